This is an optimization exercise on Yosys and OpenROAD, whose aim is small area, not a production implementation. Where RTL was checked, it was by simulation tests only, not by an equivalence proof against the original. Runs are listed by start time; runs that overlapped did not see each other's results, and the first one shown may already differ from the original design. Not every run is shown, and edits may drop behaviour that the tests do not exercise. The RTL of runs 1 to 4 was laid out without a check of its function. The flow treats the clock pin as an ideal source, which a real chip does not have. Power figures rest on the tool's default switching activity, not on a simulated workload.

**design/flow/config.mk**
```make
export PLATFORM = sky130hd
export DESIGN_NAME = lab3
export DESIGN_NICKNAME = lab3
export VERILOG_FILES = /design/flow/design.v
export SDC_FILE = /design/flow/constraint.sdc
export NUM_CORES = 4
export LEC_CHECK = 0
export CAP_MARGIN = 20
export CORE_MARGIN = 2
export CORE_UTILIZATION = 40
export PLACE_DENSITY = 0.6
export SLEW_MARGIN = 20
```
**design/flow/constraint.sdc**
```tcl
create_clock -name core_clock -period 20.0 [get_ports {clk_50M}]
set_input_delay 4.0000 -clock core_clock [delete_from_list [all_inputs] [get_ports {clk_50M}]]
set_output_delay 4.0000 -clock core_clock [all_outputs]
set_load 0.01 [all_outputs]
```
**design/flow/design.v**
```verilog
module debounce(key,clk,out,reset);
input key,clk,reset;
reg pre_key;
output out;
reg [22:0]div_count;
reg out;
wire ck_1kHz;
wire ck_1k_pos;
assign ck_1kHz=div_count[16];
reg ck_1k_d1;
reg ck_1k_d2;
assign ck_1k_pos=ck_1k_d1 & ~ck_1k_d2;
always @(posedge clk or negedge reset)
begin
	if(!reset)
	begin
		pre_key<=1'b1;
		div_count<=23'b0;
		ck_1k_d1<=1'b0;
		ck_1k_d2<=1'b0;
		out<=1'b1;
	end
   else begin	
	div_count<=div_count+1;
	ck_1k_d1<= ck_1kHz;
	ck_1k_d2<= ck_1k_d1;
	if(ck_1k_pos==1)
	begin
			if(pre_key==key)
					begin  out<=key; end
			else
					begin  out<=out; end
			pre_key<=key;			
	end
  end
end
 endmodule 
module lab3(clk_50M,key0,key1,key2,reset_n,RS,RW,DB,EN,ON);
input clk_50M,key0,key1,key2,reset_n;
output  EN,ON;
output RS,RW;
output [7:0]DB;
wire key0,key1,key2;
wire clk_50M;
reg RS,RW;
reg EN,ON;
reg [7:0]DB;
reg [20:0] counter;   
reg [3:0]init_set;     
reg [32:0]count_sec;   
reg delay_flag;   
reg  [3:0]state_counter;
reg  [2:0]counter_ST;    
reg [19:0]delay;
parameter state_initial=3'b000;
parameter state_send_address=3'b001;
parameter state_send_data=3'b010;
parameter state_delay=3'b011;
parameter state_send_delay_after=3'b100;
reg   [1:0] state;  
reg   [2:0] address;  
reg   [2:0] address_1;
reg   [2:0] address_2;
reg   [19:0] delay_state;
wire key_0,key_1,key_2;
wire neg_key0,neg_key1,neg_key2;
  debounce D1(.clk(clk_50M),.key(key0),.out(key_0),.reset(reset_n));
  debounce D2(.clk(clk_50M),.key(key1),.out(key_1),.reset(reset_n));
  debounce D3(.clk(clk_50M),.key(key2),.out(key_2),.reset(reset_n));
reg key_0_d1;
reg key_0_d2;
reg key_1_d1;
reg key_1_d2;
reg key_2_d1;
reg key_2_d2;
assign neg_key0=~key_0_d1 & key_0_d2;
assign neg_key1=~key_1_d1 & key_1_d2;
assign neg_key2=~key_2_d1 & key_2_d2; 
reg [3:0] S_1;reg [3:0] S_10;reg [3:0] M_1;reg [3:0] M_10;reg [3:0] H_1;reg [3:0] H_10;
always @ (posedge clk_50M or negedge reset_n)
begin
	if(!reset_n)
   begin
	counter<=21'd0;	
	count_sec<=33'd0;
	DB<=8'b0;
   init_set<=4'd0;
	address<=3'b0;
	address_1<=3'b0;
	address_2<=3'b0;
	state<=state_initial;
	ON<=1'b1;
	EN<=1'b0;
	 key_0_d1<=1'b0;
   key_0_d2<= 1'b0;
   key_1_d1<= 1'b0;
   key_1_d2<=1'b0;
   key_2_d1<=1'b0;
   key_2_d2<=1'b0;
	RW<=1'b1;
	RS<=1'b0;
	state_counter<=4'b0;
	counter_ST<=3'b0;
	delay_flag<=1'b0;
	delay<=20'd0;
	delay_state<=20'd0;
	H_1<=0;
	H_10<=0;
	S_1<=0;
	S_10<=0;
	M_10<=0;
	M_1<=0;   
	end
	else
	begin
	    ON<=1'b1;
		 key_0_d1<= key_0;
		 key_0_d2<= key_0_d1;
		 key_1_d1<= key_1;
		 key_1_d2<= key_1_d1;
		 key_2_d1<= key_2;
		 key_2_d2<= key_2_d1;
		if(neg_key0==1)
		begin
				if(S_1<4'd9)
				begin
						S_1<=S_1+1'b1;
				end
				else if(S_1>=4'd9)
				begin
					S_1<=4'd0;
					if(S_10<4'd5)
					begin
							S_10<=S_10+1'b1;
					end
					else if(S_10>=4'd5)
					begin
							S_10<=4'd0;
					end
		     end
		end	  
	 else	if(neg_key1==1'b1)
		begin
			if(M_1<4'd9)
			begin
					M_1<=M_1+1'b1;
			end
			else if(M_1>=4'd9)
			begin
					M_1<=4'd0;
					if(M_10<4'd5)
					begin
							M_10<=M_10+1'b1;
					end
					else if(M_10>=4'd5)
					begin
							M_10<=4'd0;
					end
			end
		end
	 else	if(neg_key2==1)
		begin
			if(H_1<4'd9)
			begin
				if(H_10==4'd2 && H_1>=4'd3)
				begin
					H_10<=4'd0; H_1<=4'd0;
				end
				else begin
				H_1<=H_1+1'b1;
				end
			end
		   else if(H_1>=4'd9)
			begin
					H_1<=4'd0;
					if(H_10<4'd2)
					begin
							H_10<=H_10+1'b1;
					end
					else if(H_10>=4'd2)
					begin
							H_10<=4'd0;
					end
			end
	 end	
		if(counter_ST<3'd7)
		begin
		counter_ST<=counter_ST+1'b1;
		end
		else if(counter_ST>=3'd7)    
		begin
			if(state_counter<4'd7)    
			begin
			state_counter<=state_counter+1'b1;
			end
			else if(state_counter>=4'd7)
			begin
				if(state_counter>=4'd7 && delay_flag==1'b1)
					begin
					state_counter<=4'd0;
					delay_flag<=1'b0;
					end
			   else if(state_counter>=4'd7 && delay_flag==1'b0)
				begin
						state_counter<=4'd7;
				end  
			end
			counter_ST<=3'd0;
		end
		case(state_counter)    
				4'd0: begin   EN<=1'b0;        delay_flag<=1'b0;      end
				4'd1: begin   EN<=1'b0;              end
				4'd2: begin   EN<=1'b1;              end
			   4'd3: begin   EN<=1'b1;              end
			   4'd4: begin   EN<=1'b1;              end
				4'd5: begin   EN<=1'b0;              end
				4'd6: begin   EN<=1'b0;              end
				4'd7: begin   EN<=1'b0;              end
			endcase	
       if(count_sec<31'd50_00_0000 )
		 begin
		      count_sec<=count_sec+1'b1;
	    end
		 else if(count_sec>=31'd50_00_0000)
	    begin
			count_sec<=31'd0;
		 if(S_1<4'd9)
		 begin
			S_1<=S_1+1'b1;
		 end 
		 else if(S_1>=4'd9)
		 begin
			S_1<=4'b0;
			if(S_10<4'd5)
			begin
					S_10<=S_10+1'b1;
			end
			else if(S_10>=4'd5)
			begin
					S_10<=4'd0;
					if(M_1<4'd9)
					begin
						M_1<=M_1+1'b1;
					end
					else if(M_1>=4'd9)
					begin
							M_1<=4'b0;
							if(M_10<4'd5)
							begin
								M_10<=M_10+1'b1;
							end
							else if(M_10>=4'd5)
							begin
									M_10<=4'b0;
									if(H_1<4'd9)
									begin
										if(H_10==4'd2 && H_1>=4'd3)
										begin
											H_1<=4'd0; H_10<=4'd0;
										end
										else begin
												H_1<=H_1+1'b1;
										end
									end
									else if(H_1>=4'd9)
									begin
									H_1<=4'b0;
									if(H_10<4'd2)
									begin
									H_10<=H_10+1'b1;
									end
								else if(H_10>=4'd2 )
									begin
									H_10<=4'd0;
									end
							end
						end
					end
			  end
		end
	end
   	if(counter<21'd2000000)
			begin
				counter<=counter+1'd1;
			end
		else if(counter>=21'd2000000)	
		   begin
			  if(state==state_initial)
			  begin 
					if(init_set==0)
					begin
						if(state_counter>=4'd0 && state_counter<4'd7)
						begin
								RS<=0; RW<=0; 
						end
						if(state_counter>=4'd0 && state_counter< 4'd7)
						begin
								DB<=8'b00111000;  
						end
						if(state_counter>=4'd7)
						begin
								if(delay<20'd250)
								begin
										delay<=delay+1'd1;
										delay_flag<=1'b0;
								end
								else if(delay>=20'd250) begin
									init_set<=init_set+1'b1;
									delay<=20'd0;
									delay_flag<=1'b1;
								end                    
						end	
				 end
					else if (init_set==1)
					begin
						if(state_counter>=4'd0 && state_counter<4'd7)
						begin
								RS<=1'b0; RW<=1'b0;
						end
						if(state_counter>=4'd0 && state_counter< 4'd7)
						begin
								DB<=8'b00001100;  
						end
						if(state_counter>=4'd7)
						begin
								if(delay<20'd250)
								begin
										delay<=delay+1'd1;
										delay_flag<=1'b0;
								end
								else if(delay>=20'd250)
								begin
								init_set<=init_set+1'b1;
								delay<=20'd0;
								delay_flag<=1'b1;
								end                      
						end
					end	
					else if(init_set==2)
					begin
						if(state_counter>=4'd0 && state_counter<4'd7)
						begin
								RS<=0;  RW<=0; 
						end		
						if(state_counter>=4'd0 && state_counter< 4'd7)
						begin
								DB<=8'b00000001;   
						end
						if(state_counter>=4'd7)
						begin
								if(delay<20'd90000)
								begin
										delay<=delay+1'd1;
										delay_flag<=1'b0;
								end
								else if(delay>=20'd90000)
								begin
								init_set<=init_set+1'b1;
								delay<=20'd0;
								delay_flag<=1'b1;
								end
                  end  				
					end
					else if (init_set==3)
					begin
						if(state_counter>=4'd0 && state_counter<4'd7)
						begin
								RS<=0;   RW<=0;
						end
						if(state_counter>=4'd0 && state_counter< 4'd7)
						begin	
								DB<=8'b00000110; 
					   end
						if(state_counter>=4'd7)
						begin
								if(delay<20'd250)
								begin
										delay<=delay+1'd1;
										delay_flag<=1'b0;
								end
								else if(delay>=20'd250)
								begin
								state<=state_send_address;
								delay<=20'd0;
								delay_flag<=1'b1;
								end
						end
					end
			 end	
				else  if(state==state_send_address)
				begin
					case (address_2)
					3'b000:begin	if(state_counter>=4'd0 && state_counter< 4'd7)   
								begin  
									DB<=8'b10000000; 
								end 
								else if(state_counter>=4'd7)
								begin   
										if(delay<20'd250)
										begin 
												delay<=delay+1'd1;   
												delay_flag<=1'b0;
										end
										else if(delay>=20'd250)
										begin    
												delay<=20'd0; 
												state<=state_send_data; 
												delay_flag<=1'b1;
										end  
								end       
					if(state_counter>=4'd0 && state_counter<4'd7)
					begin
						RS<=0;
						RW<=0;
					end
				end
			endcase
		 	end		
				else  if(state==state_send_data)
				begin
					if(state_counter>=4'd0 && state_counter<4'd7)
					begin
							RW<=1'b0;
							RS<=1'b1;
					end
					 case(address_1) 
					 3'b000:begin if(state_counter>=4'd0 && state_counter< 4'd7)begin DB<=8'b00110000+H_10;  end   else if(state_counter>=4'd7)begin 		if(delay<20'd250)begin  delay<=delay+1'd1; delay_flag<=1'b0;   end else if(delay>=20'd250)begin  delay_flag<=1'b1;  delay<=20'd0;    address_1<=address_1+1'b1;      end    end  end
					 3'b001:begin if(state_counter>=4'd0 && state_counter< 4'd7)begin DB<=8'b00110000+H_1;   end   else if(state_counter>=4'd7)begin  		if(delay<20'd250)begin  delay<=delay+1'd1; delay_flag<=1'b0;  end else if(delay>=20'd250)begin   delay_flag<=1'b1; delay<=20'd0;      address_1<=address_1+1'b1;     end   end  end
					 3'b010:begin if(state_counter>=4'd0 && state_counter< 4'd7)begin DB<=8'b00111010;       end   else if(state_counter>=4'd7)begin 		if(delay<20'd250)begin  delay<=delay+1'd1; delay_flag<=1'b0;  end else if(delay>=20'd250)begin   delay_flag<=1'b1; delay<=20'd0;      address_1<=address_1+1'b1;    end   end  end 
					 3'b011:begin if(state_counter>=4'd0 && state_counter< 4'd7)begin DB<=8'b00110000+M_10;  end   else if(state_counter>=4'd7)begin  	   if(delay<20'd250)begin  delay<=delay+1'd1; delay_flag<=1'b0;  end else if(delay>=20'd250)begin   delay_flag<=1'b1; delay<=20'd0;      address_1<=address_1+1'b1;    end   end  end
					 3'b100:begin if(state_counter>=4'd0 && state_counter< 4'd7)begin DB<=8'b00110000+M_1;   end   else if(state_counter>=4'd7)begin  		if(delay<20'd250)begin  delay<=delay+1'd1; delay_flag<=1'b0;  end else if(delay>=20'd250)begin   delay_flag<=1'b1; delay<=20'd0;      address_1<=address_1+1'b1;    end   end  end
					 3'b101:begin if(state_counter>=4'd0 && state_counter< 4'd7)begin DB<=8'b00111010;       end   else if(state_counter>=4'd7)begin  		if(delay<20'd250)begin  delay<=delay+1'd1; delay_flag<=1'b0;  end else if(delay>=20'd250)begin   delay_flag<=1'b1; delay<=20'd0;       address_1<=address_1+1'b1; end    end  end
					 3'b110:begin if(state_counter>=4'd0 && state_counter< 4'd7)begin DB<=8'b00110000+S_10;  end   else if(state_counter>=4'd7)begin   		if(delay<20'd250)begin  delay<=delay+1'd1; delay_flag<=1'b0;  end else if(delay>=20'd250)begin   delay_flag<=1'b1; delay<=20'd0;      address_1<=address_1+1'b1;     end    end   end
					 3'b111:begin if(state_counter>=4'd0 && state_counter< 4'd7)begin DB<=8'b00110000+S_1;   end   else if(state_counter>=4'd7)begin  		if(delay<20'd250)begin  delay<=delay+1'd1; delay_flag<=1'b0;  end else if(delay>=20'd250)begin   delay_flag<=1'b1; delay<=20'd0;  state<=state_send_address; address_2<=3'b0;    address_1<=3'b0;      end     end   end
				    endcase
				end
		   end
      end
  end
endmodule
```
**design/flow/run.sh**
```bash
#!/bin/bash
# synth_recipe.tcl (not shown) runs the flow's synth.tcl, then flattens the netlist and writes it again
# the make line also repeats each setting of config.mk as NAME=value (left out here)
make -C /OpenROAD-flow-scripts/flow DESIGN_CONFIG=/design/flow/config.mk WORK_HOME=/design/flow/orfs CLKGATE_MAP_FILE= SYNTH_SCRIPT=/design/flow/synth_recipe.tcl finish
```
==> results by group, run 1 <==
Cells and area
  • Layout filler cell count: 2164
  • Post-synthesis to final-layout area growth: 10.92%
  • Non-filler instance count after layout: 1275
  • Net count reported at finish: 991
  • Antenna diodes: 0
  • Ratio of cells with drive above 1 in the final layout: 5.717%

Worst hold path
  • Path class of the lowest-slack min-delay path: reg -> reg

Critical path
  • Data required time of the worst path: 16.00 ns
  • Maximum cell stage delay along the critical path: 0.53 ns
  • Cell type of the slowest stage on the worst timing path: dfstp_2
  • Setup CP Type: reg -> out
  • Element type at the critical path end: primary output
  • Launching element type of the critical path: flip-flop
  • Worst Path Max Fanout: 2
  • Cell chain of the critical path: clkdlybuf4s50_1
  • Kind of cell adding the most delay to the critical path: flip-flops
  • Worst path bufs/invs: 1
  • CP Data Arrival Time: 1.48 ns

Flow run
  • Number of max-capacitance violations reported: 0

Drt
  • Overall via count from detail_route: 6573
  • Antenna-violating nets left: 0
  • First DRT Iteration DRCs: 456
  • Remaining DRCs: 0
  • DRT Wirelength: 17.54 mm
  • Ratio of routed vias to standard cells: 5.155
  • Number of detailed-route iterations in the first pass: 6
  • DR WL/cell: 13.76 µm

Logic synthesis
  • Post-synth top area cell: dfrtp_1
  • Number of warning messages in the yosys log: 2
  • Portion of synthesized cell area occupied by the leading cell type: 49.71%
  • Number of distinct library cell variants in the gate-level netlist after synthesis: 65
  • Area contributors post-synth: dfrtp_1, xnor2_1, ha_1, nor2_1, nand2_1
  • Sequential share of the synthesized area: 51.67%
  • Top post-synthesis cells by count: dfrtp_1, nor2_1, nand2_1
  • Number of flops mapped to enable cells by yosys: 0
  • Gate count after technology mapping: 931
  • Register bit count reported by yosys: 193
  • Average cell area after synthesis: 10.06 µm²
  • Cell with the most instances after synthesis: dfrtp_1
  • Asr flop ratio synth: 100.0%
  • Syn Std Cell Area: 0.009364 mm²
  • Top flip-flop cell by instance count after synthesis: dfrtp_1

Placed design
  • Routability congestion estimate: 0.8070
  • Pre-CTS setup slack: 14.19 ns
  • Detailed placement HPWL: 11.90 mm
  • Post-Place Cells: 1243
  • PortBufs: 14

Global routing
  • Via count of the first global-routing pass: 6434
  • Number of antenna violations at the first check in global routing: 0
  • Grt total ovfl: 0
  • Largest net degree at the start of global routing: 123
  • Total routing resource utilization after global routing: 15.44%
  • Global-route wire length before repair: 30.77 mm

Clocking
  • Sink count of the clock tree: 193
  • CTS tree: done
  • CTS Buffer Depth: 2
  • Count of buffers added by post-CTS timing repair for setup: 0
  • Hold Buf Count CTS: 0
  • H-tree levels: 4
  • Clock latency (worst-skew pair): 0.44 ns
  • Number of buffers added by the clock tree synthesis step: 17
  • Reg clk slew, reported paths: 0.08 ns
  • Clock Root Buffer: clkbuf_16
  • Number of gates resized after cts: 0

Timing
  • Final Max Slew Viols: 0
  • Max Freq: 0.1824 GHz
  • Final Critical Period: 5.482 ns
  • Hold Fails Final Rpt: 0
  • Setup_tns: 0 ns
  • Total setup violations reported at the end of the flow: 0
  • Tightest Pin Transition: 0.9594 ns
  • Unrepaired setup endpoints after global routing: false
  • Worst slew margin: 36.04%
  • Hold slack: 0.3794 ns
  • Final Worst Setup Slack: 14.52 ns
  • Share of the clock period used by the worst path after layout: 27.41%
  • Worst clock skew: 0.01059 ns

Floorplanning
  • Die ar.: 0.02465 mm²
  • Standard cell core area: 0.02278 mm²
  • Count of pins on the block boundary: 17
  • # rows: 55
  • Starting density of the core: 41.11%
  • Width of the chip: 157.0 µm
  • Die Span Y: 157.0 µm

Power and ir drop
  • Overall power: 0.0007731 W
  • Worst-case vdd ir drop: 40.99 µV
  • Static leakage power: 4.591 nW
  • Power density over the cells: 74.44 mW/mm²

Run status
  • Run status: complete, no violations
## area by class of cell
type | instances | area, µm² | area share [%]
Multi-Input combinational cell | 671 | 4254 | 40.96
Sequential cell | 193 | 4838 | 46.58
Clock inverter | 13 | 126.4 | 1.217
Inverter | 51 | 191.4 | 1.843
Clock buffer | 19 | 432.9 | 4.168
Timing Repair Buffer | 15 | 151.4 | 1.458
Tap cell | 313 | 391.6 | 3.771
## layout by cell type, fill, tap and decap left out, types with 12 or more instances in the layout
cell type / instances
a21o_1: 12
a21oi_1: 26
and3_1: 23
clkbuf_16: 17
clkdlybuf4s50_1: 13
dfrtp_1: 186
ha_1: 37
inv_1: 51
nand2_1: 80
nand3_1: 58
nand4_1: 21
nor2_1: 83
nor3_1: 30
o21ai_0: 40
o21ai_1: 12
o31ai_1: 13
xnor2_1: 54
xor2_1: 32
## cell families after synthesis
kind of cell	count (synthesis)	share of synthesized area, %
xor+xnor	86	8.044
flops	193	51.67
other cells	2	0.08020
compound gates	163	11.48
simple gates	364	19.21
mux	12	1.390
fa+ha+maj	37	4.944
buf+inv	74	3.180
## state kept, by name, indices dropped and copies added (netlist names), 2 cells and up
signal         cells
address_1          3
count_sec         33
state_counter      4
D3.div_count      17
D1.div_count      17
M_10               4
S_1                4
M_1                4
counter           21
state              2
init_set           4
counter_ST         3
S_10               4
H_1                4
H_10               4
delay             20
DB                 6
D2.div_count      17
## per-layer routing
metal  wire length (µm)  up-vias  global-route usage [%]  share of wire (%)
met5                  0        -                       0                  0
met4                190        0                   4.325                1.1
met3                511       16                   3.552                2.9
met2               8179       74                   25.04                 47
met1               8661     3195                   20.80                 49
li1                   -     3288                       -                  -
## where the power goes
| part | switching [W] | internal (W) |
|---|---|---|
| Clock | 0.000160 | 0.000164 |
| Combinational | 0.0000239 | 0.0000140 |
| Sequential | 0.0000115 | 0.000399 |
| Total | 0.000196 | 0.000577 |
## per-stage QoR
stage          utilization [%]  instance area, µm²
2_1_floorplan                -                9390
3_3_place_gp             43.14                9827
3_5_place_dp             43.14                9827
4_1_cts                  45.60               10390
5_1_grt                  45.60               10390
6_report                 45.60               10390
## final timing paths
check | start | end | slack, ns | cells after the start
max | RW$_DFFE_PN1P_ | RW | 14.52 | 1
max in group asynchronous | reset_n | DB[5]$_DFFE_PN0P_ | 14.82 | 2
max reg2reg | address_1[0]$_DFFE_PN0P_ | delay[10]$_DFFE_PN0P_ | 16.98 | 8
min in group asynchronous | reset_n | D1.div_count[6]$_DFF_PN0_ | 3.71 | 1
min reg2reg | D3.ck_1k_d1$_DFF_PN0_ | D3.ck_1k_d2$_DFF_PN0_ | 0.38 | 0
min | D3.ck_1k_d1$_DFF_PN0_ | D3.ck_1k_d2$_DFF_PN0_ | 0.38 | 0
==> run 2: changes to the inputs <==
==> design/flow/design.v (replaced) <==
module debounce(key, clk, reset, sample, fell);
input key, clk, reset, sample;
output reg fell;
reg pre_key;
reg out;
always @(posedge clk or negedge reset)
begin
	if (!reset) begin
		pre_key <= 1'b1;
		out <= 1'b1;
	end else if (sample) begin
		pre_key <= key;
		if (pre_key == key) out <= key;
	end
end
always @(posedge clk)
	if (sample) fell <= out & ~pre_key & ~key;
endmodule
module lab3(clk_50M,key0,key1,key2,reset_n,RS,RW,DB,EN,ON);
input clk_50M,key0,key1,key2,reset_n;
output EN,ON;
output RS,RW;
output [7:0] DB;
reg [16:0] div;
reg [25:0] count_sec;
reg [8:0] q;
localparam [3:0] I_ADDR = 4'b1000, I_INIT = 4'b1001, I_PRE = 4'b1100;
reg [3:0] idx;
reg [3:0] dbl;    
reg [3:0] S_1; reg [2:0] S_10;
reg [3:0] M_1; reg [2:0] M_10;
reg [3:0] H_1; reg [1:0] H_10;
wire sample = (div == 17'd65537);
wire apply  = (div == 17'd65539);
wire f0, f1, f2;
debounce D1(.clk(clk_50M), .key(key0), .reset(reset_n), .sample(sample), .fell(f0));
debounce D2(.clk(clk_50M), .key(key1), .reset(reset_n), .sample(sample), .fell(f1));
debounce D3(.clk(clk_50M), .key(key2), .reset(reset_n), .sample(sample), .fell(f2));
wire tick  = &(count_sec | ~26'd50000000);
wire start = &(count_sec[25:9] | ~17'd4083);
wire neg0 = apply & f0;
wire neg1 = apply & f1 & ~f0;
wire neg2 = apply & f2 & ~f0 & ~f1;
wire s1_9  = S_1[3] & S_1[0];
wire s10_5 = S_10[2] & S_10[0];
wire m1_9  = M_1[3] & M_1[0];
wire m10_5 = M_10[2] & M_10[0];
wire h1_9  = H_1[3] & H_1[0];
wire h_23  = H_10[1] & H_1[1] & H_1[0];
wire inc_s = neg0 | tick;
wire inc_m = neg1 | (tick & s1_9 & s10_5);
wire inc_h = neg2 | (tick & s1_9 & s10_5 & m1_9 & m10_5);
wire hold   = (idx == I_PRE) & q[8] & ~q[0] & ~start;
wire inc_q  = (div[2:0] == 3'd0) & ~hold;
wire wrap   = inc_q & q[8] & q[0];
wire [8:0] q_next = wrap ? 9'd0 : q + {8'd0, inc_q};
reg [3:0] idx_step;
always @* begin
	case (idx)
		I_ADDR: idx_step = 4'd0;
		I_INIT: idx_step = 4'd1;
		I_PRE:  idx_step = count_sec[20] ? I_INIT : I_PRE;
		default: idx_step = idx + 4'd1;
	endcase
end
wire [3:0] idx_next = wrap ? idx_step : idx;
reg [3:0] byte_lo;
always @* begin
	case (idx_next)
		4'd0: byte_lo = S_1;
		4'd1: byte_lo = {1'b0, S_10};
		4'd2: byte_lo = 4'd10;
		4'd3: byte_lo = M_1;
		4'd4: byte_lo = {1'b0, M_10};
		4'd5: byte_lo = 4'd10;
		4'd6: byte_lo = H_1;
		4'd7: byte_lo = {2'b0, H_10};
		I_INIT: byte_lo = 4'd6;
		default: byte_lo = 4'd0;
	endcase
end
wire load = (q_next < 9'd7);
assign ON = 1'b1;
assign EN = (q >= 9'd2) & (q <= 9'd4);
assign RS = ~idx[3];
assign RW = idx[3] & idx[2];
assign DB = {idx == I_ADDR, 1'b0, RS, RS, dbl};
always @(posedge clk_50M or negedge reset_n)
begin
	if (!reset_n) begin
		div <= 17'd0;
		count_sec <= 26'd0;
		q <= 9'd257;
		idx <= I_PRE;
		dbl <= 4'd0;
		S_1 <= 0; S_10 <= 0; M_1 <= 0; M_10 <= 0; H_1 <= 0; H_10 <= 0;
	end else begin
		div <= div + 1'b1;
		count_sec <= tick ? 26'd0 : count_sec + 1'b1;
		q <= q_next;
		idx <= idx_next;
		if (load) dbl <= byte_lo;
		if (inc_s) begin
			S_1 <= s1_9 ? 4'd0 : S_1 + 1'b1;
			if (s1_9) S_10 <= s10_5 ? 3'd0 : S_10 + 1'b1;
		end
		if (inc_m) begin
			M_1 <= m1_9 ? 4'd0 : M_1 + 1'b1;
			if (m1_9) M_10 <= m10_5 ? 3'd0 : M_10 + 1'b1;
		end
		if (inc_h) begin
			if (h_23) begin
				H_1 <= 4'd0; H_10 <= 2'd0;
			end else if (h1_9) begin
				H_1 <= 4'd0; H_10 <= H_10 + 1'b1;
			end else
				H_1 <= H_1 + 1'b1;
		end
	end
end
endmodule
==> run 2 against run 1 <==
Effect of this change:
- still clean on timing, DRC and antenna
- first-iteration DRC count down 42%
- die area is 50% lower
- clock-buffer cell count decreased by 10
- clock power is 49% lower
- clock skew decreased by 0.0041 ns
- largest cell class unchanged
- largest power group unchanged
- highest routed layer unchanged
==> results by group, run 2 <==
Logic synthesis
  • Top flip-flop cell by instance count after synthesis: dfrtp_1 (unchanged)
  • Register bit count reported by yosys: 89 (was 193)
  • Portion of synthesized cell area occupied by the leading cell type: 41.17% (was 49.71%)
  • Average cell area after synthesis: 9.766 µm² (was 10.06 µm²)
  • Syn Std Cell Area: 0.004619 mm² (was 0.009364 mm²)
  • Cell with the most instances after synthesis: dfrtp_1 (unchanged)
  • Gate count after technology mapping: 473 (was 931)
  • Number of warning messages in the yosys log: 2 (unchanged)
  • Area contributors post-synth: dfrtp_1, dfstp_2, xor2_1, xnor2_1, o21ai_0 (was dfrtp_1, xnor2_1, ha_1, nor2_1, nand2_1)
  • Post-synth top area cell: dfrtp_1 (unchanged)
  • Top post-synthesis cells by count: dfrtp_1, nor2_1, nand2_1 (unchanged)
  • Sequential share of the synthesized area: 48.81% (was 51.67%)
  • Number of distinct library cell variants in the gate-level netlist after synthesis: 61 (was 65)
  • Number of flops mapped to enable cells by yosys: 3 (was 0)
  • Asr flop ratio synth: 96.63% (was 100.0%)

Timing
  • Final Critical Period: 6.083 ns (was 5.482 ns)
  • Tightest Pin Transition: 0.7959 ns (was 0.9594 ns)
  • Setup_tns: 0 ns (unchanged)
  • Final Worst Setup Slack: 13.92 ns (was 14.52 ns)
  • Final Max Slew Viols: 0 (unchanged)
  • Worst slew margin: 46.94% (was 36.04%)
  • Max Freq: 0.1644 GHz (was 0.1824 GHz)
  • Total setup violations reported at the end of the flow: 0 (unchanged)
  • Hold Fails Final Rpt: 0 (unchanged)
  • Share of the clock period used by the worst path after layout: 30.41% (was 27.41%)
  • Unrepaired setup endpoints after global routing: false (unchanged)
  • Worst clock skew: 0.006494 ns (was 0.01059 ns)

Critical path
  • Cell chain of the critical path: or4_1 > nor4_1 > clkdlybuf4s50_1 (was clkdlybuf4s50_1)
  • Kind of cell adding the most delay to the critical path: simple AND/OR/NAND/NOR gates (was flip-flops)
  • Data required time of the worst path: 16.00 ns (about the same)
  • Critical register-to-register path startpoint: div[0]$_DFF_PN0_ (was address_1[0]$_DFFE_PN0P_)
  • Element type at the critical path end: primary output (unchanged)
  • First element of the critical path: q[7]$_DFF_PN0_ (was RW$_DFFE_PN1P_)
  • Maximum cell stage delay along the critical path: 0.58 ns (was 0.53 ns)
  • Launching element type of the critical path: flip-flop (unchanged)
  • Worst path bufs/invs: 1 (unchanged)
  • Setup CP Type: reg -> out (unchanged)
  • Cell type of the slowest stage on the worst timing path: clkdlybuf4s50_1 (was dfstp_2)
  • Worst Path Max Fanout: 5 (was 2)
  • CP Data Arrival Time: 2.08 ns (was 1.48 ns)

Drt
  • DR WL/cell: 13.69 µm (was 13.76 µm)
  • Overall via count from detail_route: 3324 (was 6573)
  • First DRT Iteration DRCs: 266 (was 456)
  • Ratio of routed vias to standard cells: 5.259 (was 5.155)
  • Number of detailed-route iterations in the first pass: 4 (was 6)
  • Remaining DRCs: 0 (unchanged)
  • DRT Wirelength: 8.654 mm (was 17.54 mm)
  • Antenna-violating nets left: 0 (unchanged)

Clocking
  • Hold Buf Count CTS: 0 (unchanged)
  • Number of buffers added by the clock tree synthesis step: 9 (was 17)
  • CTS tree: done (unchanged)
  • Reg clk slew, reported paths: 0.06 ns (was 0.08 ns)
  • Clock Root Buffer: clkbuf_16 (unchanged)
  • CTS Buffer Depth: 2 (unchanged)
  • H-tree levels: 3 (was 4)
  • Clock latency (worst-skew pair): 0.34 ns (was 0.44 ns)
  • Number of gates resized after cts: 0 (unchanged)
  • Count of buffers added by post-CTS timing repair for setup: 0 (unchanged)
  • Sink count of the clock tree: 89 (was 193)

Power and ir drop
  • Overall power: 0.0003526 W (was 0.0007731 W)
  • Cell internal pwr: 0.0002785 W (was 0.0005773 W)
  • Static leakage power: 2.212 nW (was 4.591 nW)
  • Clock power share: 47.4% (was 42.0%)
  • Switching Fraction: 21.03% (was 25.32%)
  • Worst-case vdd ir drop: 34.45 µV (was 40.99 µV)
  • Part of the power in registers: 51.3% (was 53.1%)
  • Total net switching power: 0.00007418 W (was 0.0001958 W)
  • Comb pwr share: 1.3% (was 4.9%)
  • Power density over the cells: 68.46 mW/mm² (was 74.44 mW/mm²)

Cells and area
  • Layout filler cell count: 1099 (was 2164)
  • Most flops, register: count_sec (unchanged)
  • Biggest registers after layout: count_sec x26, div x17, q x9 (was count_sec x33, counter x21, delay x20)
  • Antenna diodes: 0 (unchanged)
  • Area used by multi-input combinational logic: 0.002187 mm² (was 0.004254 mm²)
  • Reg area: 0.002255 mm² (was 0.004838 mm²)
  • Number of flip-flops in the largest register: 26 (was 33)
  • Most common cell after layout, fill and taps aside: dfrtp_1 (unchanged)
  • Post-synthesis to final-layout area growth: 11.51% (was 10.92%)
  • Net count reported at finish: 502 (was 991)
  • Highest-count cells in the layout ignoring fill and taps: dfrtp_1, nor2_1, nand2_1 (unchanged)
  • Ratio of cells with drive above 1 in the final layout: 8.384% (was 5.717%)

Placed design
  • PortBufs: 14 (unchanged)
  • Routability congestion estimate: 0.7765 (was 0.8070)
  • Detailed placement HPWL: 5.891 mm (was 11.90 mm)
  • Pre-CTS setup slack: 14.26 ns (was 14.19 ns)

Global routing
  • Grt total ovfl: 0 (unchanged)
  • Via count of the first global-routing pass: 3247 (was 6434)
  • Largest net degree at the start of global routing: 86 (was 123)
  • Number of antenna violations at the first check in global routing: 0 (unchanged)
  • Global-route wire length before repair: 15.37 mm (was 30.77 mm)
  • Total routing resource utilization after global routing: 14.94% (was 15.44%)

Flow run
  • Number of max-capacitance violations reported: 0 (unchanged)

Floorplanning
  • Width of the chip: 111.5 µm (was 157.0 µm)
  • Die ar.: 0.01242 mm² (was 0.02465 mm²)
  • # rows: 39 (was 55)
  • Die Span Y: 111.5 µm (was 157.0 µm)
  • Standard cell core area: 0.01132 mm² (was 0.02278 mm²)
  • Starting density of the core: 40.80% (was 41.11%)
  • Count of pins on the block boundary: 17 (unchanged)

Worst hold path
  • Path class of the lowest-slack min-delay path: reg -> reg (unchanged)
  • Hold wc startpoint: div[16]$_DFF_PN0_ (was D3.ck_1k_d1$_DFF_PN0_)

Run status
  • Run status: complete, no violations (unchanged)
[run 2: cell types whose count changed after synthesis, moves of 21 or more]
| cell | change |
|---|---|
| xnor2_1 | -32 |
| nand2_1 | -37 |
| dfrtp_1 | -110 |
| nor2_1 | -37 |
| ha_1 | -24 |
| nand3_1 | -30 |
| inv_1 | -33 |
| nor3_1 | -21 |
[run 2: worst paths after layout]
kind	end	slack (ns)	depth (start not counted)
max	EN	13.92	3
min	div[16]$_DFF_PN0_	0.47	1
max reg2reg	dbl[1]$_DFFE_PN0N_	16.87	10
min reg2reg	div[16]$_DFF_PN0_	0.47	1
max in group asynchronous	dbl[1]$_DFFE_PN0N_	15.63	2
min in group asynchronous	count_sec[0]$_DFF_PN0_	3.44	1
[run 2: logic make-up after synthesis]
group                    synth area share, %
AND/OR/NAND/NOR                        21.59
buffers and inverters                  3.846
AO/OA/AOI/OAI                          11.08
XOR/XNOR                               9.101
multiplexers                           1.896
other                                 0.1626
adder cells (fa/ha/maj)                3.521
flip-flops                             48.81
[run 2: power by group through the flow]
| stage | logic [W] | clock network, W | registers, W |
|---|---|---|---|
| final | 0.00000463 | 0.000167 | 0.000181 |
| after global routing | 0.00000556 | 0.000181 | 0.000181 |
| after CTS | 0.00000496 | 0.000173 | 0.000181 |
| after detailed placement | 0.00000496 | 0 | 0.000184 |
| after global placement | 0.00000483 | 0 | 0.000184 |
| after floorplan | 0.000000596 | 0 | 0.000184 |
[run 2: area by class of cell]
type	count	area share [%]
flip-flops and latches	89	43.77
multi-input cells	347	42.46
clock buffers	9	4.372
well taps	143	3.473
repair buffers	16	3.036
inverters	21	1.530
clock inverters	7	1.360
[run 2: routing by layer]
metal | vias up | track usage, % | part of all wire (%) | wire length (µm)
li1 | 1672 | - | - | -
met1 | 1598 | 20.97 | 50 | 4363
met2 | 44 | 23.09 | 45 | 3923
met3 | 10 | 2.341 | 2.6 | 227
met4 | 0 | 6.420 | 1.6 | 140
met5 | - | 0 | 0 | 0
[run 2: stage by stage]
step / hold slack, ns / cell area [µm²] / utilization, % / instances
after floorplan: 0.4339 / 4619 / - / 473
after global placement: 0.4555 / 4852 / 42.86 / 616
after detailed placement: 0.4500 / 4852 / 42.86 / 616
after CTS: 0.4638 / 5147 / 45.47 / 632
after global routing: 0.5053 / 5151 / 45.50 / 632
final: 0.4657 / 5151 / 45.50 / 632
==> run 3: changes to the inputs <==
--- a/design/flow/design.v
+++ b/design/flow/design.v
@@ -23,7 +23,10 @@
 output [7:0] DB;
 reg [16:0] div;
+localparam [25:0] CS_INIT  = 26'h2bf2131;   
+localparam [25:0] CS_LAST  = 26'h15f9098;   
+localparam [25:0] CS_START = 26'h051e238;   
 reg [25:0] count_sec;
 reg [8:0] q;
-localparam [3:0] I_ADDR = 4'b1000, I_INIT = 4'b1001, I_PRE = 4'b1100;
+localparam [3:0] I_ADDR = 4'b1000, I_INIT = 4'b1001, I_PRE = 4'b1100, I_GO = 4'b1101;
 reg [3:0] idx;
 reg [3:0] dbl;    
@@ -37,6 +40,6 @@
 debounce D2(.clk(clk_50M), .key(key1), .reset(reset_n), .sample(sample), .fell(f1));
 debounce D3(.clk(clk_50M), .key(key2), .reset(reset_n), .sample(sample), .fell(f2));
-wire tick  = &(count_sec | ~26'd50000000);
-wire start = &(count_sec[25:9] | ~17'd4083);
+wire tick  = (count_sec == CS_LAST);
+wire start = (count_sec == CS_START);
 wire neg0 = apply & f0;
 wire neg1 = apply & f1 & ~f0;
@@ -51,5 +54,5 @@
 wire inc_m = neg1 | (tick & s1_9 & s10_5);
 wire inc_h = neg2 | (tick & s1_9 & s10_5 & m1_9 & m10_5);
-wire hold   = (idx == I_PRE) & q[8] & ~q[0] & ~start;
+wire hold   = (idx == I_PRE) & q[8] & ~q[0];
 wire inc_q  = (div[2:0] == 3'd0) & ~hold;
 wire wrap   = inc_q & q[8] & q[0];
@@ -60,9 +63,10 @@
 		I_ADDR: idx_step = 4'd0;
 		I_INIT: idx_step = 4'd1;
-		I_PRE:  idx_step = count_sec[20] ? I_INIT : I_PRE;
+		I_PRE:  idx_step = I_PRE;
+		I_GO:   idx_step = I_INIT;
 		default: idx_step = idx + 4'd1;
 	endcase
 end
-wire [3:0] idx_next = wrap ? idx_step : idx;
+wire [3:0] idx_next = wrap ? idx_step : (start & (idx == I_PRE)) ? I_GO : idx;
 reg [3:0] byte_lo;
 always @* begin
@@ -90,5 +94,5 @@
 	if (!reset_n) begin
 		div <= 17'd0;
-		count_sec <= 26'd0;
+		count_sec <= CS_INIT;
 		q <= 9'd257;
 		idx <= I_PRE;
@@ -97,5 +101,5 @@
 	end else begin
 		div <= div + 1'b1;
-		count_sec <= tick ? 26'd0 : count_sec + 1'b1;
+		count_sec <= {count_sec[24:0], count_sec[25] ^ count_sec[5] ^ count_sec[1] ^ count_sec[0] ^ tick};
 		q <= q_next;
 		idx <= idx_next;
--- a/design/flow/config.mk
+++ b/design/flow/config.mk
@@ -9,4 +9,7 @@
 export CORE_MARGIN = 2
 export CORE_UTILIZATION = 40
+export CTS_BUF_LIST = sky130_fd_sc_hd__clkbuf_8
+export CTS_CLUSTER_DIAMETER = 500
+export CTS_CLUSTER_SIZE = 100
 export PLACE_DENSITY = 0.6
 export SLEW_MARGIN = 20
==> run 3 against run 2 <==
Effect of this change:
- design area is 6.4% lower
- non-clock buffer count down 1
- combinational power fell by 2%
- die area is 4.9% lower
- hold slack got worse by 0.11 ns
- clock skew increased by 0.0060 ns
- global-route usage increased by 0.33 points
- flip-flop and latch count did not move
- via count fell by 9.2%
- setup slack gained 0.17 ns
- sequential power barely moved
- clock-buffer cell count is the same
==> results by group, run 3 <==
Logic synthesis
  • Number of distinct library cell variants in the gate-level netlist after synthesis: 74 (was 61)
  • Area contributors post-synth: dfrtp_1, dfstp_2, nand2_1, o21ai_0, ha_1 (was dfrtp_1, dfstp_2, xor2_1, xnor2_1, o21ai_0)
  • Gate count after technology mapping: 416 (was 473)
  • Portion of synthesized cell area occupied by the leading cell type: 35.97% (was 41.17%)
  • Number of warning messages in the yosys log: 2 (unchanged)
  • Number of flops mapped to enable cells by yosys: 3 (unchanged)
  • Syn Std Cell Area: 0.004383 mm² (was 0.004619 mm²)
  • Asr flop ratio synth: 96.63% (unchanged)
  • Top post-synthesis cells by count: dfrtp_1, nand2_1, o21ai_0 (was dfrtp_1, nor2_1, nand2_1)
  • Cell with the most instances after synthesis: dfrtp_1 (unchanged)
  • Post-synth top area cell: dfrtp_1 (unchanged)
  • Top flip-flop cell by instance count after synthesis: dfrtp_1 (unchanged)
  • Sequential share of the synthesized area: 51.81% (was 48.81%)
  • Register bit count reported by yosys: 89 (unchanged)
  • Average cell area after synthesis: 10.54 µm² (was 9.766 µm²)

Placed design
  • PortBufs: 14 (unchanged)
  • Routability congestion estimate: 0.8290 (was 0.7765)
  • Detailed placement HPWL: 5.710 mm (was 5.891 mm)

Floorplanning
  • Starting density of the core: 40.79% (was 40.80%)
  • Die Span Y: 108.7 µm (was 111.5 µm)
  • Width of the chip: 108.7 µm (was 111.5 µm)
  • Die ar.: 0.01181 mm² (was 0.01242 mm²)
  • # rows: 38 (was 39)
  • Count of pins on the block boundary: 17 (unchanged)
  • Standard cell core area: 0.01075 mm² (was 0.01132 mm²)

Critical path
  • CP Data Arrival Time: 1.92 ns (was 2.08 ns)
  • Launching element type of the critical path: flip-flop (unchanged)
  • Worst path bufs/invs: 2 (was 1)
  • Setup CP Type: reg -> out (unchanged)
  • Maximum cell stage delay along the critical path: 0.53 ns (was 0.58 ns)
  • Element type at the critical path end: primary output (unchanged)
  • Data required time of the worst path: 16.00 ns (about the same)
  • Worst Path Max Fanout: 6 (was 5)
  • Cell chain of the critical path: inv_1 > ha_1 > nand2_1 > nor2_1 > clkdlybuf4s50_1 (was or4_1 > nor4_1 > clkdlybuf4s50_1)
  • Kind of cell adding the most delay to the critical path: buffers and inverters (was simple AND/OR/NAND/NOR gates)
  • Cell type of the slowest stage on the worst timing path: clkdlybuf4s50_1 (unchanged)

Clocking
  • Number of gates resized after cts: 0 (unchanged)
  • Hold Buf Count CTS: 0 (unchanged)
  • Clock latency (worst-skew pair): 0.35 ns (was 0.34 ns)
  • CTS Buffer Depth: 2 (unchanged)
  • H-tree levels: 3 (unchanged)
  • Sink count of the clock tree: 89 (unchanged)
  • CTS tree: done (unchanged)
  • Count of buffers added by post-CTS timing repair for setup: 0 (unchanged)
  • Number of buffers added by the clock tree synthesis step: 9 (unchanged)
  • Reg clk slew, reported paths: 0.09 ns (was 0.06 ns)
  • Clock Root Buffer: clkbuf_8 (was clkbuf_16)

Cells and area
  • Biggest registers after layout: count_sec x26, div x17, q x9 (unchanged)
  • Net count reported at finish: 445 (was 502)
  • Antenna diodes: 0 (unchanged)
  • Ratio of cells with drive above 1 in the final layout: 13.86% (was 8.384%)
  • Post-synthesis to final-layout area growth: 9.991% (was 11.51%)
  • Highest-count cells in the layout ignoring fill and taps: dfrtp_1, nand2_1, o21ai_0 (was dfrtp_1, nor2_1, nand2_1)
  • Most flops, register: count_sec (unchanged)
  • Most common cell after layout, fill and taps aside: dfrtp_1 (unchanged)
  • Number of flip-flops in the largest register: 26 (unchanged)
  • End-of-flow core utilization: 44.86% (was 45.50%)

Drt
  • Remaining DRCs: 0 (unchanged)
  • Number of detailed-route iterations in the first pass: 4 (unchanged)
  • First DRT Iteration DRCs: 273 (was 266)
  • Antenna-violating nets left: 0 (unchanged)
  • Overall via count from detail_route: 3019 (was 3324)
  • DRT Wirelength: 8.148 mm (was 8.654 mm)
  • DR WL/cell: 14.22 µm (was 13.69 µm)
  • Ratio of routed vias to standard cells: 5.269 (was 5.259)

Worst hold path
  • Path class of the lowest-slack min-delay path: reg -> reg (unchanged)

Timing
  • Setup_tns: 0 ns (unchanged)
  • Final Max Slew Viols: 0 (unchanged)
  • Final Critical Period: 5.917 ns (was 6.083 ns)
  • Unrepaired setup endpoints after global routing: false (unchanged)
  • Worst slew margin: 52.37% (was 46.94%)
  • Hold Fails Final Rpt: 0 (unchanged)
  • Max Freq: 0.1690 GHz (was 0.1644 GHz)
  • Tightest Pin Transition: 0.7144 ns (was 0.7959 ns)
  • Share of the clock period used by the worst path after layout: 29.59% (was 30.41%)
  • Total setup violations reported at the end of the flow: 0 (unchanged)
  • Worst clock skew: 0.01252 ns (was 0.006494 ns)

Power and ir drop
  • Power density over the cells: 65.74 mW/mm² (was 68.46 mW/mm²)
  • Overall power: 0.0003169 W (was 0.0003526 W)
  • Worst-case vdd ir drop: 39.32 µV (was 34.45 µV)
  • Static leakage power: 2.071 nW (was 2.212 nW)

Global routing
  • Global-route wire length before repair: 14.10 mm (was 15.37 mm)
  • Number of antenna violations at the first check in global routing: 0 (unchanged)
  • Grt total ovfl: 0 (unchanged)
  • Total routing resource utilization after global routing: 15.27% (was 14.94%)
  • Largest net degree at the start of global routing: 81 (was 86)
  • Via count of the first global-routing pass: 2859 (was 3247)

Flow run
  • Number of max-capacitance violations reported: 0 (unchanged)

Run status
  • Run status: complete, no violations (unchanged)
## run 3: changes by cell type after synthesis, moves of 7 or more
cell     before  now
nor2_1       46   25
nand4_1      14    7
dfrtp_1      76   63
xor2_1       26    9
nand2_1      43   53
dfstp_2      10   23
nand3_1      28   15
## run 3: cell type report
cell class	instances	area, µm²
Clock inverter	7	88.84
Sequential cell	89	2271
Fill cell	1043	5924
Tap cell	140	175.2
Multi-Input combinational cell	296	1949
Inverter	17	63.81
Timing Repair Buffer	15	148.9
Clock buffer	9	123.9
## run 3: report_power, final
group	switching [W]	internal, W
Clock	0.0000621	0.0000695
Sequential	0	0.000181
Combinational	0.00000367	0.000000874
## run 3: cell families (layout without fill, tap and decap cells)
| kind of cell | Yosys count | in the layout | synth area share (%) |
|---|---|---|---|
| AOI/OAI and AO/OA | 83 | 83 | 12.70 |
| xor gates and xnor gates | 26 | 26 | 5.196 |
| adders and majority gates | 12 | 12 | 3.426 |
| buffers and inverters | 31 | 48 | 3.711 |
| DFF | 89 | 89 | 51.81 |
| muxes | 7 | 7 | 1.798 |
| other | 2 | 2 | 0.1713 |
| and+or+nand+nor | 166 | 166 | 21.18 |
## run 3: per-stage QoR
step                worst slack (ns)  std cells  area (µm²)  hold slack, ns
CTS                            14.07        573        4817          0.3622
finish                         14.08        573        4821          0.3577
global placement               14.52        557        4604          0.3523
global route                   13.93        573        4821          0.3625
floorplan                      14.98        416        4383          0.3477
detailed placement             14.47        557        4604          0.3572
## run 3: path summary, 6_finish.rpt
kind	from	to	slack [ns]	cells after the start
worst max-delay path	idx[0]$_DFF_PN0_	DB[7]	14.08	5
worst min-delay path	count_sec[16]$_DFF_PN1_	count_sec[17]$_DFF_PN1_	0.36	0
worst max register to register	div[1]$_DFF_PN0_	dbl[0]$_DFFE_PN0N_	16.77	12
worst min register to register	count_sec[16]$_DFF_PN1_	count_sec[17]$_DFF_PN1_	0.36	0
max in group asynchronous	reset_n	div[0]$_DFF_PN0_	15.66	2
min in group asynchronous	reset_n	q[3]$_DFF_PN0_	3.44	1
## run 3: routing by layer
metal | track usage [%] | wire length (µm) | vias to the layer above
met5 | 0 | 0 | -
met4 | 3.571 | 69 | 0
met3 | 4.124 | 270 | 6
met2 | 22.72 | 3668 | 40
met1 | 22.27 | 4139 | 1475
li1 | - | - | 1498
==> run 4: changes to the inputs <==
--- a/design/flow/config.mk
+++ b/design/flow/config.mk
@@ -9,7 +9,4 @@
 export CORE_MARGIN = 2
 export CORE_UTILIZATION = 40
-export CTS_BUF_LIST = sky130_fd_sc_hd__clkbuf_8
-export CTS_CLUSTER_DIAMETER = 500
-export CTS_CLUSTER_SIZE = 100
 export PLACE_DENSITY = 0.6
 export SLEW_MARGIN = 20
==> run 4 against run 3 <==
Effect of this change:
- synthesized area did not move
- global-route usage stayed put
- total power grew 0.36%
- clock-buffer cell count increased by 2
- first-iteration DRC count stayed put
- non-clock buffer count did not move
- critical endpoint unchanged
- largest power group unchanged
==> results by group, run 4 <==
Clocking
  • CTS tree: done (unchanged)
  • Number of gates resized after cts: 0 (unchanged)
  • CTS Buffer Depth: 2 (unchanged)
  • Number of buffers added by the clock tree synthesis step: 9 (unchanged)
  • H-tree levels: 3 (unchanged)
  • Reg clk slew, reported paths: 0.09 ns (about the same)
  • Hold Buf Count CTS: 0 (unchanged)
  • Clock Root Buffer: clkbuf_8 (unchanged)
  • Clock latency (worst-skew pair): 0.35 ns (about the same)
  • Sink count of the clock tree: 89 (unchanged)
  • Count of buffers added by post-CTS timing repair for setup: 0 (unchanged)

Critical path
  • Worst Path Max Fanout: 6 (unchanged)
  • Worst path bufs/invs: 2 (unchanged)
  • Kind of cell adding the most delay to the critical path: buffers and inverters (unchanged)
  • Cell type of the slowest stage on the worst timing path: clkdlybuf4s50_1 (unchanged)
  • Element type at the critical path end: primary output (unchanged)
  • Data required time of the worst path: 16.00 ns (about the same)
  • Launching element type of the critical path: flip-flop (unchanged)
  • Cell chain of the critical path: inv_1 > ha_1 > nand2_1 > nor2_1 > clkdlybuf4s50_1 (unchanged)
  • Setup CP Type: reg -> out (unchanged)
  • CP Data Arrival Time: 1.92 ns (about the same)
  • Maximum cell stage delay along the critical path: 0.53 ns (about the same)

Floorplanning
  • Die Span Y: 108.7 µm (unchanged)
  • # rows: 38 (unchanged)
  • Starting density of the core: 40.79% (unchanged)
  • Standard cell core area: 0.01075 mm² (unchanged)
  • Die ar.: 0.01181 mm² (unchanged)
  • Width of the chip: 108.7 µm (unchanged)
  • Count of pins on the block boundary: 17 (unchanged)

Cells and area
  • End-of-flow core utilization: 44.86% (unchanged)
  • Ratio of cells with drive above 1 in the final layout: 13.86% (unchanged)
  • Highest-count cells in the layout ignoring fill and taps: dfrtp_1, nand2_1, o21ai_0 (unchanged)
  • Net count reported at finish: 445 (unchanged)
  • Number of flip-flops in the largest register: 26 (unchanged)
  • Post-synthesis to final-layout area growth: 9.991% (unchanged)
  • Most flops, register: count_sec (unchanged)
  • Non-filler instance count after layout: 573 (unchanged)
  • Post-Layout Inst Area: 0.004821 mm² (unchanged)
  • Biggest registers after layout: count_sec x26, div x17, q x9 (unchanged)
  • Antenna diodes: 0 (unchanged)
  • Most common cell after layout, fill and taps aside: dfrtp_1 (unchanged)

Global routing
  • Via count of the first global-routing pass: 2859 (unchanged)
  • Largest net degree at the start of global routing: 81 (unchanged)
  • Global-route wire length before repair: 14.10 mm (unchanged)
  • Total routing resource utilization after global routing: 15.27% (unchanged)
  • Grt total ovfl: 0 (unchanged)
  • Number of antenna violations at the first check in global routing: 0 (unchanged)

Logic synthesis
  • Area contributors post-synth: dfrtp_1, dfstp_2, nand2_1, o21ai_0, ha_1 (unchanged)
  • Asr flop ratio synth: 96.63% (unchanged)
  • Post-synth top area cell: dfrtp_1 (unchanged)
  • Number of warning messages in the yosys log: 2 (unchanged)
  • Number of distinct library cell variants in the gate-level netlist after synthesis: 74 (unchanged)
  • Gate count after technology mapping: 416 (unchanged)
  • Top post-synthesis cells by count: dfrtp_1, nand2_1, o21ai_0 (unchanged)
  • Syn Std Cell Area: 0.004383 mm² (unchanged)
  • Cell with the most instances after synthesis: dfrtp_1 (unchanged)
  • Top flip-flop cell by instance count after synthesis: dfrtp_1 (unchanged)
  • Register bit count reported by yosys: 89 (unchanged)
  • Number of flops mapped to enable cells by yosys: 3 (unchanged)
  • Portion of synthesized cell area occupied by the leading cell type: 35.97% (unchanged)
  • Average cell area after synthesis: 10.54 µm² (unchanged)
  • Sequential share of the synthesized area: 51.81% (unchanged)

Timing
  • Final Critical Period: 5.924 ns (was 5.917 ns)
  • Worst slew margin: 52.34% (was 52.37%)
  • Setup_tns: 0 ns (unchanged)
  • Tightest Pin Transition: 0.7148 ns (was 0.7144 ns)
  • Final Max Slew Viols: 0 (unchanged)
  • Unrepaired setup endpoints after global routing: false (unchanged)
  • Share of the clock period used by the worst path after layout: 29.62% (was 29.59%)
  • Total setup violations reported at the end of the flow: 0 (unchanged)
  • Worst clock skew: 0.01271 ns (was 0.01252 ns)
  • Max Freq: 0.1688 GHz (was 0.1690 GHz)
  • Hold Fails Final Rpt: 0 (unchanged)

Placed design
  • Routability congestion estimate: 0.8290 (unchanged)
  • PortBufs: 14 (unchanged)
  • Post-Place Cells: 557 (unchanged)
  • Detailed placement HPWL: 5.710 mm (unchanged)
  • Placed cell areas: 0.004604 mm² (unchanged)

Drt
  • DR WL/cell: 14.25 µm (was 14.22 µm)
  • Overall via count from detail_route: 3020 (was 3019)
  • Ratio of routed vias to standard cells: 5.271 (was 5.269)
  • Antenna-violating nets left: 0 (unchanged)
  • Number of detailed-route iterations in the first pass: 4 (unchanged)
  • Remaining DRCs: 0 (unchanged)
  • DRT Wirelength: 8.167 mm (was 8.148 mm)
  • First DRT Iteration DRCs: 273 (unchanged)

Run status
  • Run status: complete, no violations (unchanged)

Power and ir drop
  • Overall power: 0.0003181 W (was 0.0003169 W)
  • Power density over the cells: 65.98 mW/mm² (was 65.74 mW/mm²)
  • Static leakage power: 2.063 nW (was 2.071 nW)
  • Worst-case vdd ir drop: 39.48 µV (was 39.32 µV)

Worst hold path
  • Path class of the lowest-slack min-delay path: reg -> reg (unchanged)

Flow run
  • Number of max-capacitance violations reported: 0 (unchanged)
-- run 4: cell types whose count changed in the layout (fill, tap and decap cells not counted), sizes merged --
cell / change
inv: -2
clkbuf: +2
-- run 4: where the power goes --
group | switching [W] | leakage [nW] | internal [W]
registers | 0 | 1.13 | 0.000181
logic | 0.00000367 | 0.830 | 0.000000874
clock network | 0.0000622 | 0.104 | 0.0000705
-- run 4: cell type report --
type                            count  area [µm²]
Sequential cell                    89        2271
Fill cell                        1043        5924
Clock buffer                       11       131.4
Clock inverter                      5       81.33
Tap cell                          140       175.2
Inverter                           17       63.81
Multi-Input combinational cell    296        1949
Timing Repair Buffer               15       148.9
-- run 4: cells by family (layout without fill, tap and decap cells) --
logic type / Yosys count / after routing / share of synthesized area, %
DFF: 89 / 89 / 51.81
and+or+nand+nor: 166 / 166 / 21.18
AOI/OAI and AO/OA: 83 / 83 / 12.70
other: 2 / 2 / 0.1713
xor gates and xnor gates: 26 / 26 / 5.196
buffers and inverters: 31 / 48 / 3.711
adders and majority gates: 12 / 12 / 3.426
muxes: 7 / 7 / 1.798
-- run 4: worst paths after layout --
| check | from | endpoint | slack, ns | cells after the start |
|---|---|---|---|---|
| setup / recovery | idx[0]$_DFF_PN0_ | DB[7] | 14.08 | 5 |
| max in group asynchronous | reset_n | div[0]$_DFF_PN0_ | 15.66 | 2 |
| min in group asynchronous | reset_n | q[3]$_DFF_PN0_ | 3.44 | 1 |
| hold reg to reg | count_sec[16]$_DFF_PN1_ | count_sec[17]$_DFF_PN1_ | 0.36 | 0 |
| hold / removal | count_sec[16]$_DFF_PN1_ | count_sec[17]$_DFF_PN1_ | 0.36 | 0 |
| setup reg to reg | div[1]$_DFF_PN0_ | dbl[0]$_DFFE_PN0N_ | 16.77 | 12 |
-- run 4: metrics by stage --
step                hold slack (ns)  setup WS [ns]
floorplan                    0.3477          14.98
finish                       0.3581          14.08
global route                 0.3627          13.93
detailed placement           0.3572          14.47
global placement             0.3523          14.52
CTS                          0.3625          14.07
-- run 4: metal layers --
metal | vias to the layer above | global-route usage (%) | routed length (µm)
met5 | - | 0 | 0
met4 | 0 | 3.571 | 69
met3 | 6 | 4.124 | 285
met2 | 40 | 22.72 | 3677
met1 | 1478 | 22.27 | 4135
li1 | 1496 | - | -
==> run 5: changes to the inputs <==
--- a/design/flow/design.v
+++ b/design/flow/design.v
@@ -1,7 +1,8 @@
-module debounce(key, clk, reset, sample, fell);
+module debounce(key, clk, reset, sample, fall);
 input key, clk, reset, sample;
-output reg fell;
+output fall;
 reg pre_key;
 reg out;
+assign fall = out & ~pre_key & ~key;
 always @(posedge clk or negedge reset)
 begin
@@ -14,6 +15,4 @@
 	end
 end
-always @(posedge clk)
-	if (sample) fell <= out & ~pre_key & ~key;
 endmodule
 module lab3(clk_50M,key0,key1,key2,reset_n,RS,RW,DB,EN,ON);
@@ -37,12 +36,15 @@
 wire apply  = (div == 17'd65539);
 wire f0, f1, f2;
-debounce D1(.clk(clk_50M), .key(key0), .reset(reset_n), .sample(sample), .fell(f0));
-debounce D2(.clk(clk_50M), .key(key1), .reset(reset_n), .sample(sample), .fell(f1));
-debounce D3(.clk(clk_50M), .key(key2), .reset(reset_n), .sample(sample), .fell(f2));
+debounce D1(.clk(clk_50M), .key(key0), .reset(reset_n), .sample(sample), .fall(f0));
+debounce D2(.clk(clk_50M), .key(key1), .reset(reset_n), .sample(sample), .fall(f1));
+debounce D3(.clk(clk_50M), .key(key2), .reset(reset_n), .sample(sample), .fall(f2));
+reg [1:0] key_field;
+always @(posedge clk_50M)
+	if (sample) key_field <= f0 ? 2'd1 : f1 ? 2'd2 : f2 ? 2'd3 : 2'd0;
 wire tick  = (count_sec == CS_LAST);
 wire start = (count_sec == CS_START);
-wire neg0 = apply & f0;
-wire neg1 = apply & f1 & ~f0;
-wire neg2 = apply & f2 & ~f0 & ~f1;
+wire neg0 = apply & (key_field == 2'd1);
+wire neg1 = apply & (key_field == 2'd2);
+wire neg2 = apply & (key_field == 2'd3);
 wire s1_9  = S_1[3] & S_1[0];
 wire s10_5 = S_10[2] & S_10[0];
==> design/flow/flow/run.sh (new file) <==
#!/bin/bash
# Own flow: the standard synthesis, its gates re-mapped for area by ABC
# (registers untouched), then the standard layout with smaller port buffers
# and a clock tree without dummy loads.
set -euo pipefail
W=$(pwd)
R=$W/orfs/results/$FLOW_PLATFORM/lab3/base
FLOWDIR=$(cd "$(dirname "${BASH_SOURCE[0]}")" && pwd)

bash standard.sh synth > $W/flow_synth.log 2>&1
cp $R/1_2_yosys.v $W/standard_1_2_yosys.v
REABC_LIB=$FLOW_HOME/platforms/$FLOW_PLATFORM/lib/sky130_fd_sc_hd__tt_025C_1v80.lib \
REABC_IN=$W/standard_1_2_yosys.v REABC_OUT=$W/reabc_1_2_yosys.v \
  yosys -c $FLOWDIR/reabc.tcl > $W/flow_reabc.log 2>&1
cp $W/reabc_1_2_yosys.v $R/1_2_yosys.v
rm -f $R/1_synth.odb $R/1_synth.sdc

bash standard.sh \
  "BUFFER_PORTS_ARGS=-buffer_cell sky130_fd_sc_hd__buf_1" \
  "CTS_ARGS=-sink_clustering_enable -repair_clock_nets -dont_use_dummy_load -buf_list sky130_fd_sc_hd__clkbuf_8" \
  finish > $W/flow_finish.log 2>&1
==> design/flow/flow/reabc.tcl (new file) <==
# Re-map the combinational logic of the standard synthesis for area.
# The flip-flops and tie cells of the standard netlist are kept as they are
# (same instances, names and cell types); only the gates between them are
# re-synthesised by ABC.
yosys -import
set lib $::env(REABC_LIB)
read_liberty -ignore_miss_func $lib
read_verilog $::env(REABC_IN)
hierarchy -top $::env(FLOW_TOP)
blackbox sky130_fd_sc_hd__df* sky130_fd_sc_hd__edf* sky130_fd_sc_hd__sdf* sky130_fd_sc_hd__dl* sky130_fd_sc_hd__conb*
flatten
opt_clean
stat -liberty $lib
abc -liberty $lib -dont_use sky130_fd_sc_hd__conb_1 -dont_use sky130_fd_sc_hd__fill_1 -dont_use sky130_fd_sc_hd__fill_2 -dont_use sky130_fd_sc_hd__fill_4 -dont_use sky130_fd_sc_hd__fill_8 -dont_use sky130_fd_sc_hd__lpflow_bleeder_1 -dont_use sky130_fd_sc_hd__lpflow_clkbufkapwr_1 -dont_use sky130_fd_sc_hd__lpflow_clkbufkapwr_16 -dont_use sky130_fd_sc_hd__lpflow_clkbufkapwr_2 -dont_use sky130_fd_sc_hd__lpflow_clkbufkapwr_4 -dont_use sky130_fd_sc_hd__lpflow_clkbufkapwr_8 -dont_use sky130_fd_sc_hd__lpflow_clkinvkapwr_1 -dont_use sky130_fd_sc_hd__lpflow_clkinvkapwr_16 -dont_use sky130_fd_sc_hd__lpflow_clkinvkapwr_2 -dont_use sky130_fd_sc_hd__lpflow_clkinvkapwr_4 -dont_use sky130_fd_sc_hd__lpflow_clkinvkapwr_8 -dont_use sky130_fd_sc_hd__lpflow_decapkapwr_12 -dont_use sky130_fd_sc_hd__lpflow_decapkapwr_3 -dont_use sky130_fd_sc_hd__lpflow_decapkapwr_4 -dont_use sky130_fd_sc_hd__lpflow_decapkapwr_6 -dont_use sky130_fd_sc_hd__lpflow_decapkapwr_8 -dont_use sky130_fd_sc_hd__lpflow_inputiso0n_1 -dont_use sky130_fd_sc_hd__lpflow_inputiso0p_1 -dont_use sky130_fd_sc_hd__lpflow_inputiso1n_1 -dont_use sky130_fd_sc_hd__lpflow_inputiso1p_1 -dont_use sky130_fd_sc_hd__lpflow_inputisolatch_1 -dont_use sky130_fd_sc_hd__lpflow_isobufsrc_1 -dont_use sky130_fd_sc_hd__lpflow_isobufsrc_16 -dont_use sky130_fd_sc_hd__lpflow_isobufsrc_2 -dont_use sky130_fd_sc_hd__lpflow_isobufsrc_4 -dont_use sky130_fd_sc_hd__lpflow_isobufsrc_8 -dont_use sky130_fd_sc_hd__lpflow_isobufsrckapwr_16 -dont_use sky130_fd_sc_hd__lpflow_lsbuf_lh_hl_isowell_tap_1 -dont_use sky130_fd_sc_hd__lpflow_lsbuf_lh_hl_isowell_tap_2 -dont_use sky130_fd_sc_hd__lpflow_lsbuf_lh_hl_isowell_tap_4 -dont_use sky130_fd_sc_hd__lpflow_lsbuf_lh_isowell_4 -dont_use sky130_fd_sc_hd__lpflow_lsbuf_lh_isowell_tap_1 -dont_use sky130_fd_sc_hd__lpflow_lsbuf_lh_isowell_tap_2 -dont_use sky130_fd_sc_hd__lpflow_lsbuf_lh_isowell_tap_4 -dont_use sky130_fd_sc_hd__probe_p_8 -dont_use sky130_fd_sc_hd__probec_p_8  -script "+strash;&get,-n;&dch,-f;&if,-a,-K,6;&mfs;&st;&dch,-f;&nf,-a,-R,1000;&put"
opt_clean -purge
hilomap -singleton -hicell sky130_fd_sc_hd__conb_1 HI -locell sky130_fd_sc_hd__conb_1 LO
insbuf -buf sky130_fd_sc_hd__buf_4 A X
splitnets
opt_clean -purge
select $::env(FLOW_TOP)
stat -liberty $lib
write_verilog -noattr -nohex -nodec -selected $::env(REABC_OUT)
==> design/flow/standard.sh (new file) <==
#!/bin/bash
# synth_recipe.tcl (not shown) runs the flow's synth.tcl, then flattens the netlist and writes it again
# the make line also repeats each setting of config.mk as NAME=value (left out here)
make -C /OpenROAD-flow-scripts/flow DESIGN_CONFIG=/design/flow/config.mk WORK_HOME=/design/flow/orfs CLKGATE_MAP_FILE= SYNTH_SCRIPT=/design/flow/synth_recipe.tcl "${@:-finish}"
removed: design/flow/run.sh
==> run 5 against run 4 <==
Effect of this change:
- clock skew rose by 0.013 ns
- synthesized cell count fell by 15%
- still clean on timing, DRC and antenna
- via count fell by 13%
- critical path depth fell by 1
- non-clock buffer count did not move
- sequential share of layout area rose by 8.7 points
- highest routed layer unchanged
- flip-flop and latch count fell by 1
- first-iteration DRC count fell by 59%
- total power fell by 13%
- clock power fell by about 30%
==> results by group, run 5 <==
Critical path
  • Element type at the critical path end: primary output (unchanged)
  • Worst Path Max Fanout: 5 (was 6)
  • Cell type of the slowest stage on the worst timing path: dfrtp_1 (was clkdlybuf4s50_1)
  • Kind of cell adding the most delay to the critical path: simple AND/OR/NAND/NOR gates (was buffers and inverters)
  • Launching element type of the critical path: flip-flop (unchanged)
  • Data required time of the worst path: 16.00 ns (about the same)
  • Worst path bufs/invs: 1 (was 2)
  • Cell chain of the critical path: nor4_1 > nand2_1 > nor3b_1 > buf_1 (was inv_1 > ha_1 > nand2_1 > nor2_1 > clkdlybuf4s50_1)
  • Maximum cell stage delay along the critical path: 0.42 ns (was 0.53 ns)
  • Reg2reg setup slack: 16.50 ns (was 16.77 ns)
  • Setup CP Type: reg -> out (unchanged)
  • CP Data Arrival Time: 1.53 ns (was 1.92 ns)

Timing
  • Max Freq: 0.1807 GHz (was 0.1688 GHz)
  • Setup_tns: 0 ns (unchanged)
  • Hold Fails Final Rpt: 0 (unchanged)
  • Share of the clock period used by the worst path after layout: 27.67% (was 29.62%)
  • Tightest Pin Transition: 0.7485 ns (was 0.7148 ns)
  • Final Max Slew Viols: 0 (unchanged)
  • Unrepaired setup endpoints after global routing: false (unchanged)
  • Final Critical Period: 5.534 ns (was 5.924 ns)
  • Total setup violations reported at the end of the flow: 0 (unchanged)
  • Worst clock skew: 0.02599 ns (was 0.01271 ns)
  • Worst slew margin: 50.10% (was 52.34%)

Drt
  • DRT Wirelength: 6.804 mm (was 8.167 mm)
  • First DRT Iteration DRCs: 113 (was 273)
  • DR WL/cell: 14.12 µm (was 14.25 µm)
  • Overall via count from detail_route: 2614 (was 3020)
  • Number of detailed-route iterations in the first pass: 4 (unchanged)
  • Antenna-violating nets left: 0 (unchanged)
  • Ratio of routed vias to standard cells: 5.423 (was 5.271)
  • Remaining DRCs: 0 (unchanged)

Global routing
  • Global-route wire length before repair: 11.96 mm (was 14.10 mm)
  • Via count of the first global-routing pass: 2500 (was 2859)
  • Grt total ovfl: 0 (unchanged)
  • Largest net degree at the start of global routing: 87 (was 81)
  • Total routing resource utilization after global routing: 15.02% (was 15.27%)
  • Number of antenna violations at the first check in global routing: 0 (unchanged)

Logic synthesis
  • Gate count after technology mapping: 354 (was 416)
  • Average cell area after synthesis: 10.57 µm² (was 10.54 µm²)
  • Syn Std Cell Area: 0.003741 mm² (was 0.004383 mm²)
  • Number of warning messages in the yosys log: 2 (unchanged)

Floorplanning
  • Starting density of the core: 40.87% (was 40.79%)
  • Standard cell core area: 0.009153 mm² (was 0.01075 mm²)
  • Count of pins on the block boundary: 17 (unchanged)
  • Die ar.: 0.01014 mm² (was 0.01181 mm²)
  • Width of the chip: 100.7 µm (was 108.7 µm)
  • Die Span Y: 100.7 µm (was 108.7 µm)
  • # rows: 35 (was 38)

Clocking
  • CTS tree: done (unchanged)
  • Sink count of the clock tree: 88 (was 89)
  • CTS Buffer Depth: 2 (unchanged)
  • Count of buffers added by post-CTS timing repair for setup: 0 (unchanged)
  • Number of buffers added by the clock tree synthesis step: 9 (unchanged)
  • Hold Buf Count CTS: 0 (unchanged)
  • H-tree levels: 3 (unchanged)
  • Clock latency (worst-skew pair): 0.35 ns (about the same)
  • Number of gates resized after cts: 0 (unchanged)
  • Clock Root Buffer: clkbuf_8 (unchanged)
  • Reg clk slew, reported paths: 0.09 ns (about the same)

Cells and area
  • Ratio of cells with drive above 1 in the final layout: 9.164% (was 13.86%)
  • Biggest registers after layout: count_sec x26, div x17, q x9 (unchanged)
  • Number of flip-flops in the largest register: 26 (unchanged)
  • Most common cell after layout, fill and taps aside: dfrtp_1 (unchanged)
  • Antenna diodes: 0 (unchanged)
  • Highest-count cells in the layout ignoring fill and taps: dfrtp_1, nor2_1, nand2_1, a21oi_1, dfstp_2 (was dfrtp_1, nand2_1, o21ai_0)
  • Post-synthesis to final-layout area growth: 7.425% (was 9.991%)
  • Most flops, register: count_sec (unchanged)
  • Net count reported at finish: 378 (was 445)
  • End-of-flow core utilization: 43.91% (was 44.86%)
  • Layout filler cell count: 882 (was 1043)

Worst hold path
  • Path class of the lowest-slack min-delay path: reg -> reg (unchanged)

Flow run
  • Number of max-capacitance violations reported: 0 (unchanged)

Power and ir drop
  • Cell internal pwr: 0.0002194 W (was 0.0002522 W)
  • Clock power share: 33.9% (was 41.7%)
  • Power density over the cells: 68.76 mW/mm² (was 65.98 mW/mm²)
  • Static leakage power: 1.777 nW (was 2.063 nW)
  • Comb pwr share: 1.5% (was 1.4%)
  • Total net switching power: 0.00005692 W (was 0.00006588 W)
  • Part of the power in registers: 64.6% (was 56.8%)
  • Switching Fraction: 20.60% (was 20.71%)
  • Worst-case vdd ir drop: 34.37 µV (was 39.48 µV)

Run status
  • Run status: complete, no violations (unchanged)

Placed design
  • Detailed placement HPWL: 4.718 mm (was 5.710 mm)
  • Routability congestion estimate: 0.8173 (was 0.8290)
  • PortBufs: 14 (unchanged)
==> run 5: final timing paths <==
check,from,endpoint,depth (start not counted)
worst max-delay path,q[4]$_DFF_PN0_,EN,4
worst min-delay path,count_sec[22]$_DFF_PN0_,count_sec[23]$_DFF_PN1_,0
worst max register to register,div[0]$_DFF_PN0_,dbl[2]$_DFFE_PN0N_,10
worst min register to register,count_sec[22]$_DFF_PN0_,count_sec[23]$_DFF_PN1_,0
max in group asynchronous,reset_n,M_1[1]$_DFFE_PN0N_,2
min in group asynchronous,reset_n,count_sec[14]$_DFF_PN0_,2
==> run 5: power by group through the flow <==
stage	Combinational, W	Sequential (W)	Clock (W)
3_3_place_gp	0.00000425	0.000182	0
4_1_cts	0.00000438	0.000179	0.0000978
3_5_place_dp	0.00000436	0.000182	0
2_1_floorplan	0.000000358	0.000182	0
6_report	0.00000413	0.000179	0.0000936
5_1_grt	0.00000496	0.000179	0.000105
==> run 5: cell type report <==
| type | count | area, µm² | area share, % |
|---|---|---|---|
| sequential | 88 | 2241 | 55.76 |
| multi-input combinational | 245 | 1395 | 34.71 |
| tap | 111 | 138.9 | 3.456 |
| clock buffer | 9 | 123.9 | 3.082 |
| timing repair buffer | 15 | 67.56 | 1.681 |
| inverter | 14 | 52.55 | 1.308 |
==> run 5: per-layer routing <==
metal / track usage [%] / vias up / routed length (µm)
li1: - / 1293 / -
met1: 21.79 / 1286 / 3506
met2: 22.05 / 33 / 3095
met3: 3.953 / 2 / 158
met4: 4.742 / 0 / 44
met5: 0 / - / 0
==> run 5: per-stage QoR <==
stage | cells | power [W] | hold slack, ns | cell area, µm² | setup slack [ns]
finish | 482 | 0.0002763 | 0.3567 | 4019 | 14.47
global route | 482 | 0.0002883 | 0.3657 | 4019 | 14.36
CTS | 482 | 0.0002807 | 0.3632 | 4015 | 14.45
detailed placement | 473 | 0.0001862 | 0.3539 | 3891 | 14.86
global placement | 473 | 0.0001861 | 0.3501 | 3891 | 14.83
floorplan | 354 | 0.0001823 | 0.3472 | 3741 | 14.94
==> run 6: changes to the inputs <==
--- a/design/flow/design.v
+++ b/design/flow/design.v
@@ -21,5 +21,6 @@
 output RS,RW;
 output [7:0] DB;
-reg [16:0] div;
+reg [16:0] kdiv;
+reg [2:0] sub;
 localparam [25:0] CS_INIT  = 26'h2bf2131;   
 localparam [25:0] CS_LAST  = 26'h15f9098;   
@@ -33,6 +34,8 @@
 reg [3:0] M_1; reg [2:0] M_10;
 reg [3:0] H_1; reg [1:0] H_10;
-wire sample = (div == 17'd65537);
-wire apply  = (div == 17'd65539);
+wire kz14   = (kdiv[15:2] == 14'd0);
+wire kz16   = kz14 & ~kdiv[1] & ~kdiv[0];
+wire sample = kz16 & ~kdiv[16];                           
+wire apply  = kz14 & kdiv[1] & ~kdiv[0] & ~kdiv[16];      
 wire f0, f1, f2;
 debounce D1(.clk(clk_50M), .key(key0), .reset(reset_n), .sample(sample), .fall(f0));
@@ -57,5 +60,5 @@
 wire inc_h = neg2 | (tick & s1_9 & s10_5 & m1_9 & m10_5);
 wire hold   = (idx == I_PRE) & q[8] & ~q[0];
-wire inc_q  = (div[2:0] == 3'd0) & ~hold;
+wire inc_q  = (sub == 3'd0) & ~hold;
 wire wrap   = inc_q & q[8] & q[0];
 wire [8:0] q_next = wrap ? 9'd0 : q + {8'd0, inc_q};
@@ -95,5 +98,6 @@
 begin
 	if (!reset_n) begin
-		div <= 17'd0;
+		kdiv <= 17'h00081;
+		sub <= 3'd0;
 		count_sec <= CS_INIT;
 		q <= 9'd257;
@@ -102,5 +106,6 @@
 		S_1 <= 0; S_10 <= 0; M_1 <= 0; M_10 <= 0; H_1 <= 0; H_10 <= 0;
 	end else begin
-		div <= div + 1'b1;
+		kdiv <= {kdiv[15:0], kdiv[16] ^ kdiv[13] ^ kz16};
+		sub <= sub + 1'b1;
 		count_sec <= {count_sec[24:0], count_sec[25] ^ count_sec[5] ^ count_sec[1] ^ count_sec[0] ^ tick};
 		q <= q_next;
==> design/flow/flow/run.sh (replaced) <==
#!/bin/bash
# Own flow: the standard synthesis, its gates re-mapped for area by ABC
# (registers untouched; the smallest of a few ABC scripts is kept), then the
# standard layout with small port buffers and a clock tree without dummy loads.
set -euo pipefail
W=$(pwd)
R=$W/orfs/results/$FLOW_PLATFORM/lab3/base
FLOWDIR=$(cd "$(dirname "${BASH_SOURCE[0]}")" && pwd)

bash standard.sh synth > $W/flow_synth.log 2>&1
cp $R/1_2_yosys.v $W/standard_1_2_yosys.v

SCRIPTS=(
  "strash;&get,-n;&dch,-f;&if,-a,-K,6;&mfs;&st;&dch,-f;&nf,-a,-R,1000;&put"
  "strash;&get,-n;&dch,-f;&nf,-a,-R,1000;&put"
  "strash;&get,-n;&st;&syn2;&dch,-f;&nf,-a,-R,1000;&put"
  "strash;dc2;dch,-f;map,-a;amap"
  "strash;&get,-n;&dch,-f;&if,-a,-K,4;&mfs;&st;&dch,-f;&nf,-a,-R,1000;&put"
)
for i in "${!SCRIPTS[@]}"; do
  REABC_LIB=$FLOW_HOME/platforms/$FLOW_PLATFORM/lib/sky130_fd_sc_hd__tt_025C_1v80.lib \
  REABC_IN=$W/standard_1_2_yosys.v REABC_OUT=$W/reabc_$i.v REABC_SCRIPT="${SCRIPTS[$i]}" \
    yosys -c $FLOWDIR/reabc.tcl > $W/flow_reabc_$i.log 2>&1 &
done
wait
best=""; best_area=""
for i in "${!SCRIPTS[@]}"; do
  [[ -s $W/reabc_$i.v && -s $W/reabc_$i.v.area ]] || continue
  a=$(grep "Chip area" $W/reabc_$i.v.area | awk '{print $NF}')
  echo "script $i area $a" >> $W/flow_reabc_choice.log
  if [[ -z "$best" ]] || awk -v a="$a" -v b="$best_area" 'BEGIN{exit !(a<b)}'; then best=$i; best_area=$a; fi
done
echo "chosen $best area $best_area" >> $W/flow_reabc_choice.log
if [[ -n "$best" ]]; then
  cp $W/reabc_$best.v $R/1_2_yosys.v
  rm -f $R/1_synth.odb $R/1_synth.sdc
fi

bash standard.sh \
  "BUFFER_PORTS_ARGS=-buffer_cell sky130_fd_sc_hd__buf_1" \
  "CTS_ARGS=-sink_clustering_enable -repair_clock_nets -dont_use_dummy_load -buf_list sky130_fd_sc_hd__clkbuf_4" \
  finish > $W/flow_finish.log 2>&1
==> design/flow/flow/reabc.tcl (replaced) <==
# Re-map the combinational logic of the standard synthesis for area.
# The flip-flops and tie cells of the standard netlist are kept as they are
# (same instances, names and cell types); only the gates between them are
# re-synthesised by ABC with the script in REABC_SCRIPT.
yosys -import
set lib $::env(REABC_LIB)
read_liberty -ignore_miss_func $lib
read_verilog $::env(REABC_IN)
hierarchy -top $::env(FLOW_TOP)
blackbox sky130_fd_sc_hd__df* sky130_fd_sc_hd__edf* sky130_fd_sc_hd__sdf* sky130_fd_sc_hd__dl* sky130_fd_sc_hd__conb*
flatten
opt_clean
abc -liberty $lib -dont_use sky130_fd_sc_hd__conb_1 -dont_use sky130_fd_sc_hd__fill_1 -dont_use sky130_fd_sc_hd__fill_2 -dont_use sky130_fd_sc_hd__fill_4 -dont_use sky130_fd_sc_hd__fill_8 -dont_use sky130_fd_sc_hd__lpflow_bleeder_1 -dont_use sky130_fd_sc_hd__lpflow_clkbufkapwr_1 -dont_use sky130_fd_sc_hd__lpflow_clkbufkapwr_16 -dont_use sky130_fd_sc_hd__lpflow_clkbufkapwr_2 -dont_use sky130_fd_sc_hd__lpflow_clkbufkapwr_4 -dont_use sky130_fd_sc_hd__lpflow_clkbufkapwr_8 -dont_use sky130_fd_sc_hd__lpflow_clkinvkapwr_1 -dont_use sky130_fd_sc_hd__lpflow_clkinvkapwr_16 -dont_use sky130_fd_sc_hd__lpflow_clkinvkapwr_2 -dont_use sky130_fd_sc_hd__lpflow_clkinvkapwr_4 -dont_use sky130_fd_sc_hd__lpflow_clkinvkapwr_8 -dont_use sky130_fd_sc_hd__lpflow_decapkapwr_12 -dont_use sky130_fd_sc_hd__lpflow_decapkapwr_3 -dont_use sky130_fd_sc_hd__lpflow_decapkapwr_4 -dont_use sky130_fd_sc_hd__lpflow_decapkapwr_6 -dont_use sky130_fd_sc_hd__lpflow_decapkapwr_8 -dont_use sky130_fd_sc_hd__lpflow_inputiso0n_1 -dont_use sky130_fd_sc_hd__lpflow_inputiso0p_1 -dont_use sky130_fd_sc_hd__lpflow_inputiso1n_1 -dont_use sky130_fd_sc_hd__lpflow_inputiso1p_1 -dont_use sky130_fd_sc_hd__lpflow_inputisolatch_1 -dont_use sky130_fd_sc_hd__lpflow_isobufsrc_1 -dont_use sky130_fd_sc_hd__lpflow_isobufsrc_16 -dont_use sky130_fd_sc_hd__lpflow_isobufsrc_2 -dont_use sky130_fd_sc_hd__lpflow_isobufsrc_4 -dont_use sky130_fd_sc_hd__lpflow_isobufsrc_8 -dont_use sky130_fd_sc_hd__lpflow_isobufsrckapwr_16 -dont_use sky130_fd_sc_hd__lpflow_lsbuf_lh_hl_isowell_tap_1 -dont_use sky130_fd_sc_hd__lpflow_lsbuf_lh_hl_isowell_tap_2 -dont_use sky130_fd_sc_hd__lpflow_lsbuf_lh_hl_isowell_tap_4 -dont_use sky130_fd_sc_hd__lpflow_lsbuf_lh_isowell_4 -dont_use sky130_fd_sc_hd__lpflow_lsbuf_lh_isowell_tap_1 -dont_use sky130_fd_sc_hd__lpflow_lsbuf_lh_isowell_tap_2 -dont_use sky130_fd_sc_hd__lpflow_lsbuf_lh_isowell_tap_4 -dont_use sky130_fd_sc_hd__probe_p_8 -dont_use sky130_fd_sc_hd__probec_p_8  -script "+$::env(REABC_SCRIPT)"
opt_clean -purge
hilomap -singleton -hicell sky130_fd_sc_hd__conb_1 HI -locell sky130_fd_sc_hd__conb_1 LO
insbuf -buf sky130_fd_sc_hd__buf_4 A X
splitnets
opt_clean -purge
select $::env(FLOW_TOP)
check
tee -o $::env(REABC_OUT).area stat -liberty $lib
write_verilog -noattr -nohex -nodec -selected $::env(REABC_OUT)
--- a/design/flow/config.mk
+++ b/design/flow/config.mk
@@ -8,5 +8,5 @@
 export CAP_MARGIN = 20
 export CORE_MARGIN = 2
-export CORE_UTILIZATION = 40
-export PLACE_DENSITY = 0.6
+export CORE_UTILIZATION = 80
+export PLACE_DENSITY = 0.9
 export SLEW_MARGIN = 20
==> run 6 against run 5 <==
Effect of this change:
- still clean
- core utilization grew 43 points
- flip-flop and latch count rose by 3
- first-iteration DRC count rose by 120%
- fmax shrank 4.8%
- critical endpoint is now DB[7]
- largest power group unchanged
==> results by group, run 6 <==
Floorplanning
  • Count of pins on the block boundary: 17 (unchanged)
  • # rows: 24 (was 35)
  • Die Span Y: 71.33 µm (was 100.7 µm)
  • Starting density of the core: 83.28% (was 40.87%)
  • Die ar.: 0.005087 mm² (was 0.01014 mm²)
  • Standard cell core area: 0.004354 mm² (was 0.009153 mm²)
  • Width of the chip: 71.33 µm (was 100.7 µm)

Clocking
  • Clock latency (worst-skew pair): 0.42 ns (was 0.35 ns)
  • CTS Buffer Depth: 2 (unchanged)
  • Hold Buf Count CTS: 0 (unchanged)
  • CTS tree: done (unchanged)
  • Reg clk slew, reported paths: 0.12 ns (was 0.09 ns)
  • Clock Root Buffer: clkbuf_4 (was clkbuf_8)
  • Number of buffers added by the clock tree synthesis step: 9 (unchanged)
  • Number of gates resized after cts: 0 (unchanged)
  • Count of buffers added by post-CTS timing repair for setup: 0 (unchanged)
  • Sink count of the clock tree: 91 (was 88)
  • H-tree levels: 3 (unchanged)

Cells and area
  • Biggest registers after layout: count_sec x26, kdiv x17, q x9 (was count_sec x26, div x17, q x9)
  • Antenna diodes: 0 (unchanged)
  • Reg area: 0.002318 mm² (was 0.002241 mm²)
  • Net count reported at finish: 352 (was 378)
  • Area used by multi-input combinational logic: 0.001214 mm² (was 0.001395 mm²)
  • Post-Layout Inst Area: 0.003774 mm² (was 0.004019 mm²)
  • Layout filler cell count: 205 (was 882)
  • Most flops, register: count_sec (unchanged)
  • Number of flip-flops in the largest register: 26 (unchanged)
  • Highest-count cells in the layout ignoring fill and taps: dfrtp_1, nand2_1, nor2_1 (was dfrtp_1, nor2_1, nand2_1, a21oi_1, dfstp_2)
  • Non-filler instance count after layout: 397 (was 482)
  • Post-synthesis to final-layout area growth: 4.072% (was 7.425%)
  • Most common cell after layout, fill and taps aside: dfrtp_1 (unchanged)
  • Ratio of cells with drive above 1 in the final layout: 10.43% (was 9.164%)

Critical path
  • Worst Path Max Fanout: 9 (was 5)
  • Maximum cell stage delay along the critical path: 0.56 ns (was 0.42 ns)
  • Critical register-to-register path startpoint: sub[0]$_DFF_PN0_ (was div[0]$_DFF_PN0_)
  • Data required time of the worst path: 16.00 ns (about the same)
  • Cell type of the slowest stage on the worst timing path: dfstp_2 (was dfrtp_1)
  • Kind of cell adding the most delay to the critical path: flip-flops (was simple AND/OR/NAND/NOR gates)
  • Launching element type of the critical path: flip-flop (unchanged)
  • First element of the critical path: idx[3]$_DFF_PN1_ (was q[4]$_DFF_PN0_)
  • Setup CP Type: reg -> out (unchanged)
  • Worst path bufs/invs: 2 (was 1)
  • CP Data Arrival Time: 1.81 ns (was 1.53 ns)
  • Element type at the critical path end: primary output (unchanged)
  • Cell chain of the critical path: clkinv_1 > nor4_1 > buf_1 (was nor4_1 > nand2_1 > nor3b_1 > buf_1)

Placed design
  • Pre-CTS setup slack: 14.67 ns (was 14.86 ns)
  • Detailed placement HPWL: 4.684 mm (was 4.718 mm)
  • PortBufs: 14 (unchanged)
  • Post-Place Cells: 388 (was 473)
  • Routability congestion estimate: 0.7961 (was 0.8173)
  • Placed cell areas: 0.003702 mm² (was 0.003891 mm²)

Global routing
  • Total routing resource utilization after global routing: 29.32% (was 15.02%)
  • Grt total ovfl: 0 (unchanged)
  • Number of antenna violations at the first check in global routing: 0 (unchanged)
  • Via count of the first global-routing pass: 2398 (was 2500)
  • Global-route wire length before repair: 11.27 mm (was 11.96 mm)
  • Largest net degree at the start of global routing: 90 (was 87)

Drt
  • First DRT Iteration DRCs: 244 (was 113)
  • Overall via count from detail_route: 2528 (was 2614)
  • DRT Wirelength: 6.660 mm (was 6.804 mm)
  • Antenna-violating nets left: 0 (unchanged)
  • Ratio of routed vias to standard cells: 6.368 (was 5.423)
  • Number of detailed-route iterations in the first pass: 5 (was 4)
  • DR WL/cell: 16.78 µm (was 14.12 µm)
  • Remaining DRCs: 0 (unchanged)

Flow run
  • Number of max-capacitance violations reported: 0 (unchanged)

Timing
  • Max Freq: 0.1720 GHz (was 0.1807 GHz)
  • Final Max Slew Viols: 0 (unchanged)
  • Unrepaired setup endpoints after global routing: false (unchanged)
  • Total setup violations reported at the end of the flow: 0 (unchanged)
  • Hold Fails Final Rpt: 0 (unchanged)
  • Worst clock skew: 0.02586 ns (was 0.02599 ns)
  • Tightest Pin Transition: 0.8989 ns (was 0.7485 ns)
  • Setup_tns: 0 ns (unchanged)
  • Worst slew margin: 40.07% (was 50.10%)
  • Final Worst Setup Slack: 14.19 ns (was 14.47 ns)
  • Final Critical Period: 5.813 ns (was 5.534 ns)
  • Share of the clock period used by the worst path after layout: 29.06% (was 27.67%)

Logic synthesis
  • Syn Std Cell Area: 0.003626 mm² (was 0.003741 mm²)
  • Number of warning messages in the yosys log: 2 (unchanged)
  • Average cell area after synthesis: 11.05 µm² (was 10.57 µm²)
  • Gate count after technology mapping: 328 (was 354)

Worst hold path
  • Hold wc startpoint: count_sec[17]$_DFF_PN1_ (was count_sec[22]$_DFF_PN0_)
  • Path class of the lowest-slack min-delay path: reg -> reg (unchanged)

Power and ir drop
  • Power density over the cells: 69.36 mW/mm² (was 68.76 mW/mm²)
  • Worst-case vdd ir drop: 72.67 µV (was 34.37 µV)
  • Static leakage power: 1.657 nW (was 1.777 nW)

Run status
  • Run status: complete, no violations (unchanged)
==> run 6: worst paths after layout <==
check	to	slack, ns	cells after the start
max in group asynchronous	S_1[0]$_DFFE_PN0N_	15.74	2
max	DB[7]	14.19	3
max reg2reg	dbl[2]$_DFFE_PN0N_	16.69	10
min reg2reg	count_sec[18]$_DFF_PN1_	0.37	0
min in group asynchronous	q[2]$_DFF_PN0_	3.71	2
min	count_sec[18]$_DFF_PN1_	0.37	0
==> run 6: per-layer routing <==
| layer | wire length, µm | global-route usage, % | part of all wire (%) |
|---|---|---|---|
| met2 | 3276 | 44.34 | 49 |
| met5 | 0 | 0 | 0 |
| met1 | 2885 | 42.33 | 43 |
| met4 | 133 | 12.16 | 2.0 |
| met3 | 364 | 6.610 | 5.5 |
==> run 6: cell type report <==
| cell class | instances | area share, % |
|---|---|---|
| tap | 52 | 1.724 |
| sequential | 91 | 61.44 |
| timing repair buffer | 15 | 1.790 |
| inverter | 11 | 1.094 |
| multi-input combinational | 219 | 32.16 |
| clock buffer | 9 | 1.790 |
==> run 6: through the flow <==
step	power, W	utilization (%)	hold slack, ns
6_report	0.0002617	86.67	0.3667
3_5_place_dp	0.0001940	85.03	0.3572
3_3_place_gp	0.0001938	85.03	0.3573
4_1_cts	0.0002628	86.58	0.3685
2_1_floorplan	0.0001900	-	0.3464
5_1_grt	0.0002693	86.67	0.3640
==> run 6: report_power, final <==
part / switching (W) / internal (W) / total [W]
Combinational: 0.00000399 / 0.000000888 / 0.00000488
Sequential: 0.000000395 / 0.000185 / 0.000186
Clock: 0.0000501 / 0.0000210 / 0.0000711
Total: 0.0000545 / 0.000207 / 0.000262
==> run 7: changes to the inputs <==
--- a/design/flow/config.mk
+++ b/design/flow/config.mk
@@ -8,5 +8,5 @@
 export CAP_MARGIN = 20
 export CORE_MARGIN = 2
-export CORE_UTILIZATION = 80
-export PLACE_DENSITY = 0.9
+export CORE_UTILIZATION = 90
+export PLACE_DENSITY = 0.95
 export SLEW_MARGIN = 20
==> run 7 against run 6 <==
Effect of this change:
- the run now fails in global placement without I/O (3_1_place_gp_skip_io)
- synthesized cell count did not move
- synthesized area did not move
==> results by group, run 7 <==
Run status
  • Run status: did not finish (was complete, no violations)
  • Failing step: global placement without I/O (3_1_place_gp_skip_io)
  • Tool Error: [ERROR GPL-0301] Utilization 100.326 % exceeds 100%.

Floorplanning
  • Die Span Y: 67.48 µm (was 71.33 µm)
  • Width of the chip: 67.48 µm (was 71.33 µm)
  • Starting density of the core: 91.97% (was 83.28%)
  • # rows: 23 (was 24)

Logic synthesis
  • Number of warning messages in the yosys log: 2 (unchanged)
  • Syn Std Cell Area: 0.003626 mm² (unchanged)
  • Average cell area after synthesis: 11.05 µm² (unchanged)
  • Gate count after technology mapping: 328 (unchanged)
==> run 8: changes to the inputs <==
--- a/design/flow/flow/run.sh
+++ b/design/flow/flow/run.sh
@@ -39,4 +39,4 @@
 bash standard.sh \
   "BUFFER_PORTS_ARGS=-buffer_cell sky130_fd_sc_hd__buf_1" \
-  "CTS_ARGS=-sink_clustering_enable -repair_clock_nets -dont_use_dummy_load -buf_list sky130_fd_sc_hd__clkbuf_4" \
+  "CTS_ARGS=-sink_clustering_enable -repair_clock_nets -dont_use_dummy_load -buf_list sky130_fd_sc_hd__clkbuf_4 -root_buf sky130_fd_sc_hd__clkbuf_8" \
   finish > $W/flow_finish.log 2>&1
--- a/design/flow/config.mk
+++ b/design/flow/config.mk
@@ -8,5 +8,5 @@
 export CAP_MARGIN = 20
 export CORE_MARGIN = 2
-export CORE_UTILIZATION = 90
-export PLACE_DENSITY = 0.95
+export CORE_UTILIZATION = 80
+export PLACE_DENSITY = 0.9
 export SLEW_MARGIN = 20
==> run 8 against run 7 <==
Effect of this change:
- now clean on timing, DRC and antenna
- synthesized cell count unchanged
- synthesized area unchanged
==> results by group, run 8 <==
Floorplanning
  • # rows: 24 (was 23)
  • Die Span Y: 71.33 µm (was 67.48 µm)
  • Standard cell core area: 0.004354 mm²
  • Die ar.: 0.005087 mm²
  • Width of the chip: 71.33 µm (was 67.48 µm)
  • Starting density of the core: 83.28% (was 91.97%)
  • Count of pins on the block boundary: 17

Clocking
  • Sink count of the clock tree: 91
  • CTS tree: done
  • Clock Root Buffer: clkbuf_8
  • Hold Buf Count CTS: 0
  • Reg clk slew, reported paths: 0.08 ns
  • Number of gates resized after cts: 0
  • Number of buffers added by the clock tree synthesis step: 9
  • Count of buffers added by post-CTS timing repair for setup: 0
  • Clock latency (worst-skew pair): 0.35 ns
  • H-tree levels: 3
  • CTS Buffer Depth: 2

Cells and area
  • Ratio of cells with drive above 1 in the final layout: 10.43%
  • Most common cell after layout, fill and taps aside: dfrtp_1
  • Non-filler instance count after layout: 397
  • Post-synthesis to final-layout area growth: 5.624%
  • Number of flip-flops in the largest register: 26
  • Net count reported at finish: 352
  • Layout filler cell count: 189
  • Most flops, register: count_sec
  • Antenna diodes: 0
  • Highest-count cells in the layout ignoring fill and taps: dfrtp_1, nand2_1, nor2_1
  • Biggest registers after layout: count_sec x26, kdiv x17, q x9
  • Post-Layout Inst Area: 0.003830 mm²

Flow run
  • Number of max-capacitance violations reported: 0

Timing
  • Worst slew margin: 40.83%
  • Worst clock skew: 0.01564 ns
  • Final Worst Setup Slack: 14.28 ns
  • Unrepaired setup endpoints after global routing: false
  • Hold slack: 0.3604 ns
  • Final Max Slew Viols: 0
  • Total setup violations reported at the end of the flow: 0
  • Share of the clock period used by the worst path after layout: 28.59%
  • Max Freq: 0.1749 GHz
  • Hold Fails Final Rpt: 0
  • Final Critical Period: 5.719 ns
  • Tightest Pin Transition: 0.8875 ns
  • Setup_tns: 0 ns

Critical path
  • Element type at the critical path end: primary output
  • R2r endpoint: dbl[2]$_DFFE_PN0N_
  • Launching element type of the critical path: flip-flop
  • Cell chain of the critical path: clkinv_1 > nor4_1 > buf_1
  • CP Data Arrival Time: 1.72 ns
  • Setup CP Type: reg -> out
  • Maximum cell stage delay along the critical path: 0.55 ns
  • Reg2reg setup slack: 16.71 ns
  • Worst Path Max Fanout: 9
  • Data required time of the worst path: 16.00 ns
  • Critical register-to-register path startpoint: sub[0]$_DFF_PN0_
  • Worst Reg2Reg Path Length in Cells: 10
  • Cell type of the slowest stage on the worst timing path: dfstp_2

Drt
  • First DRT Iteration DRCs: 340
  • Overall via count from detail_route: 2592
  • Remaining DRCs: 0
  • Ratio of routed vias to standard cells: 6.529
  • Number of detailed-route iterations in the first pass: 5
  • DR WL/cell: 18.71 µm
  • DRT Wirelength: 7.427 mm
  • Antenna-violating nets left: 0

Placed design
  • Detailed placement HPWL: 4.684 mm
  • Placed cell areas: 0.003702 mm²
  • Post-Place Cells: 388
  • Routability congestion estimate: 0.7961
  • PortBufs: 14
  • Pre-CTS setup slack: 14.67 ns

Global routing
  • Global-route wire length before repair: 12.41 mm
  • Via count of the first global-routing pass: 2539
  • Total routing resource utilization after global routing: 32.82%
  • Grt total ovfl: 0
  • Largest net degree at the start of global routing: 90
  • Number of antenna violations at the first check in global routing: 0

Worst hold path
  • Worst hold path endpoint: kdiv[11]$_DFF_PN0_
  • Path class of the lowest-slack min-delay path: reg -> reg
  • Worst hold stages: 0
  • Hold wc startpoint: kdiv[10]$_DFF_PN0_

Logic synthesis
  • Number of warning messages in the yosys log: 2 (unchanged)
  • Average cell area after synthesis: 11.05 µm² (unchanged)
  • Syn Std Cell Area: 0.003626 mm² (unchanged)
  • Gate count after technology mapping: 328 (unchanged)

Power and ir drop
  • Power density over the cells: 74.62 mW/mm²
  • Part of the power in registers: 65.0%
  • Worst-case vdd ir drop: 70.36 µV
  • Comb pwr share: 1.8%
  • Static leakage power: 1.680 nW
  • Switching Fraction: 20.74%
  • Cell internal pwr: 0.0002265 W
  • Total net switching power: 0.00005927 W
  • Clock power share: 33.2%

Run status
  • Run status: complete, no violations (was did not finish)
## run 8: layer usage
layer	GRT usage, %	part of all wire, %
met1	44.76	41
met2	52.37	51
met3	8.158	5.9
met4	12.16	2.1
met5	0	0
## run 8: critical path, delay by kind of cell, from the launching register on
kind,cells,cell delay (ns)
buffers and inverters,2,0.40
and+or+nand+nor,1,0.42
DFF,1,0.55
## run 8: how the worst max path moves through the flow
stage	cells past startpoint	endpoint	slack [ns]	from
after floorplan	2	DB[7]	14.78	idx[3]$_DFF_PN1_
after global placement	3	DB[7]	14.80	idx[3]$_DFF_PN1_
after detailed placement	3	DB[7]	14.67	idx[3]$_DFF_PN1_
after CTS	3	DB[7]	14.28	idx[3]$_DFF_PN1_
after global routing	3	DB[7]	14.15	idx[3]$_DFF_PN1_
final	3	DB[7]	14.28	idx[3]$_DFF_PN1_
## run 8: metrics by stage
step,power (W),utilization [%]
4_1_cts,0.0002860,87.87
3_5_place_dp,0.0001940,85.03
5_1_grt,0.0002923,87.96
3_3_place_gp,0.0001938,85.03
6_report,0.0002858,87.96
2_1_floorplan,0.0001900,-
## run 8: area by class of cell
| cell class | instances | area (µm²) | share of cell area, % |
|---|---|---|---|
| flip-flops and latches | 91 | 2318 | 60.54 |
| multi-input cells | 219 | 1214 | 31.69 |
| clock buffers | 9 | 123.9 | 3.234 |
| repair buffers | 15 | 67.56 | 1.764 |
| well taps | 52 | 65.06 | 1.699 |
| inverters | 11 | 41.29 | 1.078 |
## run 8: power by group through the flow
stage	sequential, W	clock, W	combinational [W]
after floorplan	0.000189	0	0.00000101
after global placement	0.000189	0	0.00000478
after detailed placement	0.000189	0	0.00000495
after CTS	0.000186	0.0000952	0.00000509
after global routing	0.000186	0.000100	0.00000602
final	0.000186	0.0000950	0.00000509
==> run 9: changes to the inputs <==
--- a/design/flow/flow/run.sh
+++ b/design/flow/flow/run.sh
@@ -2,5 +2,6 @@
 # Own flow: the standard synthesis, its gates re-mapped for area by ABC
 # (registers untouched; the smallest of a few ABC scripts is kept), then the
-# standard layout with small port buffers and a clock tree without dummy loads.
+# standard layout with small port buffers and a clock tree without dummy loads
+# (clkbuf_4, upsized to clkbuf_8 where one drives 12 or more flip-flops).
 set -euo pipefail
 W=$(pwd)
@@ -17,4 +18,7 @@
   "strash;dc2;dch,-f;map,-a;amap"
   "strash;&get,-n;&dch,-f;&if,-a,-K,4;&mfs;&st;&dch,-f;&nf,-a,-R,1000;&put"
+  "strash;&get,-n;&dch,-f;&if,-a,-K,5;&mfs;&st;&dch,-f;&nf,-a,-R,1000;&put"
+  "strash;&get,-n;&deepsyn,-I,4,-J,30,-S,2;&dch,-f;&nf,-a,-R,1000;&put"
+  "strash;&get,-n;&deepsyn,-I,20,-J,100;&dch,-f;&nf,-a,-R,1000;&put"
 )
 for i in "${!SCRIPTS[@]}"; do
@@ -39,4 +43,5 @@
 bash standard.sh \
   "BUFFER_PORTS_ARGS=-buffer_cell sky130_fd_sc_hd__buf_1" \
-  "CTS_ARGS=-sink_clustering_enable -repair_clock_nets -dont_use_dummy_load -buf_list sky130_fd_sc_hd__clkbuf_4 -root_buf sky130_fd_sc_hd__clkbuf_8" \
+  "CTS_ARGS=-sink_clustering_enable -repair_clock_nets -dont_use_dummy_load -buf_list sky130_fd_sc_hd__clkbuf_4" \
+  "POST_CTS_TCL=$FLOWDIR/post_cts.tcl" \
   finish > $W/flow_finish.log 2>&1
==> design/flow/flow/post_cts.tcl (new file) <==
set db [ord::get_db]
set block [[$db getChip] getBlock]
set big [$db findMaster sky130_fd_sc_hd__clkbuf_8]
set n 0
foreach inst [$block getInsts] {
  if { [[$inst getMaster] getName] ne "sky130_fd_sc_hd__clkbuf_4" } { continue }
  set out [$inst findITerm X]
  set net [$out getNet]
  if { $net eq "NULL" } { continue }
  set fanout [expr { [llength [$net getITerms]] - 1 }]
  if { $fanout >= 12 } {
    $inst swapMaster $big
    incr n
    puts "post_cts: [$inst getName] drives $fanout pins, now clkbuf_8"
  }
}
puts "post_cts: upsized $n clock buffers"
if { $n > 0 } {
  detailed_placement
  check_placement -verbose
  estimate_parasitics -placement
}
==> run 9 against run 8 <==
Effect of this change:
- fmax down 2.6%
- clock-buffer cell count unchanged
- via count down 11%
- critical endpoint is now EN
- largest power group unchanged
==> results by group, run 9 <==
Run status
  • Run status: complete, no violations (unchanged)

Placed design
  • PortBufs: 14 (unchanged)
  • Routability congestion estimate: 0.8705 (was 0.7961)
  • Placed cell areas: 0.003602 mm² (was 0.003702 mm²)
  • Detailed placement HPWL: 4.315 mm (was 4.684 mm)

Timing
  • Max Freq: 0.1703 GHz (was 0.1749 GHz)
  • Total setup violations reported at the end of the flow: 0 (unchanged)
  • Worst slew margin: 51.08% (was 40.83%)
  • Final Critical Period: 5.873 ns (was 5.719 ns)
  • Tightest Pin Transition: 0.7338 ns (was 0.8875 ns)
  • Hold slack: 0.3671 ns (was 0.3604 ns)
  • Final Max Slew Viols: 0 (unchanged)
  • Share of the clock period used by the worst path after layout: 29.36% (was 28.59%)
  • Hold Fails Final Rpt: 0 (unchanged)
  • Setup_tns: 0 ns (unchanged)
  • Unrepaired setup endpoints after global routing: false (unchanged)
  • Worst clock skew: 0.03949 ns (was 0.01564 ns)

Global routing
  • Global-route wire length before repair: 10.38 mm (was 12.41 mm)
  • Number of antenna violations at the first check in global routing: 0 (unchanged)
  • Total routing resource utilization after global routing: 27.70% (was 32.82%)
  • Grt total ovfl: 0 (unchanged)
  • Via count of the first global-routing pass: 2249 (was 2539)
  • Largest net degree at the start of global routing: 90 (unchanged)

Floorplanning
  • Die ar.: 0.004954 mm² (was 0.005087 mm²)
  • Die Span Y: 70.39 µm (was 71.33 µm)
  • Width of the chip: 70.39 µm (was 71.33 µm)
  • Count of pins on the block boundary: 17 (unchanged)
  • # rows: 24 (unchanged)
  • Standard cell core area: 0.004294 mm² (was 0.004354 mm²)
  • Starting density of the core: 82.11% (was 83.28%)

Cells and area
  • End-of-flow core utilization: 86.25% (was 87.96%)
  • Layout filler cell count: 219 (was 189)
  • Antenna diodes: 0 (unchanged)
  • Post-Layout Inst Area: 0.003704 mm² (was 0.003830 mm²)
  • Biggest registers after layout: count_sec x26, kdiv x17, q x9 (unchanged)
  • Ratio of cells with drive above 1 in the final layout: 11.53% (was 10.43%)
  • Most flops, register: count_sec (unchanged)
  • Net count reported at finish: 328 (was 352)
  • Highest-count cells in the layout ignoring fill and taps: dfrtp_1, nor2_1, dfstp_2, a21oi_1, nand2_1 (was dfrtp_1, nand2_1, nor2_1)
  • Most common cell after layout, fill and taps aside: dfrtp_1 (unchanged)
  • Post-synthesis to final-layout area growth: 5.039% (was 5.624%)
  • Number of flip-flops in the largest register: 26 (unchanged)

Power and ir drop
  • Power density over the cells: 73.23 mW/mm² (was 74.62 mW/mm²)
  • Switching Fraction: 20.63% (was 20.74%)
  • Clock power share: 30.0% (was 33.2%)
  • Worst-case vdd ir drop: 83.76 µV (was 70.36 µV)
  • Part of the power in registers: 68.4% (was 65.0%)
  • Total net switching power: 0.00005596 W (was 0.00005927 W)
  • Comb pwr share: 1.7% (was 1.8%)
  • Overall power: 0.0002712 W (was 0.0002858 W)
  • Cell internal pwr: 0.0002152 W (was 0.0002265 W)
  • Static leakage power: 1.617 nW (was 1.680 nW)

Logic synthesis
  • Average cell area after synthesis: 11.60 µm² (was 11.05 µm²)
  • Number of warning messages in the yosys log: 2 (unchanged)
  • Gate count after technology mapping: 304 (was 328)
  • Syn Std Cell Area: 0.003526 mm² (was 0.003626 mm²)

Critical path
  • Cell type of the slowest stage on the worst timing path: or4_1 (was dfstp_2)
  • CP Data Arrival Time: 1.87 ns (was 1.72 ns)
  • Cell chain of the critical path: or4_1 > nor3_1 > nand2_1 > nor2_1 > buf_1 (was clkinv_1 > nor4_1 > buf_1)
  • Worst Reg2Reg Path Length in Cells: 12 (was 10)
  • Data required time of the worst path: 16.00 ns (about the same)
  • Worst Path Max Fanout: 3 (was 9)
  • Launching element type of the critical path: flip-flop (unchanged)
  • Element type at the critical path end: primary output (unchanged)
  • Setup CP Type: reg -> out (unchanged)
  • Maximum cell stage delay along the critical path: 0.51 ns (was 0.55 ns)

Drt
  • First DRT Iteration DRCs: 170 (was 340)
  • DR WL/cell: 16.35 µm (was 18.71 µm)
  • Antenna-violating nets left: 0 (unchanged)
  • Number of detailed-route iterations in the first pass: 4 (was 5)
  • Overall via count from detail_route: 2298 (was 2592)
  • Remaining DRCs: 0 (unchanged)
  • Ratio of routed vias to standard cells: 6.161 (was 6.529)
  • DRT Wirelength: 6.099 mm (was 7.427 mm)

Clocking
  • Reg clk slew, reported paths: 0.08 ns (about the same)
  • Clock latency (worst-skew pair): 0.44 ns (was 0.35 ns)
  • CTS tree: done (unchanged)
  • Sink count of the clock tree: 91 (unchanged)

Worst hold path
  • Worst hold stages: 0 (unchanged)
  • Path class of the lowest-slack min-delay path: reg -> reg (unchanged)

Flow run
  • Number of max-capacitance violations reported: 0 (unchanged)
==> run 9: layer usage <==
metal / wire (µm) / global-route usage, % / part of all wire (%) / vias up
li1: - / - / - / 1102
met1: 2787 / 38.95 / 46 / 1111
met2: 2928 / 42.45 / 48 / 66
met3: 221 / 5.339 / 3.6 / 19
met4: 162 / 13.25 / 2.7 / 0
met5: 0 / 0 / 0 / -
==> run 9: through the flow <==
| step | instances | worst slack, ns |
|---|---|---|
| 2_1_floorplan | 304 | 14.67 |
| 5_1_grt | 373 | 13.98 |
| 6_report | 373 | 14.13 |
| 3_3_place_gp | 364 | 14.58 |
| 3_5_place_dp | 364 | 14.57 |
==> run 9: layout make-up <==
type	instances	area [µm²]	area share (%)
sequential	91	2318	62.60
multi-input combinational	194	1115	30.10
clock buffer	9	92.59	2.500
timing repair buffer	15	67.56	1.824
tap	52	65.06	1.757
inverter	12	45.04	1.216
==> run 9: path summary, 6_finish.rpt <==
kind,start,endpoint,slack (ns)
worst max-delay path,q[6]$_DFF_PN0_,EN,14.13
worst min-delay path,count_sec[4]$_DFF_PN1_,count_sec[5]$_DFF_PN1_,0.37
worst max register to register,count_sec[17]$_DFF_PN1_,H_10[1]$_DFFE_PN0P_,16.31
worst min register to register,count_sec[4]$_DFF_PN1_,count_sec[5]$_DFF_PN1_,0.37
max in group asynchronous,reset_n,M_1[3]$_DFFE_PN0N_,15.76
min in group asynchronous,reset_n,sub[2]$_DFF_PN0_,3.70
==> run 9: worst max-delay path, delay by kind of cell (launching register included) <==
family,cells,cell delay [ns]
flops,1,0.38
simple gates,4,0.94
buf+inv,1,0.15
==> run 9: power by group through the flow <==
stage | clock network (W) | registers [W] | logic, W
floorplan | 0 | 0.000189 | 0.000000773
global route | 0.0000867 | 0.000185 | 0.00000546
detailed placement | 0 | 0.000189 | 0.00000468
finish | 0.0000813 | 0.000185 | 0.00000453
global placement | 0 | 0.000189 | 0.00000452
==> run 10: changes to the inputs <==
--- a/design/flow/flow/run.sh
+++ b/design/flow/flow/run.sh
@@ -3,5 +3,5 @@
 # (registers untouched; the smallest of a few ABC scripts is kept), then the
 # standard layout with small port buffers and a clock tree without dummy loads
-# (clkbuf_4, upsized to clkbuf_8 where one drives 12 or more flip-flops).
+# (clkbuf_4, upsized to clkbuf_8 where one drives 11 or more flip-flops).
 set -euo pipefail
 W=$(pwd)
--- a/design/flow/flow/post_cts.tcl
+++ b/design/flow/flow/post_cts.tcl
@@ -9,5 +9,5 @@
   if { $net eq "NULL" } { continue }
   set fanout [expr { [llength [$net getITerms]] - 1 }]
-  if { $fanout >= 12 } {
+  if { $fanout >= 11 } {
     $inst swapMaster $big
     incr n
==> run 10 against run 9 <==
Effect of this change:
- hold slack got worse by 0.0083 ns
- synthesized cell count stayed put
- clock skew fell by 0.018 ns
- setup slack got worse by 0.0097 ns
- cell count stayed put
- critical path depth is the same
- sequential share of layout area is 0.32 points lower
- clock power increased by 9.3%
- critical endpoint unchanged
==> results by group, run 10 <==
Cells and area
  • Biggest registers after layout: count_sec x26, kdiv x17, q x9 (unchanged)
  • Most common cell after layout, fill and taps aside: dfrtp_1 (unchanged)
  • Post-synthesis to final-layout area growth: 5.571% (was 5.039%)
  • Most flops, register: count_sec (unchanged)
  • Antenna diodes: 0 (unchanged)
  • Number of flip-flops in the largest register: 26 (unchanged)
  • Highest-count cells in the layout ignoring fill and taps: dfrtp_1, nor2_1, dfstp_2, a21oi_1, nand2_1 (unchanged)
  • Post-Layout Inst Area: 0.003722 mm² (was 0.003704 mm²)
  • Ratio of cells with drive above 1 in the final layout: 11.53% (unchanged)
  • Net count reported at finish: 328 (unchanged)

Logic synthesis
  • Number of warning messages in the yosys log: 2 (unchanged)
  • Gate count after technology mapping: 304 (unchanged)
  • Syn Std Cell Area: 0.003526 mm² (unchanged)
  • Average cell area after synthesis: 11.60 µm² (unchanged)

Timing
  • Unrepaired setup endpoints after global routing: false (unchanged)
  • Setup_tns: 0 ns (unchanged)
  • Final Max Slew Viols: 0 (unchanged)
  • Share of the clock period used by the worst path after layout: 29.41% (was 29.36%)
  • Final Critical Period: 5.882 ns (was 5.873 ns)
  • Hold Fails Final Rpt: 0 (unchanged)
  • Total setup violations reported at the end of the flow: 0 (unchanged)
  • Worst slew margin: 49.91% (was 51.08%)
  • Worst clock skew: 0.02199 ns (was 0.03949 ns)
  • Tightest Pin Transition: 0.7514 ns (was 0.7338 ns)
  • Max Freq: 0.1700 GHz (was 0.1703 GHz)

Critical path
  • Launching element type of the critical path: flip-flop (unchanged)
  • Data required time of the worst path: 16.00 ns (about the same)
  • Worst path bufs/invs: 1 (unchanged)
  • R2r endpoint: H_10[1]$_DFFE_PN0P_ (unchanged)
  • Critical register-to-register path startpoint: count_sec[17]$_DFF_PN1_ (unchanged)
  • First element of the critical path: q[6]$_DFF_PN0_ (unchanged)
  • Setup CP Type: reg -> out (unchanged)
  • Termination of the worst setup path: EN (unchanged)
  • Kind of cell adding the most delay to the critical path: simple AND/OR/NAND/NOR gates (unchanged)
  • CP Data Arrival Time: 1.88 ns (was 1.87 ns)
  • Worst path depth: 5 (unchanged)
  • Reg2reg setup slack: 16.31 ns (about the same)
  • Cell chain of the critical path: or4_1 > nor3_1 > nand2_1 > nor2_1 > buf_1 (unchanged)
  • Cell type of the slowest stage on the worst timing path: or4_1 (unchanged)
  • Worst Reg2Reg Path Length in Cells: 12 (unchanged)
  • Worst Path Max Fanout: 3 (unchanged)
  • Element type at the critical path end: primary output (unchanged)
  • Maximum cell stage delay along the critical path: 0.51 ns (about the same)

Placed design
  • PortBufs: 14 (unchanged)
  • Placed cell areas: 0.003602 mm² (unchanged)
  • Detailed placement HPWL: 4.315 mm (unchanged)
  • Routability congestion estimate: 0.8705 (unchanged)

Worst hold path
  • Path class of the lowest-slack min-delay path: reg -> reg (unchanged)
  • Worst hold stages: 0 (unchanged)

Global routing
  • Largest net degree at the start of global routing: 90 (unchanged)
  • Grt total ovfl: 0 (unchanged)
  • Number of antenna violations at the first check in global routing: 0 (unchanged)
  • Total routing resource utilization after global routing: 29.55% (was 27.70%)
  • Global-route wire length before repair: 11.05 mm (was 10.38 mm)
  • Via count of the first global-routing pass: 2350 (was 2249)

Drt
  • First DRT Iteration DRCs: 204 (was 170)
  • Remaining DRCs: 0 (unchanged)
  • Number of detailed-route iterations in the first pass: 4 (unchanged)
  • Antenna-violating nets left: 0 (unchanged)
  • Ratio of routed vias to standard cells: 6.247 (was 6.161)
  • DR WL/cell: 17.62 µm (was 16.35 µm)
  • DRT Wirelength: 6.571 mm (was 6.099 mm)
  • Overall via count from detail_route: 2330 (was 2298)

Floorplanning
  • Standard cell core area: 0.004294 mm² (unchanged)
  • Starting density of the core: 82.11% (unchanged)
  • # rows: 24 (unchanged)
  • Width of the chip: 70.39 µm (unchanged)
  • Die ar.: 0.004954 mm² (unchanged)
  • Die Span Y: 70.39 µm (unchanged)
  • Count of pins on the block boundary: 17 (unchanged)

Power and ir drop
  • Static leakage power: 1.624 nW (was 1.617 nW)
  • Power density over the cells: 74.96 mW/mm² (was 73.23 mW/mm²)
  • Worst-case vdd ir drop: 71.84 µV (was 83.76 µV)

Flow run
  • Number of max-capacitance violations reported: 0 (unchanged)

Run status
  • Run status: complete, no violations (unchanged)

Clocking
  • Clock latency (worst-skew pair): 0.42 ns (was 0.44 ns)
  • CTS tree: done (unchanged)
  • Reg clk slew, reported paths: 0.08 ns (about the same)
  • Sink count of the clock tree: 91 (unchanged)
==> run 10: worst min-delay path by stage <==
stage                       startpoint  slack, ns                 endpoint
2_1_floorplan  count_sec[15]$_DFF_PN0_       0.35  count_sec[16]$_DFF_PN1_
3_3_place_gp    count_sec[4]$_DFF_PN1_       0.35   count_sec[5]$_DFF_PN1_
3_5_place_dp    count_sec[4]$_DFF_PN1_       0.36   count_sec[5]$_DFF_PN1_
5_1_grt        count_sec[20]$_DFF_PN1_       0.37  count_sec[21]$_DFF_PN1_
6_report       count_sec[20]$_DFF_PN1_       0.36  count_sec[21]$_DFF_PN1_
==> run 10: report_power, final <==
group          leakage (nW)  internal [W]  switching (W)
Clock                0.0595     0.0000357      0.0000532
Combinational         0.429   0.000000674     0.00000401
Sequential             1.14      0.000185    0.000000248
==> run 10: per-layer routing <==
layer  up-vias  track usage, %  part of all wire, %
li1       1102               -                    -
met1      1143           40.89                   44
met2        70           46.54                   49
met3        15           5.195                  5.2
met4         0           13.68                  2.2
met5         -               0                    0
==> run 10: stage by stage <==
step	total power [W]	hold WS [ns]	setup WS, ns	utilization [%]	cells
floorplan	0.0001895	0.3466	14.67	-	304
detailed placement	0.0001935	0.3593	14.57	83.89	364
global route	0.0002856	0.3722	13.96	86.68	373
global placement	0.0001933	0.3527	14.58	83.89	364
finish	0.0002790	0.3588	14.12	86.68	373
==> run 10: final cells by class <==
| cell class | instances | area, µm² |
|---|---|---|
| multi-input cells | 194 | 1115 |
| fillers | 201 | 571.8 |
| clock buffers | 9 | 111.4 |
| well taps | 52 | 65.06 |
| inverters | 12 | 45.04 |
| repair buffers | 15 | 67.56 |
| flip-flops and latches | 91 | 2318 |
==> run 10: worst reg2reg max path: cells and delay by family (launching register included) <==
| kind | cells | cell delay, ns |
|---|---|---|
| DFF | 1 | 0.54 |
| and+or+nand+nor | 9 | 2.67 |
| AOI/OAI and AO/OA | 3 | 0.37 |
==> run 11: changes to the inputs <==
--- a/design/flow/flow/run.sh
+++ b/design/flow/flow/run.sh
@@ -14,11 +14,10 @@
 SCRIPTS=(
   "strash;&get,-n;&dch,-f;&if,-a,-K,6;&mfs;&st;&dch,-f;&nf,-a,-R,1000;&put"
-  "strash;&get,-n;&dch,-f;&nf,-a,-R,1000;&put"
-  "strash;&get,-n;&st;&syn2;&dch,-f;&nf,-a,-R,1000;&put"
-  "strash;dc2;dch,-f;map,-a;amap"
   "strash;&get,-n;&dch,-f;&if,-a,-K,4;&mfs;&st;&dch,-f;&nf,-a,-R,1000;&put"
   "strash;&get,-n;&dch,-f;&if,-a,-K,5;&mfs;&st;&dch,-f;&nf,-a,-R,1000;&put"
   "strash;&get,-n;&deepsyn,-I,4,-J,30,-S,2;&dch,-f;&nf,-a,-R,1000;&put"
   "strash;&get,-n;&deepsyn,-I,20,-J,100;&dch,-f;&nf,-a,-R,1000;&put"
+  "strash;&get,-n;&deepsyn,-I,20,-J,100,-S,11;&dch,-f;&nf,-a,-R,1000;&put"
+  "strash;&get,-n;&dc2;&deepsyn,-I,20,-J,100;&dch,-f;&nf,-a,-R,1000;&put"
 )
 for i in "${!SCRIPTS[@]}"; do
==> run 11 against run 10 <==
Effect of this change:
- still clean on timing, DRC and antenna
- first-iteration DRC count fell by 10%
- clock-buffer cell count did not move
- core utilization fell by 0.12 points
- design area fell by 0.13%
- sequential share of layout area rose by 0.084 points
- critical path depth did not move
- flip-flop and latch count did not move
- hold slack improved by 0.0029 ns
- largest cell class unchanged
- highest routed layer unchanged
==> results by group, run 11 <==
Run status
  • Run status: complete, no violations (unchanged)

Drt
  • Number of detailed-route iterations in the first pass: 6 (was 4)
  • DRT Wirelength: 6.456 mm (was 6.571 mm)
  • First DRT Iteration DRCs: 183 (was 204)
  • Remaining DRCs: 0 (unchanged)
  • Antenna-violating nets left: 0 (unchanged)
  • DR WL/cell: 17.35 µm (was 17.62 µm)
  • Overall via count from detail_route: 2412 (was 2330)
  • Ratio of routed vias to standard cells: 6.484 (was 6.247)

Cells and area
  • Layout filler cell count: 208 (was 201)
  • Non-filler instance count after layout: 372 (was 373)
  • Reg area: 0.002318 mm² (unchanged)
  • End-of-flow core utilization: 86.57% (was 86.68%)
  • Post-synthesis to final-layout area growth: 5.467% (was 5.571%)
  • Most common cell after layout, fill and taps aside: dfrtp_1 (unchanged)
  • Number of flip-flops in the largest register: 26 (unchanged)
  • Area used by multi-input combinational logic: 0.001127 mm² (was 0.001115 mm²)
  • Ratio of cells with drive above 1 in the final layout: 11.56% (was 11.53%)
  • Antenna diodes: 0 (unchanged)
  • Net count reported at finish: 327 (was 328)
  • Highest-count cells in the layout ignoring fill and taps: dfrtp_1, nor2_1, nand2_1 (was dfrtp_1, nor2_1, dfstp_2, a21oi_1, nand2_1)
  • Biggest registers after layout: count_sec x26, kdiv x17, q x9 (unchanged)
  • Most flops, register: count_sec (unchanged)

Power and ir drop
  • Power density over the cells: 73.87 mW/mm² (was 74.96 mW/mm²)
  • Total net switching power: 0.00005526 W (was 0.00005748 W)
  • Part of the power in registers: 67.5% (was 66.4%)
  • Comb pwr share: 1.7% (about the same)
  • Switching Fraction: 20.12% (was 20.60%)
  • Clock power share: 30.8% (was 31.9%)
  • Static leakage power: 1.647 nW (was 1.624 nW)
  • Cell internal pwr: 0.0002194 W (was 0.0002215 W)
  • Worst-case vdd ir drop: 62.26 µV (was 71.84 µV)

Logic synthesis
  • Gate count after technology mapping: 302 (was 304)
  • Average cell area after synthesis: 11.67 µm² (was 11.60 µm²)
  • Syn Std Cell Area: 0.003525 mm² (was 0.003526 mm²)
  • Number of warning messages in the yosys log: 2 (unchanged)

Placed design
  • Detailed placement HPWL: 4.448 mm (was 4.315 mm)
  • Routability congestion estimate: 0.8138 (was 0.8705)
  • Post-Place Cells: 363 (was 364)
  • PortBufs: 14 (unchanged)

Global routing
  • Grt total ovfl: 0 (unchanged)
  • Largest net degree at the start of global routing: 90 (unchanged)
  • Total routing resource utilization after global routing: 29.95% (was 29.55%)
  • Global-route wire length before repair: 11.15 mm (was 11.05 mm)
  • Number of antenna violations at the first check in global routing: 0 (unchanged)
  • Via count of the first global-routing pass: 2435 (was 2350)

Critical path
  • Worst Reg2Reg Path Length in Cells: 13 (was 12)
  • Cell chain of the critical path: nor4_1 > nand2_1 > a21oi_1 > o21a_1 > buf_1 (was or4_1 > nor3_1 > nand2_1 > nor2_1 > buf_1)
  • Setup CP Type: reg -> out (unchanged)
  • Element type at the critical path end: primary output (unchanged)
  • Launching element type of the critical path: flip-flop (unchanged)
  • Data required time of the worst path: 16.00 ns (about the same)
  • Worst Path Max Fanout: 3 (unchanged)
  • Cell type of the slowest stage on the worst timing path: dfrtp_1 (was or4_1)
  • Maximum cell stage delay along the critical path: 0.40 ns (was 0.51 ns)
  • CP Data Arrival Time: 1.71 ns (was 1.88 ns)

Clocking
  • CTS tree: done (unchanged)
  • Clock latency (worst-skew pair): 0.43 ns (was 0.42 ns)
  • Sink count of the clock tree: 91 (unchanged)
  • Reg clk slew, reported paths: 0.08 ns (about the same)

Worst hold path
  • Path class of the lowest-slack min-delay path: reg -> reg (unchanged)
  • Worst hold stages: 0 (unchanged)

Timing
  • Setup_tns: 0 ns (unchanged)
  • Max Freq: 0.1752 GHz (was 0.1700 GHz)
  • Worst slew margin: 50.64% (was 49.91%)
  • Share of the clock period used by the worst path after layout: 28.54% (was 29.41%)
  • Tightest Pin Transition: 0.7403 ns (was 0.7514 ns)
  • Final Critical Period: 5.707 ns (was 5.882 ns)
  • Hold slack: 0.3617 ns (was 0.3588 ns)
  • Hold Fails Final Rpt: 0 (unchanged)
  • Unrepaired setup endpoints after global routing: false (unchanged)
  • Final Max Slew Viols: 0 (unchanged)
  • Worst clock skew: 0.01993 ns (was 0.02199 ns)
  • Total setup violations reported at the end of the flow: 0 (unchanged)

Floorplanning
  • # rows: 24 (unchanged)
  • Count of pins on the block boundary: 17 (unchanged)
  • Starting density of the core: 82.08% (was 82.11%)
  • Standard cell core area: 0.004294 mm² (unchanged)
  • Die ar.: 0.004953 mm² (was 0.004954 mm²)
  • Width of the chip: 70.38 µm (was 70.39 µm)
  • Die Span Y: 70.38 µm (was 70.39 µm)

Flow run
  • Number of max-capacitance violations reported: 0 (unchanged)
run 11: cell types whose count changed in the layout (fill, tap and decap cells not counted), moves of 3 or more:
| cell | change |
|---|---|
| nand2_1 | +5 |
| clkinv_1 | -5 |
| o22ai_1 | +3 |
| o21ai_0 | -6 |
| a21oi_1 | -3 |
run 11: path summary, 6_finish.rpt:
path | startpoint | to | slack (ns)
min reg2reg | count_sec[20]$_DFF_PN1_ | count_sec[21]$_DFF_PN1_ | 0.36
max reg2reg | count_sec[17]$_DFF_PN1_ | H_10[0]$_DFFE_PN0P_ | 15.93
max | q[5]$_DFF_PN0_ | EN | 14.29
min | count_sec[20]$_DFF_PN1_ | count_sec[21]$_DFF_PN1_ | 0.36
min in group asynchronous | reset_n | idx[1]$_DFF_PN0_ | 3.74
max in group asynchronous | reset_n | S_1[1]$_DFFE_PN0N_ | 15.75
run 11: metrics by stage:
step	power (W)	cell area [µm²]	setup WS [ns]
floorplan	0.0001895	3525	14.84
global placement	0.0001933	3608	14.79
global route	0.0002837	3717	14.18
detailed placement	0.0001935	3608	14.77
finish	0.0002746	3717	14.29
run 11: worst max-delay path: cells and delay by family (launching register included):
| family | cells | cell delay, ns |
|---|---|---|
| simple gates | 2 | 0.37 |
| compound gates | 2 | 0.36 |
| buf+inv | 1 | 0.14 |
| flops | 1 | 0.40 |
run 11: power groups by stage:
stage                     Sequential, W   Clock, W  Combinational, W
final                          0.000185  0.0000846        0.00000457
after global routing           0.000185  0.0000927        0.00000550
after detailed placement       0.000189          0        0.00000465
after global placement         0.000189          0        0.00000452
after floorplan                0.000189          0       0.000000773
run 11: routing by layer:
layer  vias to the layer above  wire length [µm]  GRT usage, %
met5                         -                 0             0
met4                         0               178         12.39
li1                       1103                 -             -
met3                        27               372         7.071
met1                      1186              2693         40.34
met2                        96              3212         47.69
run 11: layout make-up:
class                           count  share of cell area (%)
Tap cell                           52                   1.750
Sequential cell                    91                   62.37
Clock buffer                        9                   2.827
Inverter                            7                  0.7068
Timing Repair Buffer               16                   2.020
Multi-Input combinational cell    197                   30.33
==> run 12: changes to the inputs <==
--- a/design/flow/flow/run.sh
+++ b/design/flow/flow/run.sh
@@ -20,4 +20,6 @@
   "strash;&get,-n;&deepsyn,-I,20,-J,100,-S,11;&dch,-f;&nf,-a,-R,1000;&put"
   "strash;&get,-n;&dc2;&deepsyn,-I,20,-J,100;&dch,-f;&nf,-a,-R,1000;&put"
+  "strash;&get,-n;&deepsyn,-I,20,-J,100,-S,3;&dch,-f;&nf,-a,-R,1000;&put"
+  "strash;&get,-n;&dc2;&deepsyn,-I,20,-J,100,-S,7;&dch,-f;&nf,-a,-R,1000;&put"
 )
 for i in "${!SCRIPTS[@]}"; do
==> run 12 against run 11 <==
Effect of this change:
- die area did not move
- synthesized area did not move
- critical endpoint unchanged
- sequential power barely moved
==> results by group, run 12 <==
Drt
  • DR WL/cell: 17.35 µm (unchanged)
  • Overall via count from detail_route: 2412 (unchanged)
  • Ratio of routed vias to standard cells: 6.484 (unchanged)
  • Number of detailed-route iterations in the first pass: 6 (unchanged)
  • DRT Wirelength: 6.456 mm (unchanged)
  • First DRT Iteration DRCs: 183 (unchanged)
  • Antenna-violating nets left: 0 (unchanged)
  • Remaining DRCs: 0 (unchanged)

Timing
  • Final Critical Period: 5.707 ns (unchanged)
  • Unrepaired setup endpoints after global routing: false (unchanged)
  • Tightest Pin Transition: 0.7403 ns (unchanged)
  • Final Max Slew Viols: 0 (unchanged)
  • Worst clock skew: 0.01993 ns (unchanged)
  • Worst slew margin: 50.64% (unchanged)
  • Max Freq: 0.1752 GHz (unchanged)
  • Share of the clock period used by the worst path after layout: 28.54% (unchanged)
  • Hold Fails Final Rpt: 0 (unchanged)
  • Hold slack: 0.3617 ns (unchanged)
  • Setup_tns: 0 ns (unchanged)
  • Total setup violations reported at the end of the flow: 0 (unchanged)

Global routing
  • Global-route wire length before repair: 11.15 mm (unchanged)
  • Via count of the first global-routing pass: 2435 (unchanged)
  • Met1 GRT Util: 40.34% (unchanged)
  • Number of antenna violations at the first check in global routing: 0 (unchanged)
  • Grt total ovfl: 0 (unchanged)
  • Most congested layer reported by global routing: met2 (unchanged)
  • Largest net degree at the start of global routing: 90 (unchanged)
  • Met2 track utilization from global routing: 47.69% (unchanged)
  • Total routing resource utilization after global routing: 29.95% (unchanged)
  • Met3 usage in global routing: 7.071% (unchanged)

Clocking
  • Sink count of the clock tree: 91 (unchanged)
  • Reg clk slew, reported paths: 0.08 ns (about the same)
  • CTS tree: done (unchanged)
  • Clock latency (worst-skew pair): 0.43 ns (about the same)

Critical path
  • CP Data Arrival Time: 1.71 ns (about the same)
  • Cell chain of the critical path: nor4_1 > nand2_1 > a21oi_1 > o21a_1 > buf_1 (unchanged)
  • Launching element type of the critical path: flip-flop (unchanged)
  • Element type at the critical path end: primary output (unchanged)
  • Setup CP Type: reg -> out (unchanged)
  • Maximum cell stage delay along the critical path: 0.40 ns (about the same)
  • Worst Path Max Fanout: 3 (unchanged)
  • Data required time of the worst path: 16.00 ns (about the same)
  • Cell type of the slowest stage on the worst timing path: dfrtp_1 (unchanged)

Cells and area
  • End-of-flow core utilization: 86.57% (unchanged)
  • Most flops, register: count_sec (unchanged)
  • Most common cell after layout, fill and taps aside: dfrtp_1 (unchanged)
  • Biggest registers after layout: count_sec x26, kdiv x17, q x9 (unchanged)
  • Ratio of cells with drive above 1 in the final layout: 11.56% (unchanged)
  • Post-synthesis to final-layout area growth: 5.467% (unchanged)
  • Number of flip-flops in the largest register: 26 (unchanged)
  • Antenna diodes: 0 (unchanged)
  • Highest-count cells in the layout ignoring fill and taps: dfrtp_1, nor2_1, nand2_1 (unchanged)
  • Net count reported at finish: 327 (unchanged)
  • Non-filler instance count after layout: 372 (unchanged)

Logic synthesis
  • Average cell area after synthesis: 11.67 µm² (unchanged)
  • Number of warning messages in the yosys log: 2 (unchanged)
  • Gate count after technology mapping: 302 (unchanged)
  • Syn Std Cell Area: 0.003525 mm² (unchanged)

Power and ir drop
  • Static leakage power: 1.647 nW (unchanged)
  • Power density over the cells: 73.87 mW/mm² (unchanged)
  • Worst-case vdd ir drop: 62.26 µV (unchanged)

Placed design
  • PortBufs: 14 (unchanged)
  • Routability congestion estimate: 0.8138 (unchanged)
  • Detailed placement HPWL: 4.448 mm (unchanged)
  • Post-Place Cells: 363 (unchanged)

Run status
  • Run status: complete, no violations (unchanged)

Worst hold path
  • Path class of the lowest-slack min-delay path: reg -> reg (unchanged)

Flow run
  • Number of max-capacitance violations reported: 0 (unchanged)

Floorplanning
  • Die ar.: 0.004953 mm² (unchanged)
  • Die Span Y: 70.38 µm (unchanged)
  • # rows: 24 (unchanged)
  • Count of pins on the block boundary: 17 (unchanged)
  • Width of the chip: 70.38 µm (unchanged)
  • Starting density of the core: 82.08% (unchanged)
  • Standard cell core area: 0.004294 mm² (unchanged)
## run 12: worst max-delay path, delay by kind of cell (launching register included)
family | cells | cell delay (ns)
buffers and inverters | 1 | 0.14
DFF | 1 | 0.40
AOI/OAI and AO/OA | 2 | 0.36
and+or+nand+nor | 2 | 0.37
## run 12: routing by layer
layer	up-vias	wire length (µm)
li1	1103	-
met1	1186	2693
met2	96	3212
met3	27	372
met4	0	178
met5	-	0
## run 12: per-stage QoR
step / setup slack [ns] / power, W / area, µm²
2_1_floorplan: 14.84 / 0.0001895 / 3525
3_3_place_gp: 14.79 / 0.0001933 / 3608
3_5_place_dp: 14.77 / 0.0001935 / 3608
5_1_grt: 14.18 / 0.0002837 / 3717
6_report: 14.29 / 0.0002746 / 3717
## run 12: area by class of cell
type / instances / area, µm²
fillers: 208 / 576.8
clock buffers: 9 / 105.1
well taps: 52 / 65.06
multi-input cells: 197 / 1127
flip-flops and latches: 91 / 2318
inverters: 7 / 26.28
repair buffers: 16 / 75.07
## run 12: path summary, 6_finish.rpt
check / startpoint / cells past startpoint / endpoint / slack, ns
max in group asynchronous: reset_n / 2 / S_1[1]$_DFFE_PN0N_ / 15.75
min in group asynchronous: reset_n / 2 / idx[1]$_DFF_PN0_ / 3.74
hold reg to reg: count_sec[20]$_DFF_PN1_ / 0 / count_sec[21]$_DFF_PN1_ / 0.36
setup reg to reg: count_sec[17]$_DFF_PN1_ / 13 / H_10[0]$_DFFE_PN0P_ / 15.93
hold / removal: count_sec[20]$_DFF_PN1_ / 0 / count_sec[21]$_DFF_PN1_ / 0.36
setup / recovery: q[5]$_DFF_PN0_ / 5 / EN / 14.29
## run 12: power breakdown
part           switching [W]    total, W  leakage (nW)  internal [W]
clock network      0.0000511   0.0000846        0.0569     0.0000335
logic             0.00000389  0.00000457         0.454   0.000000675
registers        0.000000243    0.000185          1.14      0.000185
total              0.0000553    0.000275          1.65      0.000219
==> run 13: changes to the inputs <==
--- a/design/flow/config.mk
+++ b/design/flow/config.mk
@@ -6,7 +6,7 @@
 export NUM_CORES = 4
 export LEC_CHECK = 0
-export CAP_MARGIN = 20
+export CAP_MARGIN = 0
 export CORE_MARGIN = 2
 export CORE_UTILIZATION = 80
 export PLACE_DENSITY = 0.9
-export SLEW_MARGIN = 20
+export SLEW_MARGIN = 0
==> run 13 against run 12 <==
Effect of this change:
- synthesized area unchanged
- setup slack better by 0.016 ns
- non-clock buffer count unchanged
- register-to-register slack better by 0.02 ns
- critical endpoint unchanged
- total power down 0.19%
- highest routed layer unchanged
- clock power down 0.5%
==> results by group, run 13 <==
Cells and area
  • Antenna diodes: 0 (unchanged)
  • Net count reported at finish: 327 (unchanged)
  • Post-synthesis to final-layout area growth: 5.360% (was 5.467%)
  • Highest-count cells in the layout ignoring fill and taps: dfrtp_1, nor2_1, nand2_1 (unchanged)
  • Ratio of cells with drive above 1 in the final layout: 11.56% (unchanged)
  • End-of-flow core utilization: 86.48% (was 86.57%)
  • Biggest registers after layout: count_sec x26, kdiv x17, q x9 (unchanged)
  • Most flops, register: count_sec (unchanged)
  • Number of flip-flops in the largest register: 26 (unchanged)
  • Most common cell after layout, fill and taps aside: dfrtp_1 (unchanged)

Critical path
  • Cell chain of the critical path: nor4_1 > nand2_1 > a21oi_1 > o21a_1 > buf_1 (unchanged)
  • Setup CP Type: reg -> out (unchanged)
  • Element type at the critical path end: primary output (unchanged)
  • Maximum cell stage delay along the critical path: 0.40 ns (about the same)
  • Launching element type of the critical path: flip-flop (unchanged)
  • Worst Path Max Fanout: 3 (unchanged)
  • Cell type of the slowest stage on the worst timing path: dfrtp_1 (unchanged)
  • Data required time of the worst path: 16.00 ns (about the same)
  • CP Data Arrival Time: 1.69 ns (was 1.71 ns)

Global routing
  • Total routing resource utilization after global routing: 29.95% (unchanged)
  • Number of antenna violations at the first check in global routing: 0 (unchanged)
  • Via count of the first global-routing pass: 2435 (unchanged)
  • Grt total ovfl: 0 (unchanged)
  • Global-route wire length before repair: 11.15 mm (unchanged)
  • Largest net degree at the start of global routing: 90 (unchanged)

Power and ir drop
  • Comb pwr share: 1.6% (was 1.7%)
  • Overall power: 0.0002741 W (was 0.0002746 W)
  • Part of the power in registers: 67.6% (was 67.5%)
  • Worst-case vdd ir drop: 61.87 µV (was 62.26 µV)
  • Static leakage power: 1.645 nW (was 1.647 nW)
  • Total net switching power: 0.00005475 W (was 0.00005526 W)
  • Clock power share: 30.7% (was 30.8%)
  • Power density over the cells: 73.81 mW/mm² (was 73.87 mW/mm²)
  • Switching Fraction: 19.97% (was 20.12%)
  • Cell internal pwr: 0.0002193 W (was 0.0002194 W)

Drt
  • First DRT Iteration DRCs: 175 (was 183)
  • Remaining DRCs: 0 (unchanged)
  • Ratio of routed vias to standard cells: 6.384 (was 6.484)
  • Overall via count from detail_route: 2375 (was 2412)
  • Antenna-violating nets left: 0 (unchanged)
  • DR WL/cell: 17.14 µm (was 17.35 µm)
  • DRT Wirelength: 6.375 mm (was 6.456 mm)
  • Number of detailed-route iterations in the first pass: 6 (unchanged)

Clocking
  • CTS tree: done (unchanged)
  • Clock latency (worst-skew pair): 0.42 ns (was 0.43 ns)
  • Sink count of the clock tree: 91 (unchanged)
  • Reg clk slew, reported paths: 0.08 ns (about the same)

Timing
  • Hold Fails Final Rpt: 0 (unchanged)
  • Setup_tns: 0 ns (unchanged)
  • Unrepaired setup endpoints after global routing: false (unchanged)
  • Worst slew margin: 31.49% (was 50.64%)
  • Total setup violations reported at the end of the flow: 0 (unchanged)
  • Worst clock skew: 0.01874 ns (was 0.01993 ns)
  • Final Max Slew Viols: 0 (unchanged)
  • Max Freq: 0.1757 GHz (was 0.1752 GHz)
  • Share of the clock period used by the worst path after layout: 28.45% (was 28.54%)
  • Tightest Pin Transition: 1.028 ns (was 0.7403 ns)
  • Final Critical Period: 5.691 ns (was 5.707 ns)

Floorplanning
  • Count of pins on the block boundary: 17 (unchanged)
  • Die Span Y: 70.38 µm (unchanged)
  • Starting density of the core: 82.08% (unchanged)
  • # rows: 24 (unchanged)
  • Die ar.: 0.004953 mm² (unchanged)
  • Width of the chip: 70.38 µm (unchanged)
  • Standard cell core area: 0.004294 mm² (unchanged)

Flow run
  • Number of max-capacitance violations reported: 0 (unchanged)

Placed design
  • Routability congestion estimate: 0.8138 (unchanged)
  • Detailed placement HPWL: 4.448 mm (unchanged)
  • PortBufs: 14 (unchanged)

Logic synthesis
  • Average cell area after synthesis: 11.67 µm² (unchanged)
  • Gate count after technology mapping: 302 (unchanged)
  • Syn Std Cell Area: 0.003525 mm² (unchanged)
  • Number of warning messages in the yosys log: 2 (unchanged)

Worst hold path
  • Path class of the lowest-slack min-delay path: reg -> reg (unchanged)

Run status
  • Run status: complete, no violations (unchanged)
[run 13: changes by cell type in the layout (fill, tap and decap cells not counted)]
cell and change:
buf_4 +1, buf_6 -1
[run 13: layout make-up]
cell class / count / area (µm²)
Inverter: 7 / 26.28
Clock buffer: 9 / 105.1
Multi-Input combinational cell: 197 / 1127
Timing Repair Buffer: 16 / 71.32
Fill cell: 210 / 580.6
Tap cell: 52 / 65.06
Sequential cell: 91 / 2318
[run 13: critical path: cells and delay by family (launching register included)]
| family | cells | cell delay (ns) |
|---|---|---|
| flip-flops | 1 | 0.40 |
| AND/OR/NAND/NOR | 2 | 0.37 |
| AO/OA/AOI/OAI | 2 | 0.36 |
| buffers and inverters | 1 | 0.14 |
[run 13: per-stage QoR]
stage	hold slack [ns]	setup slack [ns]	std cells	area (µm²)
finish	0.3649	14.31	372	3714
global route	0.3722	14.18	372	3714
detailed placement	0.3543	14.77	363	3608
global placement	0.3513	14.79	363	3608
floorplan	0.3466	14.84	302	3525
[run 13: routing by layer]
layer  wire, µm  global-route usage, %  up-vias
met2       3233                  47.69       84
met5          0                      0        -
met1       2697                  40.34     1171
li1           -                      -     1102
met4        134                  12.39        0
met3        309                  7.071       18
[run 13: worst paths after layout]
check	end	slack (ns)	depth (start not counted)	start
setup / recovery	EN	14.31	5	q[5]$_DFF_PN0_
hold / removal	count_sec[21]$_DFF_PN1_	0.36	0	count_sec[20]$_DFF_PN1_
setup reg to reg	H_10[0]$_DFFE_PN0P_	15.95	13	count_sec[17]$_DFF_PN1_
hold reg to reg	count_sec[21]$_DFF_PN1_	0.36	0	count_sec[20]$_DFF_PN1_
max in group asynchronous	count_sec[11]$_DFF_PN0_	15.46	2	reset_n
min in group asynchronous	count_sec[24]$_DFF_PN0_	3.88	2	reset_n
[run 13: power groups by stage]
stage	clock network [W]	logic [W]	registers [W]
global route	0.0000927	0.00000544	0.000185
finish	0.0000842	0.00000447	0.000185
floorplan	0	0.000000773	0.000189
detailed placement	0	0.00000465	0.000189
global placement	0	0.00000452	0.000189

## separate check: timing with driven ports
The results above use ideal ports. As a check the final layouts listed here were re-extracted and re-timed, cells and wires unchanged.
Step 1 (the two cells are an assumption about what drives the block):
set clk [get_ports {clk_50M}]
set_driving_cell -lib_cell sky130_fd_sc_hd__clkbuf_16 $clk
set_driving_cell -lib_cell sky130_fd_sc_hd__buf_2 [delete_from_list [all_inputs] $clk]
Step 2 adds t to the input delays and takes it off the output delays; t is the mean of the earliest and latest rising clock arrival at the registers after step 1. Input paths then give back, and output paths get back, about the clock's delay inside the block.
Three values: no drivers, after step 1, after step 2; two values: the first two.
| run | t (ns) | setup slack, ns | worst slew at a driven data input, ns |
|---|---|---|---|
| run 1 | 0.476 | 14.518 / 14.472 / 14.358 | 0.03 |
| run 2 | 0.370 | 13.917 / 13.880 / 14.250 | 0.03 |
| run 3 | 0.374 | 14.083 / 14.052 / 14.427 | 0.03 |
| run 4 | 0.374 | 14.076 / 14.046 / 14.420 | 0.03 |
| run 5 | 0.366 | 14.466 / 14.434 / 14.800 | 0.03 |
| run 6 | 0.436 | 14.188 / 14.161 / 14.597 | 0.03 |
| run 8 | 0.371 | 14.281 / 14.252 / 14.624 | 0.05 |
| run 9 | 0.445 | 14.128 / 14.100 / 14.545 | 0.03 |
| run 10 | 0.438 | 14.118 / 14.091 / 14.529 | 0.03 |
| run 11 | 0.448 | 14.293 / 14.265 / 14.713 | 0.03 |
| run 12 | 0.448 | 14.293 / 14.265 / 14.713 | 0.03 |
| run 13 | 0.436 | 14.309 / 14.282 / 14.718 | 0.03 |
After both steps every run listed still meets setup and hold. For run 1, which loses most, drivers alone change the setup slack by -0.046 ns; drivers and shift together by -0.160 ns. Setup slack includes reset recovery checks.
